From an optimization exercise on the open Yosys and OpenROAD flow, aimed at small area; shortcuts taken in it are not production practice. Function was checked by simulation only, so behaviour that the tests miss may differ from the original. The runs stand in the order in which they began. Some may have run side by side, so a run need not build on the results above it, and the first need not be the original design. The series may have gaps, and a smaller design here may also do less where the tests do not look. The clock port is modelled as an ideal driver; clocking choices that lean on that would not hold on a real chip. Power figures rest on the tool's default switching activity, not on a simulated workload.

**design.v**
```verilog
`timescale 1ns / 1ps
module clk_div_disp(
    input clk,
    input rst,
    input reset,
    output slow_clk,
    output time_clk,
    output slow_tick,
    output time_tick
    );
    reg [9:0] slow;
    reg [12:0] time_count;
    reg slow_reg;
    reg time_c;
    assign slow_clk = slow_reg;
    assign time_clk = time_c;
    assign time_tick = !(time_count < 5000) && !time_c;
    assign slow_tick = !(slow < 1000) && !slow_reg;
    always @(posedge clk) begin
        if (rst) begin
            time_count <= 0;
            time_c <= 0;
          end
        else if (time_count < 5000) begin 
            time_count <= time_count + 1;
          end
        else begin
            time_c <= ~time_c;
            time_count <= 0;
          end
    end
    always @(posedge clk) begin
        if (rst) begin
            slow <= 0;
            slow_reg <= 0;
          end
        else if (slow < 1000) begin 
            slow <= slow + 1;
          end
        else begin
            slow_reg <= ~slow_reg;
            slow <= 0;
          end
    end
endmodule
`timescale 1ns / 1ps
module hexto7segment(
    input [3:0] x,
    output reg [6:0] r
    );
    always @(*)
        case(x)
            4'b0000: r = 7'b0000001;
            4'b0001: r = 7'b1001111;
            4'b0010: r = 7'b0010010;
            4'b0011: r = 7'b0000110;
            4'b0100: r = 7'b1001100;
            4'b0101: r = 7'b0100100;
            4'b0110: r = 7'b0100000;
            4'b0111: r = 7'b0001111;
            4'b1000: r = 7'b0000000;
            4'b1001: r = 7'b0000100;
            default: r = 7'b1111111;
        endcase
endmodule
`timescale 1ns / 1ps
module stopwatch(
    input clk,
    input rst,    
    input en,     
    input toggle,
    input reset,
    input [1:0] mode,
    input [7:0] sw,
    output reg [3:0] reg_d0,  
    output reg [3:0] reg_d1,  
    output reg [3:0] reg_d2,  
    output reg [3:0] reg_d3   
    );
    reg toggle_ff;
    reg ss;
    reg finish;
    reg idle;
always @ (posedge clk) begin
  if (rst) begin
    toggle_ff <= 0;
    ss <= 1;
  end
  else if (en) begin
    toggle_ff <= toggle;
    if( toggle_ff && !toggle)
        ss <= ~ss;
  end
end
always @ (posedge clk) begin
  if (rst) begin
    reg_d0 <= 0;
    reg_d1 <= 0;
    reg_d2 <= 0;
    reg_d3 <= 0;
    finish = 0;
    idle = 1;
  end
  else if (en) begin
    if (mode == 2'b00) begin
        if (ss == 1 && reset == 1)  
             begin 
                reg_d0 <= 0;  
                reg_d1 <= 0;  
                reg_d2 <= 0;  
                reg_d3 <= 0;  
                finish = 0;
            end
        else if (ss == 1 && reset != 0) 
           begin
           reg_d0 <= reg_d0;
           reg_d1 <= reg_d1;
           reg_d2 <= reg_d2;
           reg_d3 <= reg_d3;
           end
           else if (ss != 1 && finish != 1)
              begin
              if(reg_d0 == 9) begin           
                 reg_d0 <= 0;                          
                   if (reg_d1 == 9) begin          
                      reg_d1 <= 0;                  
                         if (reg_d2 == 9) begin
                           reg_d2 <= 0;       
                                if(reg_d3 == 9)begin
                                  reg_d2 <= 9;
                                  reg_d1 <= 9;
                                  reg_d0 <= 9;
                                  finish = 1;
                                end else
                                reg_d3 <= reg_d3 + 1; 
                          end else                      
                          reg_d2 <= reg_d2 + 1;
                        end else                             
                        reg_d1 <= reg_d1 + 1; 
                  end else                                    
                  reg_d0 <= reg_d0 + 1;
               end
     end
     if (mode == 2'b01) begin
         if(ss == 1 && reset == 0 && idle == 1) begin
              reg_d0 <= 0;  
              reg_d1 <= 0;  
              reg_d2 <= sw[3:0];  
              reg_d3 <= sw[7:4];  
              finish = 0;
              end
      if (ss == 1 && reset ==1)  
            begin 
              reg_d0 <= 0;  
              reg_d1 <= 0;  
              reg_d2 <= sw[3:0];  
              reg_d3 <= sw[7:4];  
              finish = 0;
              idle = 1;
            end
      else if (ss == 1 && reset != 0) 
           begin
             reg_d0 <= reg_d0;
             reg_d1 <= reg_d1;
             reg_d2 <= reg_d2;
             reg_d3 <= reg_d3;
             idle = 1;
           end
      else if (ss != 1 && finish != 1)
          begin
              idle = 0;
                if(reg_d0 == 9) begin              
                  reg_d0 <= 0;                          
                    if (reg_d1 == 9) begin          
                       reg_d1 <= 0;                  
                          if (reg_d2 == 9) begin     
                          reg_d2 <= 0;       
                          if(reg_d3 == 9)begin
                          reg_d2 <= 9;
                          reg_d1 <= 9;
                          reg_d0 <= 9;
                          finish = 1;
                          end else
                          reg_d3 <= reg_d3 + 1; 
                          end else                      
                          reg_d2 <= reg_d2 + 1;
                    end else                             
                    reg_d1 <= reg_d1 + 1; 
                end else                                    
                reg_d0 <= reg_d0 + 1;
          end
      end
    if (mode == 2'b10) begin
         if (ss == 1 && reset ==1)
         begin 
             reg_d0 <= 9;
             reg_d1 <= 9;
             reg_d2 <= 9;
             reg_d3 <= 9;
         end
         else if (ss == 1 && reset != 0) 
         begin
             reg_d0 <= reg_d0;  
             reg_d1 <= reg_d1;  
             reg_d2 <= reg_d2;  
             reg_d3 <= reg_d3;  
         end
         else if (ss != 1 && finish == 0) begin
           if(reg_d0 == 0) begin
              reg_d0 <= 9;
              if (reg_d1 == 0) begin
                     reg_d1 <= 9;
                     if (reg_d2 == 0) begin
                             reg_d2 <= 9; 
                             if(reg_d3 == 0) begin
                                 reg_d0 <= 0;
                                 reg_d1 <= 0;
                                 reg_d2 <= 0;
                                 reg_d3 <= 0;
                                 finish = 1;
                             end else
                                 reg_d3 <= reg_d3 - 1;
                         end else
                             reg_d2 <= reg_d2 - 1;
                  end else
                      reg_d1 <= reg_d1 - 1; 
           end else 
             reg_d0 <= reg_d0 - 1;
          end
    end
    if (mode == 2'b11) begin
      if (ss == 1 && reset == 0  && idle == 1) begin
          reg_d0 <= 0;
          reg_d1 <= 0;
          reg_d2 <= sw[3:0];
          reg_d3 <= sw[7:4];
      end
      else if (ss == 1 && reset != 0) begin
          reg_d0 <= reg_d0;  
          reg_d1 <= reg_d1;  
          reg_d2 <= reg_d2;  
          reg_d3 <= reg_d3;  
          idle = 1;
      end
      else if (ss != 1 && finish == 0) begin  
        idle = 0;
        if(reg_d0 == 0) begin
              reg_d0 <= 9;
              if (reg_d1 == 0) begin
                     reg_d1 <= 9;
                     if (reg_d2 == 0) begin
                             reg_d2 <= 9; 
                             if(reg_d3 == 0) begin
                                 reg_d0 <= 0;
                                 reg_d1 <= 0;
                                 reg_d2 <= 0;
                                 reg_d3 <= 0;
                                 finish = 1;
                             end else
                              reg_d3 <= reg_d3 - 1;
                     end else
                     reg_d2 <= reg_d2 - 1;
              end else
              reg_d1 <= reg_d1 - 1; 
        end else 
        reg_d0 <= reg_d0 - 1;
        end            
 end
end
  end
endmodule
`timescale 1ns / 1ps
module time_fsm(
    input clk,
    input rst,
    input en,
    input reset,
    input [6:0] in0,
    input [6:0] in1,
    input [6:0] in2,
    input [6:0] in3,
    output reg dp,
    output reg [3:0] an,
    output reg [6:0] sseg
    );
    reg [1:0] state;
    reg [1:0] next;
    always @ (*) begin
        case(state)
            2'b00: next = 2'b01;
            2'b01: next = 2'b10;
            2'b10: next = 2'b11;
            2'b11: next = 2'b00;
        endcase
    end
    always @ (*) begin
        case(state)
            2'b00: sseg = in0;
            2'b01: sseg = in1;
            2'b10: sseg = in2;
            2'b11: sseg = in3;
        endcase
        case(state)
            2'b00: begin 
                    an = 4'b1110;
                    dp =1;
                    end
            2'b01: begin 
                    an = 4'b1101;
                    dp =1;
                    end
            2'b10: begin 
                    an = 4'b1011;
                   dp = 0;
                   end
            2'b11: begin 
                    an = 4'b0111;
                   dp =1;
                   end
        endcase
    end
    always @ (posedge clk) begin
        if (rst || reset)
            state <= 2'b00;
        else if (en)
            state <= next;
    end
endmodule
`timescale 1ns / 1ps
module time_multiplex_main(
    input clk,
    input rst,
    input toggle,
    input reset,
    input [7:0] sw,
    input [1:0] mode,
    output dp,
    output [3:0] an,
    output [6:0] sseg
    );
    wire [6:0] in0, in1, in2, in3;
    wire slow_clk;
    wire time_clk;
    wire slow_tick;
    wire time_tick;
    wire [3:0] reg_d0;  
    wire [3:0] reg_d1;  
    wire [3:0] reg_d2;  
    wire [3:0] reg_d3;  
    hexto7segment c1 (.x(reg_d0), .r(in0));
    hexto7segment c2 (.x(reg_d1), .r(in1));
    hexto7segment c3 (.x(reg_d2), .r(in2));
    hexto7segment c4 (.x(reg_d3), .r(in3));
    clk_div_disp clock (.clk(clk), .rst(rst), .reset(reset), .slow_clk(slow_clk), .time_clk(time_clk),
        .slow_tick(slow_tick), .time_tick(time_tick));
    stopwatch stopwatch_a (
        .clk(clk),
        .rst(rst),
        .en(time_tick),
        .toggle(toggle),
        .reset(reset),
        .mode(mode[1:0]),
        .sw(sw[7:0]),
        .reg_d0(reg_d0),
        .reg_d1(reg_d1),
        .reg_d2(reg_d2),
        .reg_d3(reg_d3));
    time_fsm c6 (
        .clk(clk),
        .rst(rst),
        .en(slow_tick),
        .reset(reset),
        .in0(in0),
        .in1(in1),
        .in2(in2),
        .in3(in3),
        .dp(dp),
        .an(an),
        .sseg(sseg));   
endmodule
```
**run.sh**
```bash
#!/bin/bash
# synth_recipe.tcl (not shown) runs the flow's synth.tcl, then flattens the netlist and writes it again
# the make line also repeats each setting of config.mk as NAME=value (left out here)
make -C /OpenROAD-flow-scripts/flow DESIGN_CONFIG=/design/flow/config.mk WORK_HOME=/design/flow/orfs CLKGATE_MAP_FILE= SYNTH_SCRIPT=/design/flow/synth_recipe.tcl finish
```
**config.mk**
```make
export PLATFORM = sky130hd
export DESIGN_NAME = time_multiplex_main
export DESIGN_NICKNAME = time_multiplex_main
export VERILOG_FILES = /design/flow/design.v
export SDC_FILE = /design/flow/constraint.sdc
export NUM_CORES = 4
export LEC_CHECK = 0
export CAP_MARGIN = 20
export CORE_MARGIN = 2
export CORE_UTILIZATION = 40
export SLEW_MARGIN = 20
```
**constraint.sdc**
```tcl
create_clock -name core_clock -period 10.0 [get_ports {clk}]
set_input_delay 2.0000 -clock core_clock [delete_from_list [all_inputs] [get_ports {clk}]]
set_output_delay 2.0000 -clock core_clock [all_outputs]
set_load 0.01 [all_outputs]
```
==> reports/qor.yml, run 1 <==
buffer_ports.inserted: 25
outcome: "timing/DRC/antenna clean"
track_usage: 0.237
wire_length_of_the_first_global_routing_pass_um: 28200
floorplan.initialDensity: 0.410
irDropWorstVdd_v: 0.0000842
tritoncts: "done"
cell_accounting_for_the_most_synthesized_area: "sky130_fd_sc_hd__dfxtp_1"
final_core_util: 0.453
power.density_nw_per_um2: 107
netlist_instances: 734
maxClockFrequency_mhz: 181
async_reset_ff_frac: 0
core_um2: 13900
drive_gt1_frac: 0.0704
timing_max_transition_violations_final: 0
route.detailed.vias_per_inst: 6.15
fin_crit_sh: 0.552
die_area_um2: 15200
seq_area_frac_synth: 0.264
largest_register_ffs: 13
postSynthAreaPerCell_um2: 7.75
total_power_mw: 0.671
cts_setup_buffers: 0
drv_cap: 0
die_x_extent_um: 123
largest_net_degree_at_the_start_of_global_routing: 48
count_of_instances_resized_after_the_clock_tree_is_built: 0
timing.critical_path.required_ns: 10.24
placedCellCount: 903
clock_pin_transition_on_the_worst_setup_and_hold_timing_paths_ns: 0.06
worstMarginPinSlew_ns: 0.938
final.fill_count: 1392
max_transition_margin: 0.373
wl_per_cell_um: 18.9
grt_remaining_overflow: 0
cts_inserted_buffers: 9
layout_common_cells: "sky130_fd_sc_hd__nor2_1, sky130_fd_sc_hd__dfxtp_1, sky130_fd_sc_hd__a21oi_1"
cellLeakagePower_nw: 2.48
type_of_destination_of_the_critical_path: "flip-flop"
ctsLongestPathBuffers: 2
layout_commonest_cell: "sky130_fd_sc_hd__nor2_1"
floorplan.io_pins: 26
via_count: 5652
cts_hold_buf: 0
finalWirelength_um: 17300
fin_worst_hold_slack_ns: 0.463
hold_path_class: "flip-flop to flip-flop"
dieHeight_um: 123
flow.area_growth_from_synthesis_pct: 10.6
grt_pass1_vias: 5311
timing_hold_violations_final: 0
mappedNetlistNets: 788
cp-start-kind: "input pin"
ys_warn_count: 4
num_rows: 43
cpMaxStageDelayCell: "sky130_fd_sc_hd__clkdlybuf4s50_1"
routabilityCongestion: 0.966
post_detail_place_hpwl_um: 12900
final_setup_skew_ns: 0.00951
critical_path.max_stage_delay_ns: 0.90
grt_setup_unrepaired: "false"
detailedRoute.firstPassIterationCount: 5
final_antenna_net_count: 0
synth.area.top_cells: "sky130_fd_sc_hd__dfxtp_1, sky130_fd_sc_hd__ha_1, sky130_fd_sc_hd__nor2_1"
synthesis.area_um2: 5690
ys_ff_latch: 75
insertion_delay_to_the_later_sink_of_the_worst_skew_pair_ns: 0.34
diodes: 0
cts_max_level: 3
clock-root-buffer: "sky130_fd_sc_hd__clkbuf_16"
instances_no_fill: 919
crit_path_cell_trace: "clkdlybuf4s50_1 > or2_2 > nor4_2 > o21ai_0 > a21o_1 > a222oi_1 > o21bai_1 > a21oi_1 > nand2b_1 > ha_1 > a311oi_1"
synth_flop_cell: "sky130_fd_sc_hd__dfxtp_1"
layout_min_cycle_time_ns: 5.52
tritoncts_num_sinks: 75
worst_ep_arrival_time_ns: 5.76
finalSetupTns_ns: 0
synth_top_area_frac: 0.264
drt_drc_violations_left: 0
crit_path_max_fanout: 26
synth.distinct_cells: 87
r2r_slack_ns: 6.35
number_of_antenna_violations_at_the_first_check_in_global_routing: 0
timing.final.setup_violations: 0
timing.setup.critical_path_class: "input pin to flip-flop"
fin_nets: 788
detail_route.iter0.violations: 529
synth_edf_count: 0
-- layer usage --
| layer | GRT usage | vias up | wire [um] |
|---|---|---|---|
| met3 | 0.0434 | 31 | 1210 |
| met1 | 0.338 | 2721 | 8030 |
| met4 | 0.0824 | 0 | 405 |
| met2 | 0.357 | 222 | 7680 |
| li1 | - | 2678 | - |
| met5 | 0 | - | 0 |
-- Yosys cell counts (4+ instances only) --
library cell	count
sky130_fd_sc_hd__a211oi_1	8
sky130_fd_sc_hd__a311oi_1	4
sky130_fd_sc_hd__clkbuf_1	13
sky130_fd_sc_hd__a21o_1	5
sky130_fd_sc_hd__and3_1	9
sky130_fd_sc_hd__o21ai_1	5
sky130_fd_sc_hd__xnor2_1	12
sky130_fd_sc_hd__nor3_1	22
sky130_fd_sc_hd__inv_1	41
sky130_fd_sc_hd__or2_2	4
sky130_fd_sc_hd__xor2_1	10
sky130_fd_sc_hd__o311ai_0	4
sky130_fd_sc_hd__nor3b_1	4
sky130_fd_sc_hd__a21oi_1	55
sky130_fd_sc_hd__buf_2	20
sky130_fd_sc_hd__or3_1	5
sky130_fd_sc_hd__o22ai_1	7
sky130_fd_sc_hd__a31oi_1	16
sky130_fd_sc_hd__a41oi_1	4
sky130_fd_sc_hd__nand3b_1	5
sky130_fd_sc_hd__o21ai_0	39
sky130_fd_sc_hd__a222oi_1	8
sky130_fd_sc_hd__nor4_1	7
sky130_fd_sc_hd__nand4_1	4
sky130_fd_sc_hd__ha_1	40
sky130_fd_sc_hd__nor2_1	90
sky130_fd_sc_hd__nand3_1	24
sky130_fd_sc_hd__a22o_1	6
sky130_fd_sc_hd__a22oi_1	6
sky130_fd_sc_hd__and3b_1	6
sky130_fd_sc_hd__dfxtp_1	75
sky130_fd_sc_hd__o211ai_1	6
sky130_fd_sc_hd__nand2b_1	10
sky130_fd_sc_hd__mux2i_1	14
sky130_fd_sc_hd__o31ai_1	7
sky130_fd_sc_hd__nand2_1	54
sky130_fd_sc_hd__mux2_2	4
-- worst paths after layout --
path / depth (start not counted) / from / end
setup / recovery: 11 / mode[0] / c6.in2[3]
hold / removal: 1 / clock.slow[0] / clock.slow[0]
setup reg to reg: 8 / stopwatch_a.ss / c6.in2[3]
hold reg to reg: 1 / clock.slow[0] / clock.slow[0]
-- stage by stage --
step                      cell area (um2)  worst slack (ns)
after floorplan                      5690              5.67
after global placement               6010              4.31
after detailed placement             6010              4.20
after CTS                            6290              4.57
after global routing                 6290              4.31
final                                6290              4.48
-- logic make-up after synthesis --
kind of cell / share of synthesized area
flip-flops: 0.264
buffers and inverters: 0.0611
multiplexers: 0.0345
AND/OR/NAND/NOR: 0.264
XOR/XNOR: 0.0339
AO/OA/AOI/OAI: 0.255
adder cells (fa/ha/maj): 0.0880
-- worst max-delay path: cells and delay by family --
kind | cells | cell delay, ns
compound gates | 6 | 1.32
simple gates | 3 | 1.25
buf+inv | 1 | 0.90
fa+ha+maj | 1 | 0.29
-- cell type report --
class,count,area [um2],share of cell area
clock inverters,2,35.0,0.00557
multi-input cells,576,3840,0.610
repair buffers,28,273,0.0433
inverters,44,165,0.0262
flip-flops and latches,75,1500,0.239
well taps,180,225,0.0358
clock buffers,14,254,0.0403
-- power breakdown --
group | internal [mW] | switching, mW
clock network | 0.200 | 0.120
logic | 0.0167 | 0.0319
registers | 0.301 | 0.00188
total | 0.518 | 0.154
==> inputs of run 2 (changes only) <==
==> design.v (replaced) <==
`timescale 1ns / 1ps
module clk_div_disp(
    input clk,
    input rst,
    output slow_tick,
    output time_tick
    );
    reg [13:0] t;
    assign time_tick = ((t ^ 14'b10011000101010) & 14'b11111101111101) == 14'd0;
    always @(posedge clk) begin
        if (rst)
            t <= 14'b11101001100001;
        else if (time_tick)
            t <= 14'd0;
        else
            t <= {~t[12:0], t[0] ^ t[13]};
    end
    reg [10:0] s;
    assign slow_tick = ((s ^ 11'b11000000000) & 11'b01111111111) == 11'd0;
    always @(posedge clk) begin
        if (rst)
            s <= 11'b01010100110;
        else if (slow_tick)
            s <= 11'd0;
        else
            s <= {~s[9:0], ~(s[1] ^ s[10])};
    end
endmodule
`timescale 1ns / 1ps
module hexto7segment(
    input [3:0] x,
    output reg [6:0] r
    );
    always @(*)
        case(x)
            4'b0000: r = 7'b0000001;
            4'b0001: r = 7'b1001111;
            4'b0010: r = 7'b0010010;
            4'b0011: r = 7'b0000110;
            4'b0100: r = 7'b1001100;
            4'b0101: r = 7'b0100100;
            4'b0110: r = 7'b0100000;
            4'b0111: r = 7'b0001111;
            4'b1000: r = 7'b0000000;
            4'b1001: r = 7'b0000100;
            default: r = 7'b1111111;
        endcase
endmodule
`timescale 1ns / 1ps
module stopwatch(
    input clk,
    input rst,    
    input en,     
    input toggle,
    input reset,
    input [1:0] mode,
    input [7:0] sw,
    output reg [3:0] reg_d0,  
    output reg [3:0] reg_d1,  
    output reg [3:0] reg_d2,  
    output reg [3:0] reg_d3   
    );
    reg toggle_ff;
    reg ss;
    reg finish;
    reg idle;
    wire up  = ~mode[1];    
    wire lsw = mode[0];     
    wire cnt = ~ss & ~finish;
    wire m0 = up ? (reg_d0 == 4'd9) : (reg_d0 == 4'd0);
    wire m1 = up ? (reg_d1 == 4'd9) : (reg_d1 == 4'd0);
    wire m2 = up ? (reg_d2 == 4'd9) : (reg_d2 == 4'd0);
    wire m3 = up ? (reg_d3 == 4'd9) : (reg_d3 == 4'd0);
    wire last = m0 & m1 & m2 & m3;    
    wire c0 = cnt & ~last;
    wire c1 = c0 & m0;
    wire c2 = c1 & m1;
    wire c3 = c2 & m2;
    wire ld0  = ss & reset & ~mode[1] & ~mode[0];
    wire ld9  = ss & reset & mode[1] & ~mode[0];
    wire ldsw = ss & lsw & (up ? (reset | idle) : (~reset & idle));
    wire clrf = ss & up & (reset | (lsw & idle));
    function [3:0] step(input [3:0] d, input m, input u);
        step = m ? (u ? 4'd0 : 4'd9) : (u ? d + 4'd1 : d - 4'd1);
    endfunction
    always @(posedge clk) begin
        if (rst) begin
            toggle_ff <= 1'b0;
            ss <= 1'b1;
            finish <= 1'b0;
            idle <= 1'b1;
            reg_d0 <= 4'd0;
            reg_d1 <= 4'd0;
            reg_d2 <= 4'd0;
            reg_d3 <= 4'd0;
        end
        else if (en) begin
            toggle_ff <= toggle;
            if (toggle_ff && !toggle)
                ss <= ~ss;
            if (cnt & last)
                finish <= 1'b1;
            else if (clrf)
                finish <= 1'b0;
            if (lsw) begin
                if (ss & reset)
                    idle <= 1'b1;
                else if (cnt)
                    idle <= 1'b0;
            end
            if (ld0) begin
                reg_d0 <= 4'd0;
                reg_d1 <= 4'd0;
                reg_d2 <= 4'd0;
                reg_d3 <= 4'd0;
            end
            else if (ld9) begin
                reg_d0 <= 4'd9;
                reg_d1 <= 4'd9;
                reg_d2 <= 4'd9;
                reg_d3 <= 4'd9;
            end
            else if (ldsw) begin
                reg_d0 <= 4'd0;
                reg_d1 <= 4'd0;
                reg_d2 <= sw[3:0];
                reg_d3 <= sw[7:4];
            end
            else begin
                if (c0) reg_d0 <= step(reg_d0, m0, up);
                if (c1) reg_d1 <= step(reg_d1, m1, up);
                if (c2) reg_d2 <= step(reg_d2, m2, up);
                if (c3) reg_d3 <= step(reg_d3, m3, up);
            end
        end
    end
endmodule
`timescale 1ns / 1ps
module time_fsm(
    input clk,
    input rst,
    input en,
    input reset,
    input [3:0] d0,
    input [3:0] d1,
    input [3:0] d2,
    input [3:0] d3,
    output dp,
    output [3:0] an,
    output [6:0] sseg
    );
    reg [1:0] state;
    reg [3:0] x;
    always @(*)
        case (state)
            2'b00: x = d0;
            2'b01: x = d1;
            2'b10: x = d2;
            default: x = d3;
        endcase
    hexto7segment dec (.x(x), .r(sseg));
    assign an = ~(4'b0001 << state);
    assign dp = ~(state == 2'b10);
    always @(posedge clk) begin
        if (rst || reset)
            state <= 2'b00;
        else if (en)
            state <= state + 2'b01;
    end
endmodule
`timescale 1ns / 1ps
module time_multiplex_main(
    input clk,
    input rst,
    input toggle,
    input reset,
    input [7:0] sw,
    input [1:0] mode,
    output dp,
    output [3:0] an,
    output [6:0] sseg
    );
    wire slow_tick;
    wire time_tick;
    wire [3:0] reg_d0, reg_d1, reg_d2, reg_d3;
    clk_div_disp clock (.clk(clk), .rst(rst), .slow_tick(slow_tick), .time_tick(time_tick));
    stopwatch stopwatch_a (
        .clk(clk),
        .rst(rst),
        .en(time_tick),
        .toggle(toggle),
        .reset(reset),
        .mode(mode),
        .sw(sw),
        .reg_d0(reg_d0),
        .reg_d1(reg_d1),
        .reg_d2(reg_d2),
        .reg_d3(reg_d3));
    time_fsm c6 (
        .clk(clk),
        .rst(rst),
        .en(slow_tick),
        .reset(reset),
        .d0(reg_d0),
        .d1(reg_d1),
        .d2(reg_d2),
        .d3(reg_d3),
        .dp(dp),
        .an(an),
        .sseg(sseg));
endmodule
--- a/config.mk
+++ b/config.mk
@@ -5,6 +5,7 @@
 export SDC_FILE = /design/flow/constraint.sdc
 export NUM_CORES = 4
 export LEC_CHECK = 0
+export ABC_AREA = 1
 export CAP_MARGIN = 20
 export CORE_MARGIN = 2
 export CORE_UTILIZATION = 40
==> reports/qor.yml, run 2 <==
type_of_destination_of_the_critical_path: "output pin"
routabilityCongestion: 0.922
wl_per_cell_um: 12.9
cpMaxStageDelayCell: "sky130_fd_sc_hd__clkdlybuf4s50_1"
detail_route.iter0.violations: 165
reg_top3: "clock.t: 14 flops, clock.s: 11 flops"
synth_edf_count: 0
detailedRoute.firstPassIterationCount: 5
drt_drc_violations_left: 0
grt_remaining_overflow: 0
synth_top_family_by_area: "simple AND/OR/NAND/NOR gates"
buffer_ports.inserted: 25
die_area_um2: 7850
timing.critical_path.required_ns: 8.00
post_detail_place_hpwl_um: 4980
core_um2: 6870
worstHoldStart: "clock.t[1]"
largest_register_ffs: 14
intPower_mw: 0.258
fin_nets: 450
final_setup_skew_ns: 0.00606
largest_net_degree_at_the_start_of_global_routing: 22
track_usage: 0.187
clock-root-buffer: "sky130_fd_sc_hd__clkbuf_8"
flow.area_growth_from_synthesis_pct: 15.2
async_reset_ff_frac: 0
crit_top_cell: "sky130_fd_sc_hd__inv_1"
cts_max_level: 2
combinationalPowerShare: 0.108
swShare: 0.284
grtUsageMet2: 0.291
min_delay_path_depth: 1
cell_accounting_for_the_most_synthesized_area: "sky130_fd_sc_hd__dfxtp_1"
synth.area.mux_share: 0
synth_fa_ha_area_frac: 0.111
crit-reg2reg-capture: "stopwatch_a.reg_d2[2]"
cts_setup_buffers: 0
clock_pin_transition_on_the_worst_setup_and_hold_timing_paths_ns: 0.10
groute.layer.met1.usage: 0.265
worst_ep_arrival_time_ns: 2.88
synth.distinct_cells: 41
cp-start-kind: "flip-flop"
synthesis.area_um2: 2860
grt_pass1_vias: 2360
floorplan.initialDensity: 0.417
min_delay_worst_endpoint: "clock.t[2]"
diodes: 0
num_rows: 30
dieHeight_um: 88.6
grt_setup_unrepaired: "false"
irDropWorstVdd_v: 0.0000816
postSynthAreaPerCell_um2: 7.42
timing.final.setup_violations: 0
layout_min_cycle_time_ns: 4.88
most_instantiated_cells_after_synthesis: "sky130_fd_sc_hd__nand2_1, sky130_fd_sc_hd__dfxtp_1, sky130_fd_sc_hd__inv_1, sky130_fd_sc_hd__nor2_1, sky130_fd_sc_hd__o21ai_0"
timing_max_transition_violations_final: 0
via_count: 2485
count_of_instances_resized_after_the_clock_tree_is_built: 0
met3_usage: 0.0354
max_transition_margin: 0.346
route.detailed.vias_per_inst: 4.87
power.density_nw_per_um2: 109
fin_crit_sh: 0.488
wire_length_of_the_first_global_routing_pass_um: 11400
ctsLongestPathBuffers: 2
layout_commonest_cell: "sky130_fd_sc_hd__nand2_1"
power.net_switching_mw: 0.102
grt_most_used_layer: "met2"
netlist_instances: 386
synth_xor_xnor_area_share: 0.0306
mappedNetlistNets: 423
ys_warn_count: 4
floorplan.io_pins: 26
layout_common_cells: "sky130_fd_sc_hd__nand2_1, sky130_fd_sc_hd__dfxtp_1, sky130_fd_sc_hd__inv_1, sky130_fd_sc_hd__nor2_1, sky130_fd_sc_hd__o21ai_0"
worst-r2r-cell-count: 7
synth_top_area_frac: 0.329
worstMarginPinSlew_ns: 0.979
cellLeakagePower_nw: 1.41
sequentialPowerShare: 0.541
timing.setup.critical_path_class: "flip-flop to output pin"
outcome: "timing/DRC/antenna clean"
insertion_delay_to_the_later_sink_of_the_worst_skew_pair_ns: 0.31
die_x_extent_um: 88.6
max_flop_register: "clock.t"
cts_hold_buf: 0
ys_ff_latch: 47
total_power_mw: 0.360
compound_cell_area_share_of_the_yosys_netlist: 0.146
timing_hold_violations_final: 0
crit_path_cell_trace: "inv_1 > ha_1 > inv_1 > o22ai_1 > o22ai_1 > inv_1 > ha_1 > o21ai_0 > clkdlybuf4s50_1"
synth_flop_cell: "sky130_fd_sc_hd__dfxtp_1"
r2r_slack_ns: 8.24
drv_cap: 0
synth-simple-area-share: 0.304
number_of_antenna_violations_at_the_first_check_in_global_routing: 0
synth.area.top_cells: "sky130_fd_sc_hd__dfxtp_1, sky130_fd_sc_hd__nand2_1, sky130_fd_sc_hd__ha_1"
tritoncts: "done"
finalSetupTns_ns: 0
seq_area_frac_synth: 0.329
clkPwrFrac: 0.350
final_antenna_net_count: 0
finalWirelength_um: 6600
tritoncts_num_sinks: 47
rr_startpoint: "stopwatch_a.reg_d2[0]"
cts_inserted_buffers: 5
crit_path_max_fanout: 6
critical_path.max_stage_delay_ns: 0.57
maxClockFrequency_mhz: 205
synth_most_common_cell: "sky130_fd_sc_hd__nand2_1"
hold_path_class: "flip-flop to flip-flop"
drive_gt1_frac: 0.0966
[run 2: cell types whose count changed after synthesis, sizes merged, moves of 14 or more]
cell and change:
dfxtp -28, nor2 -39, a31oi -16, nor3 -22, ha -21, a21oi -32
buf -24, nand2 +26, mux2i -14
[run 2: worst max-delay path, delay by kind of cell, from the launching register on]
kind	cells	cell delay, ns
AO/OA/AOI/OAI	3	0.66
adder cells (fa/ha/maj)	2	0.52
buffers and inverters	4	0.99
flip-flops	1	0.40
[run 2: cell families after synthesis]
logic type | count (synthesis)
XOR/XNOR | 10
flip-flops | 47
adder cells (fa/ha/maj) | 23
buffers and inverters | 56
AO/OA/AOI/OAI | 72
AND/OR/NAND/NOR | 178
[run 2: final cells by class]
class	count	area [um2]
fill	713	3570
multi-input combinational	283	1700
sequential	47	941
timing repair buffer	25	250
inverter	51	196
tap	96	120
clock buffer	5	68.8
clock inverter	3	25.0
[run 2: layer usage]
layer  up-vias  share of wire
met3         7          0.034
met4         0          0.014
met2        33           0.45
met1      1123           0.50
met5         -              0
li1       1322              -
[run 2: worst max-delay path by stage]
| stage | to | slack (ns) | cells after the start | from |
|---|---|---|---|---|
| floorplan | sseg[5] | 6.13 | 8 | c6.state[0] |
| global placement | stopwatch_a.reg_d2[2] | 5.33 | 8 | mode[1] |
| detailed placement | stopwatch_a.reg_d2[2] | 5.30 | 8 | mode[1] |
| CTS | sseg[5] | 5.13 | 9 | c6.state[0] |
| global route | sseg[0] | 4.85 | 10 | c6.state[0] |
| finish | sseg[5] | 5.12 | 9 | c6.state[0] |
[run 2: power by group through the flow]
stage          registers, mW  logic, mW  clock network [mW]
3_3_place_gp           0.199     0.0390                   0
4_1_cts                0.195     0.0390               0.130
2_1_floorplan          0.199     0.0266                   0
5_1_grt                0.196     0.0440               0.137
6_report               0.195     0.0390               0.126
3_5_place_dp           0.199     0.0388                   0
[run 2: stage by stage]
stage                     setup slack, ns   util  hold WS [ns]  instance area (um2)  instances
after floorplan                      6.13      -         0.367                 2860        386
after global placement               5.33  0.466         0.370                 3200        502
after detailed placement             5.30  0.466         0.372                 3200        502
after CTS                            5.13  0.480         0.388                 3300        510
after global routing                 4.85  0.480         0.395                 3300        510
final                                5.12  0.480         0.386                 3300        510
==> inputs of run 3 (changes only) <==
==> design.v (replaced) <==
`timescale 1ns / 1ps
module clk_div_disp(
    input clk,
    input rst,
    output slow_tick,
    output time_tick
    );
    reg p;
    reg [12:0] a;    
    reg [9:0] b;     
    wire a_last = ((a ^ 13'b1001010000001) & 13'b1111101111100) == 13'd0;
    wire b_last = b == 10'b1100000001;
    assign time_tick = a_last & ~p;
    assign slow_tick = b_last & ~p;
    always @(posedge clk) begin
        if (rst)
            p <= 1'b0;
        else
            p <= ~p;
        if (rst || a_last)
            a <= 13'd0;
        else
            a <= {~a[11:0], a[2] ^ a[12]};
        if (rst || b_last)
            b <= 10'd0;
        else
            b <= {~b[8:0], b[2] ^ b[9]};
    end
endmodule
`timescale 1ns / 1ps
module hexto7segment(
    input [3:0] x,
    output reg [6:0] r
    );
    always @(*)
        case(x)
            4'b0000: r = 7'b0000001;
            4'b0001: r = 7'b1001111;
            4'b0010: r = 7'b0010010;
            4'b0011: r = 7'b0000110;
            4'b0100: r = 7'b1001100;
            4'b0101: r = 7'b0100100;
            4'b0110: r = 7'b0100000;
            4'b0111: r = 7'b0001111;
            4'b1000: r = 7'b0000000;
            4'b1001: r = 7'b0000100;
            default: r = 7'b1111111;
        endcase
endmodule
`timescale 1ns / 1ps
module stopwatch(
    input clk, input rst, input en, input toggle, input reset,
    input [1:0] mode, input [7:0] sw,
    output reg [3:0] reg_d0, output reg [3:0] reg_d1,
    output reg [3:0] reg_d2, output reg [3:0] reg_d3);
    reg toggle_ff, ss, finish, idle;
    wire up  = ~mode[1];
    wire lsw = mode[0];
    wire cnt = ~ss & ~finish;
    wire m0 = up ? (reg_d0 == 4'd9) : (reg_d0 == 4'd0);
    wire m1 = up ? (reg_d1 == 4'd9) : (reg_d1 == 4'd0);
    wire m2 = up ? (reg_d2 == 4'd9) : (reg_d2 == 4'd0);
    wire m3 = up ? (reg_d3 == 4'd9) : (reg_d3 == 4'd0);
    wire last = m0 & m1 & m2 & m3;
    wire ld9  = reset & mode[1] & ~mode[0];
    wire ldsw = lsw & (up ? (reset | idle) : (~reset & idle));
    wire ld0  = reset & ~mode[1] & ~mode[0];
    wire L  = en & ss & (ld0 | ld9 | ldsw) & ~rst;
    wire G0 = en & cnt & ~last & ~rst;
    wire G1 = G0 & m0;
    wire G2 = G1 & m1;
    wire G3 = G2 & m2;
    wire K  = ~(rst | L);           
    wire N9 = L & ld9;              
    wire [3:0] s0 = m0 ? (up ? 4'd0 : 4'd9) : (up ? reg_d0 + 4'd1 : reg_d0 - 4'd1);
    wire [3:0] s1 = m1 ? (up ? 4'd0 : 4'd9) : (up ? reg_d1 + 4'd1 : reg_d1 - 4'd1);
    wire [3:0] s2 = m2 ? (up ? 4'd0 : 4'd9) : (up ? reg_d2 + 4'd1 : reg_d2 - 4'd1);
    wire [3:0] s3 = m3 ? (up ? 4'd0 : 4'd9) : (up ? reg_d3 + 4'd1 : reg_d3 - 4'd1);
    wire LS = L & ldsw;
    wire [3:0] h0 = (reg_d0 & {4{K}}) | {N9, 1'b0, 1'b0, N9};
    wire [3:0] h1 = (reg_d1 & {4{K}}) | {N9, 1'b0, 1'b0, N9};
    wire [3:0] h2 = (reg_d2 & {4{K}}) | {N9, 1'b0, 1'b0, N9} | (sw[3:0] & {4{LS}});
    wire [3:0] h3 = (reg_d3 & {4{K}}) | {N9, 1'b0, 1'b0, N9} | (sw[7:4] & {4{LS}});
    always @(posedge clk) begin
        reg_d0 <= G0 ? s0 : h0;
        reg_d1 <= G1 ? s1 : h1;
        reg_d2 <= G2 ? s2 : h2;
        reg_d3 <= G3 ? s3 : h3;
        if (rst) begin
            toggle_ff <= 1'b0; ss <= 1'b1; finish <= 1'b0; idle <= 1'b1;
        end
        else if (en) begin
            toggle_ff <= toggle;
            if (toggle_ff && !toggle) ss <= ~ss;
            if (cnt & last) finish <= 1'b1;
            else if (ss & up & (reset | (lsw & idle))) finish <= 1'b0;
            if (lsw) begin
                if (ss & reset) idle <= 1'b1;
                else if (cnt) idle <= 1'b0;
            end
        end
    end
endmodule
`timescale 1ns / 1ps
module time_fsm(
    input clk,
    input rst,
    input en,
    input reset,
    input [3:0] d0,
    input [3:0] d1,
    input [3:0] d2,
    input [3:0] d3,
    output dp,
    output [3:0] an,
    output [6:0] sseg
    );
    reg [1:0] state;
    reg [3:0] x;
    always @(*)
        case (state)
            2'b00: x = d0;
            2'b01: x = d1;
            2'b10: x = d2;
            default: x = d3;
        endcase
    hexto7segment dec (.x(x), .r(sseg));
    assign an = ~(4'b0001 << state);
    assign dp = ~(state == 2'b10);
    always @(posedge clk) begin
        if (rst || reset)
            state <= 2'b00;
        else if (en)
            state <= state + 2'b01;
    end
endmodule
`timescale 1ns / 1ps
module time_multiplex_main(
    input clk,
    input rst,
    input toggle,
    input reset,
    input [7:0] sw,
    input [1:0] mode,
    output dp,
    output [3:0] an,
    output [6:0] sseg
    );
    wire slow_tick;
    wire time_tick;
    wire [3:0] reg_d0, reg_d1, reg_d2, reg_d3;
    clk_div_disp clock (.clk(clk), .rst(rst), .slow_tick(slow_tick), .time_tick(time_tick));
    stopwatch stopwatch_a (
        .clk(clk),
        .rst(rst),
        .en(time_tick),
        .toggle(toggle),
        .reset(reset),
        .mode(mode),
        .sw(sw),
        .reg_d0(reg_d0),
        .reg_d1(reg_d1),
        .reg_d2(reg_d2),
        .reg_d3(reg_d3));
    time_fsm c6 (
        .clk(clk),
        .rst(rst),
        .en(slow_tick),
        .reset(reset),
        .d0(reg_d0),
        .d1(reg_d1),
        .d2(reg_d2),
        .d3(reg_d3),
        .dp(dp),
        .an(an),
        .sseg(sseg));
endmodule
==> flow/run.sh (new file) <==
#!/bin/bash
# Own layout flow: the standard synthesis, then an area re-mapping of the
# logic between the (unchanged) flip-flops, then the standard layout steps
# with smaller port buffers and a small clock tree.
set -euo pipefail
W=$(pwd)
F=$W/flow
R=$W/orfs/results/${FLOW_PLATFORM}/time_multiplex_main/base

# 1. standard synthesis, unchanged
bash standard.sh synth > $W/1_synth_std.log 2>&1
cp $R/1_2_yosys.v $W/1_2_yosys_std.v

# 2. re-map the combinational logic for area (flip-flops untouched)
export RESYNTH_IN=$W/1_2_yosys_std.v RESYNTH_OUT=$W/1_2_yosys_rs.v
export RESYNTH_ABC=$F/area.abc RESYNTH_STAT=$W/resynth_stat.txt
export RESYNTH_DONT_USE="$(grep -oE 'sky130_fd_sc_hd__(probe\w*|lpflow\w*)' $FLOW_HOME/platforms/sky130hd/config.mk | sort -u | tr '\n' ' ')"
yosys -c $F/resynth.tcl > $W/1_resynth.log 2>&1
diff <(grep -oE 'sky130_fd_sc_hd__df\w+ +\S+' $RESYNTH_IN | sort) \
     <(grep -oE 'sky130_fd_sc_hd__df\w+ +\S+' $RESYNTH_OUT | sort) > $W/ff_diff.txt
cp $RESYNTH_OUT $R/1_2_yosys.v
touch $R/1_2_yosys.v

# 3. the standard layout from the new netlist
export BUFFER_PORTS_ARGS="-buffer_cell sky130_fd_sc_hd__buf_1"
export CTS_ARGS="-sink_clustering_enable -repair_clock_nets -sink_clustering_size 100 -sink_clustering_max_diameter 500 -buf_list sky130_fd_sc_hd__clkbuf_8 -dont_use_dummy_load"
bash standard.sh > $W/2_layout.log 2>&1
==> flow/area.abc (new file) <==
strash
&get -n
&deepsyn -T 20
&put
dch -f
amap
topo
==> flow/resynth.tcl (new file) <==
# Re-map the combinational logic of the standard synthesis netlist for area.
# The flip-flops are kept as they are (same instances, names and cell type);
# only the logic between them is rebuilt by ABC.
yosys -import
set lib $::env(FLOW_HOME)/platforms/sky130hd/lib/sky130_fd_sc_hd__tt_025C_1v80.lib
set in  $::env(RESYNTH_IN)
set out $::env(RESYNTH_OUT)
set dont_use {}
foreach c $::env(RESYNTH_DONT_USE) { lappend dont_use -dont_use $c }

read_liberty -ignore_miss_func $lib
blackbox sky130_fd_sc_hd__dfxtp_1
read_verilog $in
hierarchy -top $::env(FLOW_TOP)
flatten
opt_clean -purge
# start again from the flattened logic with every library cell a black box,
# so the mapped netlist refers to plain library cells
write_verilog -noattr $out.generic.v
design -reset
read_liberty -lib $lib
read_verilog $out.generic.v
hierarchy -top $::env(FLOW_TOP)
simplemap
opt_clean -purge
abc -liberty $lib {*}$dont_use -script $::env(RESYNTH_ABC)
opt_clean -purge
hilomap -singleton -hicell sky130_fd_sc_hd__conb_1 HI -locell sky130_fd_sc_hd__conb_1 LO
insbuf -buf sky130_fd_sc_hd__buf_1 A X
splitnets
opt_clean -purge
tee -o $::env(RESYNTH_STAT) stat -liberty $lib
check -assert -mapped
write_verilog -noattr -nohex -nodec $out
==> standard.sh (new file) <==
#!/bin/bash
# synth_recipe.tcl (not shown) runs the flow's synth.tcl, then flattens the netlist and writes it again
# the make line also repeats each setting of config.mk as NAME=value (left out here)
make -C /OpenROAD-flow-scripts/flow DESIGN_CONFIG=/design/flow/config.mk WORK_HOME=/design/flow/orfs CLKGATE_MAP_FILE= SYNTH_SCRIPT=/design/flow/synth_recipe.tcl "${@:-finish}"
removed: run.sh
==> reports/qor.yml, run 3 <==
insertion_delay_to_the_later_sink_of_the_worst_skew_pair_ns: 0.29
finalSetupTns_ns: 0
type_of_destination_of_the_critical_path: "flip-flop"
worst-r2r-cell-count: 15
tritoncts_num_sinks: 46
total_power_mw: 0.315
route.detailed.vias_per_inst: 5.21
crit_path_max_fanout: 6
detail_route.iter0.violations: 114
layout_common_cells: "sky130_fd_sc_hd__nor2_1, sky130_fd_sc_hd__dfxtp_1, sky130_fd_sc_hd__clkinv_1"
hold_path_class: "flip-flop to flip-flop"
maxClockFrequency_mhz: 214
grt_pass1_vias: 1630
wire_length_of_the_first_global_routing_pass_um: 7310
drt_drc_violations_left: 0
count_of_instances_resized_after_the_clock_tree_is_built: 0
buffer_ports.inserted: 25
groute.layer.met1.usage: 0.217
final_area_um2: 2270
clock_pin_transition_on_the_worst_setup_and_hold_timing_paths_ns: 0.07
rr_startpoint: "clock.a[2]"
timing.critical_path.required_ns: 10.13
timing.final.setup_violations: 0
die_x_extent_um: 75.5
worst_ep_arrival_time_ns: 4.81
number_of_antenna_violations_at_the_first_check_in_global_routing: 0
met3_usage: 0.0437
post_detail_place_hpwl_um: 3530
via_count: 1907
final_antenna_net_count: 0
netlist_instances: 275
r2r_slack_ns: 6.73
routabilityCongestion: 0.926
max_transition_margin: 0.631
crit-reg2reg-capture: "stopwatch_a.reg_d2[3]"
clock-root-buffer: "sky130_fd_sc_hd__clkbuf_8"
largest_net_degree_at_the_start_of_global_routing: 16
placed_area_um2: 2200
drv_cap: 0
max_flop_register: "clock.a"
largest_register_ffs: 13
grt_most_used_layer: "met2"
cts_max_level: 2
core_um2: 5010
postSynthAreaPerCell_um2: 7.43
detailedRoute.firstPassIterationCount: 4
ys_warn_count: 4
diodes: 0
fin_nets: 312
floorplan.initialDensity: 0.408
timing.setup.critical_path_class: "input pin to flip-flop"
min_delay_path_depth: 1
drive_gt1_frac: 0.0236
irDropWorstVdd_v: 0.000133
min_delay_worst_endpoint: "clock.a[8]"
outcome: "timing/DRC/antenna clean"
floorplan.io_pins: 26
worstHoldStart: "clock.a[7]"
power.density_nw_per_um2: 139
synthesis.area_um2: 2040
worstMarginPinSlew_ns: 0.539
grt_remaining_overflow: 0
layout_min_cycle_time_ns: 4.68
cellLeakagePower_nw: 0.809
critical_path.startpoint: "mode[1]"
timing_max_transition_violations_final: 0
tritoncts: "done"
grtUsageMet2: 0.281
fin_ws_ns: 5.32
reg_top3: "clock.a: 13 flops, clock.b: 10 flops"
finalWirelength_um: 4600
num_rows: 26
final_setup_skew_ns: 0.0183
track_usage: 0.171
pre_cts_ws_ns: 4.99
cp-start-kind: "input pin"
ctsLongestPathBuffers: 2
cts_hold_buf: 0
mappedNetlistNets: 289
flow.area_growth_from_synthesis_pct: 11.0
cts_inserted_buffers: 5
fin_crit_sh: 0.468
cts_setup_buffers: 0
die_area_um2: 5700
grt_setup_unrepaired: "false"
wl_per_cell_um: 12.6
dieHeight_um: 75.5
timing_hold_violations_final: 0
layout_commonest_cell: "sky130_fd_sc_hd__nor2_1"
[run 3: how the worst max path moves through the flow]
stage | end | cells after the start
after CTS | stopwatch_a.reg_d1[3] | 14
after global routing | stopwatch_a.reg_d1[3] | 14
after global placement | stopwatch_a.reg_d1[3] | 14
final | stopwatch_a.reg_d1[3] | 14
after floorplan | stopwatch_a.reg_d2[3] | 7
after detailed placement | stopwatch_a.reg_d1[3] | 14
[run 3: area by class of cell]
type | instances | area (um2)
Clock buffer | 5 | 68.8
Fill cell | 548 | 2740
Inverter | 36 | 135
Multi-Input combinational cell | 182 | 948
Sequential cell | 46 | 921
Tap cell | 70 | 87.6
Timing Repair Buffer | 27 | 109
[run 3: layer usage]
layer | vias to the layer above | wire (um) | part of all wire
li1 | 987 | - | -
met1 | 864 | 2210 | 0.48
met2 | 48 | 2090 | 0.45
met3 | 8 | 219 | 0.048
met4 | 0 | 78 | 0.017
met5 | - | 0 | 0
[run 3: power breakdown]
part           total [mW]  switching (mW)  internal, mW
logic              0.0217          0.0136       0.00805
clock network      0.0991          0.0540        0.0451
registers           0.194         0.00378         0.191
total               0.315          0.0714         0.244
[run 3: per-stage QoR]
| stage | cells | utilization | hold WS, ns |
|---|---|---|---|
| after CTS | 366 | 0.453 | 0.384 |
| after global placement | 361 | 0.439 | 0.371 |
| after floorplan | 275 | - | 0.368 |
| after detailed placement | 361 | 0.439 | 0.372 |
| final | 366 | 0.453 | 0.383 |
| after global routing | 366 | 0.453 | 0.391 |
[run 3: worst max-delay path: stages]
cell and delay [ns]:
sky130_fd_sc_hd__buf_1 0.25, sky130_fd_sc_hd__clkinv_1 0.23, sky130_fd_sc_hd__nor2_1 0.22, sky130_fd_sc_hd__o22ai_1 0.09, sky130_fd_sc_hd__nor2_1 0.18, sky130_fd_sc_hd__clkinv_1 0.13
sky130_fd_sc_hd__or3_1 0.42, sky130_fd_sc_hd__o21bai_1 0.18, sky130_fd_sc_hd__nor2_1 0.09, sky130_fd_sc_hd__o21ai_0 0.18, sky130_fd_sc_hd__or3_1 0.18, sky130_fd_sc_hd__nor2_1 0.06
sky130_fd_sc_hd__a2111oi_0 0.42, sky130_fd_sc_hd__o22ai_1 0.17
==> inputs of run 4 (changes only) <==
==> flow/run.sh (replaced) <==
#!/bin/bash
# Own layout flow: the standard synthesis, then an area re-mapping of the
# logic between the (unchanged) flip-flops, then the standard layout steps
# with smaller port buffers and a small clock tree.
set -euo pipefail
W=$(pwd)
F=$W/flow
R=$W/orfs/results/${FLOW_PLATFORM}/time_multiplex_main/base

# 1. standard synthesis, unchanged
bash standard.sh synth > $W/1_synth_std.log 2>&1
cp $R/1_2_yosys.v $W/1_2_yosys_std.v

# 2. re-map the combinational logic for area (flip-flops untouched), with a
# few ABC scripts side by side; keep the smallest result
export RESYNTH_IN=$W/1_2_yosys_std.v
export RESYNTH_DONT_USE="$(grep -oE 'sky130_fd_sc_hd__(probe\w*|lpflow\w*)' $FLOW_HOME/platforms/sky130hd/config.mk | sort -u | tr '\n' ' ')"
for s in $F/area*.abc; do
  n=$(basename $s .abc)
  RESYNTH_OUT=$W/1_2_yosys_$n.v RESYNTH_ABC=$s RESYNTH_STAT=$W/resynth_$n.txt \
    yosys -c $F/resynth.tcl > $W/1_resynth_$n.log 2>&1 &
done
wait
best=""; best_area=""
for s in $F/area*.abc; do
  n=$(basename $s .abc)
  a=$(awk '/Chip area/ {print $NF}' $W/resynth_$n.txt 2>/dev/null || true)
  [[ -n "$a" && -f $W/1_2_yosys_$n.v ]] || continue
  if [[ -z "$best" ]] || awk "BEGIN {exit !($a < $best_area)}"; then best=$n; best_area=$a; fi
done
echo "resynth: using $best ($best_area um2)" > $W/resynth_choice.txt
RESYNTH_OUT=$W/1_2_yosys_$best.v
diff <(grep -oE 'sky130_fd_sc_hd__df\w+ +\S+' $RESYNTH_IN | sort) \
     <(grep -oE 'sky130_fd_sc_hd__df\w+ +\S+' $RESYNTH_OUT | sort) > $W/ff_diff.txt
cp $RESYNTH_OUT $R/1_2_yosys.v
touch $R/1_2_yosys.v

# 3. the standard layout from the new netlist
export BUFFER_PORTS_ARGS="-buffer_cell sky130_fd_sc_hd__buf_1"
# clock tree: a root buffer and a few leaf buffers, each leaf driving the
# clock pins of one group of nearby registers (flow/clock_tree.tcl)
export PRE_CTS_TCL=$F/clock_tree.tcl
export OWN_CLK_ROOT=${OWN_CLK_ROOT:-sky130_fd_sc_hd__clkbuf_2}
export OWN_CLK_LEAF=${OWN_CLK_LEAF:-sky130_fd_sc_hd__clkbuf_8}
export OWN_CLK_LEAVES=${OWN_CLK_LEAVES:-3}
export CTS_ARGS="-clk_nets clk -buf_list sky130_fd_sc_hd__clkbuf_8 -dont_use_dummy_load"
bash standard.sh > $W/2_layout.log 2>&1
==> flow/area1.abc (new file) <==
strash
&get -n
&deepsyn -T 20
&put
dch -f
amap
topo
==> flow/area2.abc (new file) <==
strash
&get -n
&deepsyn -T 20 -S 1
&put
dch -f
amap
topo
==> flow/area3.abc (new file) <==
strash
&get -n
&deepsyn -T 20 -S 2
&put
dch -f
amap
topo
==> flow/area4.abc (new file) <==
strash
dc2
dc2
&get -n
&deepsyn -T 20
&put
dch -f
amap
topo
==> flow/clock_tree.tcl (new file) <==
# A two-level clock tree by hand: one root buffer at the clock port's net,
# driving k leaf buffers, each at the centre of a group of clock pins
# (groups split by position along the longer side of the sink region).
proc my_clock_tree { root_master leaf_master k } {
  set block [ord::get_db_block]
  set db [ord::get_db]
  set clknet [$block findNet clk]
  $clknet setSigType CLOCK
  set sinks {}
  foreach it [$clknet getITerms] {
    set loc [[$it getInst] getLocation]
    lappend sinks [list $it [lindex $loc 0] [lindex $loc 1]]
  }
  set xs [lmap s $sinks {lindex $s 1}]; set ys [lmap s $sinks {lindex $s 2}]
  set w [expr {[tcl::mathfunc::max {*}$xs] - [tcl::mathfunc::min {*}$xs]}]
  set h [expr {[tcl::mathfunc::max {*}$ys] - [tcl::mathfunc::min {*}$ys]}]
  set key [expr {$w >= $h ? 1 : 2}]
  set sinks [lsort -integer -index $key $sinks]
  set n [llength $sinks]
  set root [odb::dbInst_create $block [$db findMaster $root_master] clkbuf_root]
  set rootnet [odb::dbNet_create $block clknet_root]
  $rootnet setSigType CLOCK
  foreach s $sinks { [lindex $s 0] disconnect }
  [$root findITerm A] connect $clknet
  [$root findITerm X] connect $rootnet
  set rx 0; set ry 0
  for {set g 0} {$g < $k} {incr g} {
    set lo [expr {$g * $n / $k}]; set hi [expr {($g + 1) * $n / $k - 1}]
    set leaf [odb::dbInst_create $block [$db findMaster $leaf_master] clkbuf_leaf_$g]
    set net [odb::dbNet_create $block clknet_leaf_$g]
    $net setSigType CLOCK
    [$leaf findITerm A] connect $rootnet
    [$leaf findITerm X] connect $net
    set sx 0; set sy 0
    foreach s [lrange $sinks $lo $hi] {
      [lindex $s 0] connect $net
      set sx [expr {$sx + [lindex $s 1]}]; set sy [expr {$sy + [lindex $s 2]}]
    }
    set m [expr {$hi - $lo + 1}]
    $leaf setLocation [expr {$sx / $m}] [expr {$sy / $m}]
    $leaf setPlacementStatus PLACED
    set rx [expr {$rx + $sx / $m}]; set ry [expr {$ry + $sy / $m}]
  }
  $root setLocation [expr {$rx / $k}] [expr {$ry / $k}]
  $root setPlacementStatus PLACED
}

# Run as ORFS's PRE_CTS_TCL hook: build the tree here; TritonCTS, limited to
# the port net (-clk_nets clk), then finds a single sink there and leaves it.
my_clock_tree $::env(OWN_CLK_ROOT) $::env(OWN_CLK_LEAF) $::env(OWN_CLK_LEAVES)
--- a/flow/resynth.tcl
+++ b/flow/resynth.tcl
@@ -22,6 +22,11 @@
 read_verilog $out.generic.v
 hierarchy -top $::env(FLOW_TOP)
 simplemap
+# internal nets get private names, so that none is kept beside a port's
+# name; the ports and the registers' output nets keep theirs
+select -set keep t:sky130_fd_sc_hd__dfxtp_1 %x:+\[Q\] w:* %i
+yosys rename -hide w:* i:* o:* %u @keep %u %d
+select -clear
 opt_clean -purge
 abc -liberty $lib {*}$dont_use -script $::env(RESYNTH_ABC)
 opt_clean -purge
removed: flow/area.abc
==> reports/qor.yml, run 4 <==
layout_commonest_cell: "sky130_fd_sc_hd__nor2_1"
grt_setup_unrepaired: "false"
min_delay_path_depth: 1
postSynthAreaPerCell_um2: 7.67
instances_no_fill: 358
via_count: 1857
timing.final.setup_violations: 0
insertion_delay_to_the_later_sink_of_the_worst_skew_pair_ns: 0.34
pre_cts_ws_ns: 4.82
max_flop_register: "clock.a"
timing.setup.critical_path_class: "input pin to flip-flop"
cellLeakagePower_nw: 0.776
post_detail_place_hpwl_um: 3520
ys_warn_count: 4
clock_pin_transition_on_the_worst_setup_and_hold_timing_paths_ns: 0.10
placed_area_um2: 2190
layout_common_cells: "sky130_fd_sc_hd__nor2_1, sky130_fd_sc_hd__dfxtp_1, sky130_fd_sc_hd__clkinv_1"
hold_path_class: "flip-flop to flip-flop"
irDropWorstVdd_v: 0.000114
layout_min_cycle_time_ns: 4.88
maxClockFrequency_mhz: 205
buffer_ports.inserted: 25
die_x_extent_um: 74.7
timing_hold_violations_final: 0
type_of_destination_of_the_critical_path: "flip-flop"
floorplan.initialDensity: 0.418
outcome: "timing/DRC/antenna clean"
routabilityCongestion: 0.867
grt_remaining_overflow: 0
route.detailed.vias_per_inst: 5.19
timing_max_transition_violations_final: 0
largest_register_ffs: 13
cts_setup_buffers: 0
diodes: 0
detail_route.iter0.violations: 130
drv_cap: 0
mappedNetlistNets: 275
worst_ep_arrival_time_ns: 5.13
number_of_antenna_violations_at_the_first_check_in_global_routing: 0
final_setup_skew_ns: 0.00989
timing.critical_path.required_ns: 10.25
num_rows: 25
placedCellCount: 354
finalWirelength_um: 4540
floorplan.io_pins: 26
track_usage: 0.168
grt_pass1_vias: 1692
core_um2: 4790
dieHeight_um: 74.7
worstHoldStart: "clock.a[7]"
final.fill_count: 510
finalSetupTns_ns: 0
drive_gt1_frac: 0.0206
count_of_instances_resized_after_the_clock_tree_is_built: 0
critical_path.startpoint: "mode[1]"
power.density_nw_per_um2: 134
rr_startpoint: "clock.a[2]"
final_antenna_net_count: 0
fin_nets: 307
drt_drc_violations_left: 0
fin_ws_ns: 5.12
wire_length_of_the_first_global_routing_pass_um: 7670
fin_worst_hold_slack_ns: 0.389
crit_path_max_fanout: 7
netlist_instances: 261
final_area_um2: 2240
wl_per_cell_um: 12.7
worstMarginPinSlew_ns: 0.653
flow.area_growth_from_synthesis_pct: 11.8
cts_hold_buf: 0
synthesis.area_um2: 2000
worst-r2r-cell-count: 15
die_area_um2: 5580
fin_crit_sh: 0.488
max_transition_margin: 0.554
largest_net_degree_at_the_start_of_global_routing: 17
detailedRoute.firstPassIterationCount: 4
cp-start-kind: "input pin"
reg_top3: "clock.a: 13 flops, clock.b: 10 flops"
==> run 4: per-layer routing <==
layer  vias up  wire, um  global-route usage  part of all wire
met1       839      2330               0.245              0.51
met2        28      2010               0.285              0.44
met3         7       116             0.00937             0.026
met4         0        74              0.0238             0.016
met5         -         0                   0                 0
li1        983         -                   -                 -
==> run 4: where the power goes <==
part	switching, mW	leakage, nW	internal (mW)
Sequential	0.00397	0.379	0.191
Clock	0.0536	0.0257	0.0299
Combinational	0.0140	0.371	0.00817
==> run 4: layout make-up <==
cell class / count / area [um2] / area share
buffer: 4 / 46.3 / 0.0207
inverter: 34 / 128 / 0.0570
multi-input combinational: 180 / 950 / 0.424
sequential: 46 / 921 / 0.412
tap: 67 / 83.8 / 0.0375
timing repair buffer: 27 / 109 / 0.0487
==> run 4: final timing paths <==
| kind | endpoint | slack [ns] |
|---|---|---|
| worst max-delay path | stopwatch_a.reg_d2[3] | 5.12 |
| worst min-delay path | clock.a[8] | 0.39 |
| worst max register to register | stopwatch_a.reg_d2[3] | 6.49 |
| worst min register to register | clock.a[8] | 0.39 |
==> run 4: critical path, stage by stage <==
cell and delay [ns]:
sky130_fd_sc_hd__buf_1 0.29, sky130_fd_sc_hd__clkinv_1 0.23, sky130_fd_sc_hd__nor2_1 0.23, sky130_fd_sc_hd__o22ai_1 0.10, sky130_fd_sc_hd__nor2_1 0.17, sky130_fd_sc_hd__clkinv_1 0.11
sky130_fd_sc_hd__nor2_1 0.19, sky130_fd_sc_hd__o21ai_0 0.19, sky130_fd_sc_hd__or3_1 0.36, sky130_fd_sc_hd__a221oi_1 0.39, sky130_fd_sc_hd__o221ai_1 0.33, sky130_fd_sc_hd__nor2_1 0.23
sky130_fd_sc_hd__clkinv_1 0.10, sky130_fd_sc_hd__o32ai_1 0.21
==> run 4: per-stage QoR <==
stage / power (mW) / util
6_report: 0.300 / 0.467
5_1_grt: 0.313 / 0.467
4_1_cts: 0.284 / 0.467
3_5_place_dp: 0.221 / 0.458
3_3_place_gp: 0.221 / 0.458
2_1_floorplan: 0.212 / -
==> inputs of run 5 (changes only) <==
--- a/flow/run.sh
+++ b/flow/run.sh
@@ -15,10 +15,13 @@
 # few ABC scripts side by side; keep the smallest result
 export RESYNTH_IN=$W/1_2_yosys_std.v
 export RESYNTH_DONT_USE="$(grep -oE 'sky130_fd_sc_hd__(probe\w*|lpflow\w*)' $FLOW_HOME/platforms/sky130hd/config.mk | sort -u | tr '\n' ' ')"
+i=0
 for s in $F/area*.abc; do
   n=$(basename $s .abc)
   RESYNTH_OUT=$W/1_2_yosys_$n.v RESYNTH_ABC=$s RESYNTH_STAT=$W/resynth_$n.txt \
     yosys -c $F/resynth.tcl > $W/1_resynth_$n.log 2>&1 &
+  i=$((i + 1))
+  if (( i % ${NUM_CORES:-4} == 0 )); then wait; fi
 done
 wait
 best=""; best_area=""
==> flow/area3.abc (replaced) <==
strash
&get -n
&deepsyn -T 20
&put
dch -f -p
amap
topo
==> flow/area5.abc (new file) <==
strash
&get -n
&deepsyn -T 20
&put
dch -f
amap -F 4 -A 10
topo
==> flow/area6.abc (new file) <==
strash
&get -n
&deepsyn -T 20 -S 2
&put
dch -f -p
amap
topo
==> flow/area7.abc (new file) <==
strash
&get -n
&deepsyn -T 20 -S 3
&put
dch -f
amap
topo
==> flow/area8.abc (new file) <==
strash
dc2
&get -n
&deepsyn -T 20 -S 4
&put
dch -f -p
amap
topo
--- a/flow/clock_tree.tcl
+++ b/flow/clock_tree.tcl
@@ -17,12 +17,17 @@
   set key [expr {$w >= $h ? 1 : 2}]
   set sinks [lsort -integer -index $key $sinks]
   set n [llength $sinks]
-  set root [odb::dbInst_create $block [$db findMaster $root_master] clkbuf_root]
-  set rootnet [odb::dbNet_create $block clknet_root]
-  $rootnet setSigType CLOCK
   foreach s $sinks { [lindex $s 0] disconnect }
-  [$root findITerm A] connect $clknet
-  [$root findITerm X] connect $rootnet
+  if { $root_master eq "none" } {
+    # the leaves hang on the port's net itself
+    set rootnet $clknet
+  } else {
+    set root [odb::dbInst_create $block [$db findMaster $root_master] clkbuf_root]
+    set rootnet [odb::dbNet_create $block clknet_root]
+    $rootnet setSigType CLOCK
+    [$root findITerm A] connect $clknet
+    [$root findITerm X] connect $rootnet
+  }
   set rx 0; set ry 0
   for {set g 0} {$g < $k} {incr g} {
     set lo [expr {$g * $n / $k}]; set hi [expr {($g + 1) * $n / $k - 1}]
@@ -41,8 +46,10 @@
     $leaf setPlacementStatus PLACED
     set rx [expr {$rx + $sx / $m}]; set ry [expr {$ry + $sy / $m}]
   }
-  $root setLocation [expr {$rx / $k}] [expr {$ry / $k}]
-  $root setPlacementStatus PLACED
+  if { $root_master ne "none" } {
+    $root setLocation [expr {$rx / $k}] [expr {$ry / $k}]
+    $root setPlacementStatus PLACED
+  }
 }
 
 # Run as ORFS's PRE_CTS_TCL hook: build the tree here; TritonCTS, limited to
==> reports/qor.yml, run 5 <==
timing.critical_path.required_ns: 10.29
r2r_slack_ns: 6.65
wire_length_of_the_first_global_routing_pass_um: 7440
drive_gt1_frac: 0.0201
clock_pin_transition_on_the_worst_setup_and_hold_timing_paths_ns: 0.11
ys_warn_count: 4
die_area_um2: 5630
reg_top3: "clock.a: 13 flops, clock.b: 10 flops"
netlist_instances: 270
grt_pass1_vias: 1711
fin_nets: 315
flow.area_growth_from_synthesis_pct: 11.6
floorplan.initialDensity: 0.422
rr_startpoint: "clock.a[8]"
worst-path-stages: 16
detail_route.iter0.violations: 102
timing.critical_path.buf_inv: 4
largest_net_degree_at_the_start_of_global_routing: 17
grt_remaining_overflow: 0
worstMarginPinSlew_ns: 1.05
postSynthAreaPerCell_um2: 7.47
worst_ep_arrival_time_ns: 5.31
crit_top_cell: "sky130_fd_sc_hd__nor2_1"
combinationalPowerShare: 0.054
diodes: 0
worstHoldStart: "clock.a[1]"
final_core_util: 0.471
drt_drc_violations_left: 0
finalSetupTns_ns: 0
via_count: 1931
layout_min_cycle_time_ns: 5.02
power.net_switching_mw: 0.0682
maxClockFrequency_mhz: 199
wl_per_cell_um: 12.4
outcome: "timing/DRC/antenna clean"
sequentialPowerShare: 0.658
num_rows: 25
post_detail_place_hpwl_um: 3440
cp-start-kind: "input pin"
intPower_mw: 0.226
crit_path_max_fanout: 9
hold_path_class: "flip-flop to flip-flop"
detailedRoute.firstPassIterationCount: 4
cts_setup_buffers: 0
crit-reg2reg-capture: "stopwatch_a.reg_d2[2]"
crit_path_cell_trace: "buf_1 > clkinv_1 > nor2_1 > a22oi_1 > nor2_1 > clkinv_1 > or4_1 > nor4_1 > nor2_1 > clkinv_1 > nor2_1 > o21ai_0 > nor2_1 > a211oi_1 > nand3_1 > o21ai_0"
die_x_extent_um: 75.0
critical_path.startpoint: "mode[1]"
floorplan.io_pins: 26
cts_hold_buf: 0
irDropWorstVdd_v: 0.0000860
routabilityCongestion: 0.867
final_antenna_net_count: 0
layout_common_cells: "sky130_fd_sc_hd__nor2_1, sky130_fd_sc_hd__dfxtp_1, sky130_fd_sc_hd__clkinv_1"
critical_path.top_delay_family: "simple AND/OR/NAND/NOR gates"
track_usage: 0.164
number_of_antenna_violations_at_the_first_check_in_global_routing: 0
largest_register_ffs: 13
timing.setup.critical_path_class: "input pin to flip-flop"
count_of_instances_resized_after_the_clock_tree_is_built: 0
layout_commonest_cell: "sky130_fd_sc_hd__nor2_1"
max_flop_register: "clock.a"
critical_path.max_stage_delay_ns: 0.55
swShare: 0.232
buffer_ports.inserted: 25
insertion_delay_to_the_later_sink_of_the_worst_skew_pair_ns: 0.35
fin_crit_sh: 0.502
dieHeight_um: 75.0
timing_max_transition_violations_final: 0
core_um2: 4790
type_of_destination_of_the_critical_path: "flip-flop"
max_transition_margin: 0.296
timing.final.setup_violations: 0
cellLeakagePower_nw: 0.806
cpMaxStageDelayCell: "sky130_fd_sc_hd__or4_1"
synthesis.area_um2: 2020
worst-r2r-cell-count: 11
grt_setup_unrepaired: "false"
mappedNetlistNets: 284
timing_hold_violations_final: 0
finalWirelength_um: 4540
drv_cap: 0
final_setup_skew_ns: 0.0156
power.density_nw_per_um2: 131
clkPwrFrac: 0.288
route.detailed.vias_per_inst: 5.28
critPathCapture: "stopwatch_a.reg_d2[3]"
-- run 5: power by group through the flow --
stage	Sequential [mW]	Clock [mW]	Combinational, mW
after floorplan	0.197	0	0.00985
after global placement	0.198	0	0.0158
after detailed placement	0.198	0	0.0160
after CTS	0.198	0.0621	0.0161
after global routing	0.195	0.0956	0.0184
final	0.194	0.0849	0.0159
-- run 5: how the worst min path moves through the flow --
| stage | to | slack [ns] | cells after the start |
|---|---|---|---|
| after floorplan | clock.a[1] | 0.37 | 1 |
| after global placement | clock.a[2] | 0.37 | 1 |
| after detailed placement | clock.a[2] | 0.37 | 1 |
| after CTS | clock.a[2] | 0.37 | 1 |
| after global routing | clock.a[2] | 0.41 | 1 |
| final | clock.a[2] | 0.39 | 1 |
-- run 5: per-layer routing --
metal  vias up  routed length [um]  track usage
li1        999                   -            -
met1       889                2260        0.230
met2        38                2030        0.277
met3         5                 180      0.00937
met4         0                  71       0.0377
met5         -                   0            0
-- run 5: metrics by stage --
step	instance area (um2)	setup WS (ns)	cells	power (mW)	hold slack (ns)
floorplan	2020	5.55	270	0.207	0.368
global placement	2210	4.84	362	0.214	0.370
detailed placement	2210	4.68	362	0.214	0.372
CTS	2250	4.65	366	0.276	0.373
global route	2250	4.60	366	0.309	0.410
finish	2250	4.98	366	0.294	0.385
-- run 5: cell type report --
| class | count | area (um2) |
|---|---|---|
| sequential | 46 | 921 |
| fill | 509 | 2530 |
| inverter | 35 | 131 |
| timing repair buffer | 26 | 101 |
| tap | 67 | 83.8 |
| multi-input combinational | 188 | 968 |
| buffer | 4 | 46.3 |
==> inputs of run 6 (changes only) <==
--- a/design.v
+++ b/design.v
@@ -116,17 +116,10 @@
     output [6:0] sseg
     );
     reg [1:0] state;
-    reg [3:0] x;
-    always @(*)
-        case (state)
-            2'b00: x = d0;
-            2'b01: x = d1;
-            2'b10: x = d2;
-            default: x = d3;
-        endcase
-    hexto7segment dec (.x(x), .r(sseg));
     assign an = ~(4'b0001 << state);
     assign dp = ~(state == 2'b10);
+    wire [3:0] x = (d0 | {4{an[0]}}) & (d1 | {4{an[1]}}) & (d2 | {4{an[2]}}) & (d3 | {4{an[3]}});
+    hexto7segment dec (.x(x), .r(sseg));
     always @(posedge clk) begin
         if (rst || reset)
             state <= 2'b00;
==> reports/qor.yml, run 6 <==
clock_pin_transition_on_the_worst_setup_and_hold_timing_paths_ns: 0.10
grt_pass1_vias: 1583
buffer_ports.inserted: 25
layout_common_cells: "sky130_fd_sc_hd__nor2_1, sky130_fd_sc_hd__dfxtp_1, sky130_fd_sc_hd__clkinv_1"
largest_register_ffs: 13
power.density_nw_per_um2: 132
outcome: "timing/DRC/antenna clean"
detailedRoute.firstPassIterationCount: 4
timing.setup.critical_path_class: "flip-flop to output pin"
number_of_antenna_violations_at_the_first_check_in_global_routing: 0
critical_path.max_stage_delay_ns: 0.64
netlist_instances: 255
fin_crit_sh: 0.492
core_um2: 4750
wl_per_cell_um: 12.2
postSynthAreaPerCell_um2: 7.81
floorplan.io_pins: 26
flow.area_growth_from_synthesis_pct: 11.1
type_of_destination_of_the_critical_path: "output pin"
grt_setup_unrepaired: "false"
drive_gt1_frac: 0.0141
max_flop_register: "clock.a"
insertion_delay_to_the_later_sink_of_the_worst_skew_pair_ns: 0.34
timing_max_transition_violations_final: 0
cpMaxStageDelayCell: "sky130_fd_sc_hd__nor4_1"
final_antenna_net_count: 0
floorplan.initialDensity: 0.419
worstMarginPinSlew_ns: 0.967
timing.final.setup_violations: 0
layout_min_cycle_time_ns: 4.92
cp-start-kind: "flip-flop"
timing.critical_path.required_ns: 8.00
maxClockFrequency_mhz: 203
cts_setup_buffers: 0
die_x_extent_um: 74.6
worst_ep_arrival_time_ns: 2.92
wire_length_of_the_first_global_routing_pass_um: 7120
count_of_instances_resized_after_the_clock_tree_is_built: 0
timing_hold_violations_final: 0
crit_top_cell: "sky130_fd_sc_hd__o21ai_0"
crit_path_cell_trace: "clkinv_1 > nand2_1 > nor2_1 > nor4_1 > o21ai_0 > a22oi_1 > o21ai_0 > o311a_1 > buf_1"
routabilityCongestion: 0.943
detail_route.iter0.violations: 93
diodes: 0
reg_top3: "clock.a: 13 flops, clock.b: 10 flops"
finalWirelength_um: 4280
critical_path.top_delay_family: "compound AO/OA/AOI/OAI gates"
num_rows: 25
hold_path_class: "flip-flop to flip-flop"
track_usage: 0.157
die_area_um2: 5560
dieHeight_um: 74.6
timing.critical_path.buf_inv: 2
fin_nets: 299
mappedNetlistNets: 269
via_count: 1808
cts_hold_buf: 0
cellLeakagePower_nw: 0.791
finalSetupTns_ns: 0
drv_cap: 0
irDropWorstVdd_v: 0.0000826
ys_warn_count: 4
pre_cts_ws_ns: 4.86
final_core_util: 0.465
crit_path_max_fanout: 6
layout_commonest_cell: "sky130_fd_sc_hd__nor2_1"
synthesis.area_um2: 1990
post_detail_place_hpwl_um: 3360
max_transition_margin: 0.350
route.detailed.vias_per_inst: 5.17
final_setup_skew_ns: 0.00770
largest_net_degree_at_the_start_of_global_routing: 17
drt_drc_violations_left: 0
grt_remaining_overflow: 0
fin_ws_ns: 5.08
-- run 6: cell count changes in the layout (fill, tap and decap cells not counted), sizes merged, moves of 4 or more --
cell    change
clkinv      -6
nand2       -5
nand3       -4
o21ai       -5
o221ai      +6
o22ai      -10
-- run 6: worst register-to-register path: stages (launching register included) --
cell,delay [ns]
sky130_fd_sc_hd__dfxtp_1,0.32
sky130_fd_sc_hd__or4_1,0.51
sky130_fd_sc_hd__nor3_1,0.14
sky130_fd_sc_hd__nand4b_1,0.15
sky130_fd_sc_hd__nor2_1,0.25
sky130_fd_sc_hd__clkinv_1,0.15
sky130_fd_sc_hd__or3_1,0.39
sky130_fd_sc_hd__or2_0,0.25
sky130_fd_sc_hd__nor2_1,0.20
sky130_fd_sc_hd__clkinv_1,0.17
sky130_fd_sc_hd__nor2_1,0.20
sky130_fd_sc_hd__clkinv_1,0.13
sky130_fd_sc_hd__a211oi_1,0.29
sky130_fd_sc_hd__o221ai_1,0.23
sky130_fd_sc_hd__or2_0,0.27
sky130_fd_sc_hd__nor2_1,0.11
sky130_fd_sc_hd__a21oi_1,0.04
-- run 6: final cells by class --
| cell class | instances | area (um2) |
|---|---|---|
| fill | 511 | 2540 |
| multi-input combinational | 179 | 958 |
| sequential | 46 | 921 |
| inverter | 29 | 109 |
| timing repair buffer | 25 | 93.8 |
| tap | 67 | 83.8 |
| buffer | 4 | 46.3 |
-- run 6: path summary, 6_finish.rpt --
path / cells after the start / startpoint / endpoint / slack, ns
setup / recovery: 9 / c6.state[0] / sseg[5] / 5.08
setup reg to reg: 16 / clock.a[3] / stopwatch_a.reg_d3[3] / 6.08
hold reg to reg: 1 / clock.a[0] / clock.a[1] / 0.39
hold / removal: 1 / clock.a[0] / clock.a[1] / 0.39
-- run 6: per-layer routing --
| metal | part of all wire | up-vias | GRT usage |
|---|---|---|---|
| li1 | - | 953 | - |
| met1 | 0.49 | 808 | 0.229 |
| met2 | 0.44 | 40 | 0.259 |
| met3 | 0.051 | 7 | 0.0122 |
| met4 | 0.019 | 0 | 0.0298 |
| met5 | 0 | - | 0 |
-- run 6: per-stage QoR --
| stage | instance area, um2 | cells | power, mW | hold WS, ns |
|---|---|---|---|---|
| final | 2210 | 350 | 0.293 | 0.388 |
| after detailed placement | 2170 | 346 | 0.214 | 0.371 |
| after global placement | 2170 | 346 | 0.214 | 0.368 |
| after global routing | 2210 | 350 | 0.305 | 0.408 |
| after CTS | 2210 | 350 | 0.276 | 0.373 |
| after floorplan | 1990 | 255 | 0.208 | 0.368 |
-- run 6: report_power, final --
| part | total, mW | internal, mW | switching [mW] |
|---|---|---|---|
| registers | 0.194 | 0.190 | 0.00339 |
| logic | 0.0158 | 0.00588 | 0.00993 |
| clock network | 0.0830 | 0.0299 | 0.0531 |
| total | 0.293 | 0.226 | 0.0665 |
==> inputs of run 7 (changes only) <==
==> flow/area1.abc (replaced) <==
strash
&get -n
&deepsyn -T 40
&put
dch -f
amap
topo
==> flow/area2.abc (replaced) <==
strash
&get -n
&deepsyn -T 40 -S 1
&put
dch -f
amap
topo
==> flow/area3.abc (replaced) <==
strash
&get -n
&deepsyn -T 40
&put
dch -f -p
amap
topo
==> flow/area4.abc (replaced) <==
strash
dc2
dc2
&get -n
&deepsyn -T 40
&put
dch -f
amap
topo
==> flow/area5.abc (replaced) <==
strash
&get -n
&deepsyn -T 40
&put
dch -f
amap -F 4 -A 10
topo
==> flow/area6.abc (replaced) <==
strash
&get -n
&deepsyn -T 40 -S 2
&put
dch -f -p
amap
topo
==> flow/area7.abc (replaced) <==
strash
&get -n
&deepsyn -T 40 -S 3
&put
dch -f
amap
topo
==> flow/area8.abc (replaced) <==
strash
dc2
&get -n
&deepsyn -T 40 -S 4
&put
dch -f -p
amap
topo
==> reports/qor.yml, run 7 <==
critical_path.max_stage_delay_ns: 0.64
fin_ws_ns: 5.08
drive_gt1_frac: 0.0141
final_core_util: 0.465
flow.area_growth_from_synthesis_pct: 11.1
dieHeight_um: 74.6
final_setup_skew_ns: 0.00770
synthesis.area_um2: 1990
track_usage: 0.157
routabilityCongestion: 0.943
ys_warn_count: 4
finalWirelength_um: 4280
timing.critical_path.required_ns: 8.00
timing.critical_path.buf_inv: 2
wire_length_of_the_first_global_routing_pass_um: 7120
max_transition_margin: 0.350
detailedRoute.firstPassIterationCount: 4
buffer_ports.inserted: 25
largest_register_ffs: 13
postSynthAreaPerCell_um2: 7.81
num_rows: 25
outcome: "timing/DRC/antenna clean"
worst_ep_arrival_time_ns: 2.92
drv_cap: 0
pre_cts_ws_ns: 4.86
max_flop_register: "clock.a"
clock_pin_transition_on_the_worst_setup_and_hold_timing_paths_ns: 0.10
timing_max_transition_violations_final: 0
floorplan.io_pins: 26
cellLeakagePower_nw: 0.791
crit_top_cell: "sky130_fd_sc_hd__o21ai_0"
worstMarginPinSlew_ns: 0.967
grt_remaining_overflow: 0
hold_path_class: "flip-flop to flip-flop"
cts_hold_buf: 0
cpMaxStageDelayCell: "sky130_fd_sc_hd__nor4_1"
instances_no_fill: 350
grt_pass1_vias: 1583
finalSetupTns_ns: 0
floorplan.initialDensity: 0.419
largest_net_degree_at_the_start_of_global_routing: 17
power.density_nw_per_um2: 132
timing_hold_violations_final: 0
count_of_instances_resized_after_the_clock_tree_is_built: 0
route.detailed.vias_per_inst: 5.17
wl_per_cell_um: 12.2
placedCellCount: 346
drt_drc_violations_left: 0
final_area_um2: 2210
crit_path_max_fanout: 6
detail_route.iter0.violations: 93
cts_setup_buffers: 0
timing.final.setup_violations: 0
critical_path.top_delay_family: "compound AO/OA/AOI/OAI gates"
crit_path_cell_trace: "clkinv_1 > nand2_1 > nor2_1 > nor4_1 > o21ai_0 > a22oi_1 > o21ai_0 > o311a_1 > buf_1"
layout_common_cells: "sky130_fd_sc_hd__nor2_1, sky130_fd_sc_hd__dfxtp_1, sky130_fd_sc_hd__clkinv_1"
cp-start-kind: "flip-flop"
grt_setup_unrepaired: "false"
netlist_instances: 255
layout_min_cycle_time_ns: 4.92
core_um2: 4750
die_x_extent_um: 74.6
via_count: 1808
fin_crit_sh: 0.492
reg_top3: "clock.a: 13 flops, clock.b: 10 flops"
r2r_slack_ns: 6.08
number_of_antenna_violations_at_the_first_check_in_global_routing: 0
die_area_um2: 5560
type_of_destination_of_the_critical_path: "output pin"
maxClockFrequency_mhz: 203
final_antenna_net_count: 0
timing.setup.critical_path_class: "flip-flop to output pin"
post_detail_place_hpwl_um: 3360
fin_nets: 299
placed_area_um2: 2170
mappedNetlistNets: 269
insertion_delay_to_the_later_sink_of_the_worst_skew_pair_ns: 0.34
layout_commonest_cell: "sky130_fd_sc_hd__nor2_1"
irDropWorstVdd_v: 0.0000826
diodes: 0
-- run 7: path summary, 6_finish.rpt --
kind,startpoint,endpoint,cells past startpoint
min reg2reg,clock.a[0],clock.a[1],1
max,c6.state[0],sseg[5],9
min,clock.a[0],clock.a[1],1
max reg2reg,clock.a[3],stopwatch_a.reg_d3[3],16
-- run 7: worst register-to-register path: stages, from the launching register on --
cell,delay (ns)
sky130_fd_sc_hd__dfxtp_1,0.32
sky130_fd_sc_hd__or4_1,0.51
sky130_fd_sc_hd__nor3_1,0.14
sky130_fd_sc_hd__nand4b_1,0.15
sky130_fd_sc_hd__nor2_1,0.25
sky130_fd_sc_hd__clkinv_1,0.15
sky130_fd_sc_hd__or3_1,0.39
sky130_fd_sc_hd__or2_0,0.25
sky130_fd_sc_hd__nor2_1,0.20
sky130_fd_sc_hd__clkinv_1,0.17
sky130_fd_sc_hd__nor2_1,0.20
sky130_fd_sc_hd__clkinv_1,0.13
sky130_fd_sc_hd__a211oi_1,0.29
sky130_fd_sc_hd__o221ai_1,0.23
sky130_fd_sc_hd__or2_0,0.27
sky130_fd_sc_hd__nor2_1,0.11
sky130_fd_sc_hd__a21oi_1,0.04
-- run 7: power by group --
part / total (mW) / internal (mW) / switching, mW
sequential: 0.194 / 0.190 / 0.00339
clock: 0.0830 / 0.0299 / 0.0531
combinational: 0.0158 / 0.00588 / 0.00993
-- run 7: final cells by class --
type                       instances  area, um2
inverter                          29        109
multi-input combinational        179        958
tap                               67       83.8
sequential                        46        921
timing repair buffer              25       93.8
fill                             511       2540
buffer                             4       46.3
-- run 7: per-stage QoR --
stage                     total power, mW  hold WS (ns)
final                               0.293         0.388
after global routing                0.305         0.408
after CTS                           0.276         0.373
after detailed placement            0.214         0.371
after global placement              0.214         0.368
after floorplan                     0.208         0.368
-- run 7: per-layer routing --
metal / up-vias / wire length, um / global-route usage
li1: 953 / - / -
met1: 808 / 2100 / 0.229
met2: 40 / 1880 / 0.259
met3: 7 / 220 / 0.0122
met4: 0 / 83 / 0.0298
met5: - / 0 / 0

-- separate check: timing with driven ports --
The results above use ideal ports. As a check the final layouts listed here were re-extracted and re-timed, cells and wires unchanged. Step 1 (the two cells are an assumption about what drives the block):
set clk [get_ports {clk}]
set_driving_cell -lib_cell sky130_fd_sc_hd__clkbuf_16 $clk
set_driving_cell -lib_cell sky130_fd_sc_hd__buf_2 [delete_from_list [all_inputs] $clk]
Step 2 adds t to the input delays and takes it off the output delays; t is the mean of the earliest and latest rising clock arrival at the registers after step 1. Input paths then give back, and output paths get back, about the clock's delay inside the block. a / b / c = no drivers / after step 1 / after step 2; a / b = the first two.
run | t, ns | slack for setup (ns) | slew at the worst register clock pin (ns) | cell pins on the clock port's net
run 1 | 0.369 | 4.478 / 4.489 / 4.119 | 0.06 / 0.06 | 1
run 2 | 0.335 | 5.122 / 5.093 / 5.265 | 0.10 / 0.10 | 1
run 3 | 0.311 | 5.317 / 5.292 / 5.010 | 0.09 / 0.09 | 1
run 4 | 0.352 | 5.123 / 5.113 / 4.761 | 0.10 / 0.10 | 1
run 5 | 0.368 | 4.978 / 4.976 / 4.608 | 0.11 / 0.11 | 1
run 6 | 0.355 | 5.080 / 5.057 / 4.834 | 0.10 / 0.10 | 1
run 7 | 0.355 | 5.080 / 5.057 / 4.834 | 0.10 / 0.10 | 1
After both steps setup and hold are still met in every run listed. For run 5, which loses most, drivers alone change the setup slack by -0.002 ns; drivers and shift together by -0.370 ns.
